Source: an optimization exercise on an open RTL-to-GDS flow (aim: small area, a short achievable clock period and few clock cycles per item). Production flows keep margins and buffers that such runs may drop.
RTL that was checked went through simulation tests only; none was proved equivalent to the original.
Runs are listed by start time; runs that overlapped did not see each other's results, and the first one shown may already differ from the original design.
Some runs may be left out. An edit can pass the tests and still lose a function that they never use.
For run 1, only the layout was checked, not whether the RTL still works.
Power and IR drop assume default switching activity.

===== flow/run.sh =====
#!/bin/bash
# synth_recipe.tcl (not shown) runs the flow's synth.tcl, then flattens the netlist and writes it again
# the make line also repeats each setting of config.mk as NAME=value (left out here)
make -C /OpenROAD-flow-scripts/flow DESIGN_CONFIG=/design/flow/config.mk WORK_HOME=/design/flow/orfs CLKGATE_MAP_FILE= SYNTH_SCRIPT=/design/flow/synth_recipe.tcl finish

===== flow/config.mk =====
export PLATFORM = sky130hd
export DESIGN_NAME = cache
export DESIGN_NICKNAME = cache
export VERILOG_FILES = /design/flow/design.v
export SDC_FILE = /design/flow/constraint.sdc
export NUM_CORES = 4
export LEC_CHECK = 0
export CAP_MARGIN = 40
export CORE_MARGIN = 2
export CORE_UTILIZATION = 35
export SLEW_MARGIN = 40
export SYNTH_HIERARCHICAL = 1
export SYNTH_MEMORY_MAX_BITS = 65536

===== flow/constraint.sdc =====
create_clock -name core_clock -period 12.0 [get_ports {clk}]
set_input_delay 2.4000 -clock core_clock [delete_from_list [all_inputs] [get_ports {clk}]]
set_output_delay 2.4000 -clock core_clock [all_outputs]
set_load 0.01 [all_outputs]

===== flow/design.v =====
module mp_cache_data_array #(
    parameter NUM_WMASKS = 32,
    parameter DATA_WIDTH = 256,
    parameter ADDR_WIDTH = 4
) (
    input  logic                  clk0,
    input  logic                  csb0,     
    input  logic                  web0,     
    input  logic [NUM_WMASKS-1:0] wmask0,
    input  logic [ADDR_WIDTH-1:0] addr0,
    input  logic [DATA_WIDTH-1:0] din0,
    output logic [DATA_WIDTH-1:0] dout0
);
  localparam RAM_DEPTH = 1 << ADDR_WIDTH;
  logic [DATA_WIDTH-1:0] mem[RAM_DEPTH];
  logic                  web0_reg;
  logic [NUM_WMASKS-1:0] wmask0_reg;
  logic [ADDR_WIDTH-1:0] addr0_reg;
  logic [DATA_WIDTH-1:0] din0_reg;
  always_ff @(posedge clk0) begin
    if (!csb0) begin
      web0_reg   <= web0;
      wmask0_reg <= wmask0;
      addr0_reg  <= addr0;
      din0_reg   <= din0;
    end
  end
  logic [DATA_WIDTH-1:0] bitmask;
  always_comb begin
    for (integer i = 0; i < NUM_WMASKS; i++) bitmask[i*8+:8] = {8{wmask0_reg[i]}};
  end
  always_ff @(posedge clk0) begin
    if (!web0_reg) mem[addr0_reg] <= (mem[addr0_reg] & ~bitmask) | (din0_reg & bitmask);
  end
  assign dout0 = mem[addr0_reg];
endmodule
module mp_cache_tag_array #(
    parameter DATA_WIDTH = 23,
    parameter ADDR_WIDTH = 4
) (
    input  logic                  clk0,
    input  logic                  csb0,     
    input  logic                  web0,     
    input  logic [ADDR_WIDTH-1:0] addr0,
    input  logic [DATA_WIDTH-1:0] din0,
    output logic [DATA_WIDTH-1:0] dout0
);
  localparam RAM_DEPTH = 1 << ADDR_WIDTH;
  logic [DATA_WIDTH-1:0] mem[RAM_DEPTH];
  logic                  web0_reg;
  logic [ADDR_WIDTH-1:0] addr0_reg;
  logic [DATA_WIDTH-1:0] din0_reg;
  always_ff @(posedge clk0) begin
    if (!csb0) begin
      web0_reg  <= web0;
      addr0_reg <= addr0;
      din0_reg  <= din0;
    end
  end
  always_ff @(posedge clk0) begin
    if (!web0_reg) mem[addr0_reg] <= din0_reg;
  end
  assign dout0 = mem[addr0_reg];
endmodule
module sp_ff_array #(
            parameter               S_INDEX     = 4,
            parameter               WIDTH       = 1
)(
    input   logic                   clk0,
    input   logic                   rst0,
    input   logic                   csb0,
    input   logic                   web0,
    input   logic   [S_INDEX-1:0]   addr0,
    input   logic   [WIDTH-1:0]     din0,
    output  logic   [WIDTH-1:0]     dout0
);
            localparam              NUM_SETS    = 2**S_INDEX;
            logic                   web0_reg;
            logic   [S_INDEX-1:0]   addr0_reg;
            logic   [WIDTH-1:0]     din0_reg;
            logic   [WIDTH-1:0]     internal_array [NUM_SETS];
    always_ff @(posedge clk0) begin
        if (rst0) begin
            web0_reg  <= 1'b1;
            addr0_reg <= 'x;
            din0_reg  <= 'x;
        end else begin
            if (!csb0) begin
                web0_reg  <= web0;
                addr0_reg <= addr0;
                din0_reg  <= din0;
            end
        end
    end
    always_ff @(posedge clk0) begin
        if (rst0) begin
            for (integer i = 0; i < NUM_SETS; i++) begin
                internal_array[i] <= '0;
            end
        end else begin
            if (!web0_reg) begin
                internal_array[addr0_reg] <= din0_reg;
            end
        end
    end
    always_comb begin
        dout0 = internal_array[addr0_reg];
    end
endmodule : sp_ff_array
module cache (
    input logic clk,
    input logic rst,
    input  logic [ 31:0] ufp_addr,
    input  logic [  3:0] ufp_rmask,
    input  logic [  3:0] ufp_wmask,
    output logic [255:0] ufp_rdata,
    input  logic [ 31:0] ufp_wdata,
    output logic         ufp_resp,
    output logic [ 31:0] dfp_addr,
    output logic         dfp_read,
    output logic         dfp_write,
    input  logic [255:0] dfp_rdata,
    output logic [255:0] dfp_wdata,
    input  logic         dfp_resp,
    input  logic [ 31:0] dfp_raddr
);
  localparam int L = 16;   
  logic [255:0] data_q [L];
  logic [ 24:0] tag_q  [L];
  logic [L-1:0] valid_q;
  logic [L-1:0] dirty_q;
  logic [  2:0] plru_q [4];
  logic        req;
  logic        is_wr;
  logic [24:0] tag;
  logic [ 1:0] set;
  logic [ 2:0] word;
  assign req   = (ufp_rmask != 4'b0) || (ufp_wmask != 4'b0);
  assign is_wr = (ufp_wmask != 4'b0);
  assign tag   = ufp_addr[31:7];
  assign set   = ufp_addr[6:5];
  assign word  = ufp_addr[4:2];
  logic [L-1:0] set_dec;
  logic [L-1:0] line_hit;
  logic         hit;
  logic [ 1:0] hit_way;
  always_comb begin
    for (int l = 0; l < L; l++) begin
      set_dec[l]  = (set == l[3:2]);
      line_hit[l] = set_dec[l] && valid_q[l] && (tag_q[l] == tag);
    end
    hit = |line_hit;
    hit_way = 2'd0;
    for (int l = 0; l < L; l++) if (line_hit[l]) hit_way = l[1:0];
  end
  logic [2:0] plru;
  logic [1:0] victim;
  logic [L-1:0] victim_line;
  logic [24:0] victim_tag;
  logic victim_dirty;   
  always_comb begin
    plru = plru_q[set];
    casez (plru)
      3'b0?0:  victim = 2'd3;
      3'b1?0:  victim = 2'd2;
      3'b?01:  victim = 2'd1;
      default: victim = 2'd0;
    endcase
    for (int l = 0; l < L; l++) victim_line[l] = set_dec[l] && (victim == l[1:0]);
    victim_tag   = tag_q[{set, victim}];
    victim_dirty = valid_q[{set, victim}] && dirty_q[{set, victim}];
  end
  logic fill;   
  logic wb_done;   
  assign dfp_read  = req && !hit && !victim_dirty;
  assign dfp_write = req && !hit && victim_dirty;
  assign dfp_addr  = victim_dirty ? {victim_tag, set, 5'b0} : {ufp_addr[31:5], 5'b0};
  assign fill      = dfp_read && dfp_resp;
  assign wb_done   = dfp_write && dfp_resp;
  logic [L-1:0] line_sel;
  logic         mem_sel;
  logic [255:0] line_out;
  always_comb begin
    for (int l = 0; l < L; l++)
      line_sel[l] = line_hit[l] || (victim_line[l] && victim_dirty && !hit);
    mem_sel = dfp_resp && !victim_dirty;
  end
  line_mux #(
      .N(L + 1),
      .W(256)
  ) out_mux (
      .sel ({mem_sel, line_sel}),
      .din ({dfp_rdata, data_q[15], data_q[14], data_q[13], data_q[12], data_q[11], data_q[10],
             data_q[9], data_q[8], data_q[7], data_q[6], data_q[5], data_q[4], data_q[3],
             data_q[2], data_q[1], data_q[0]}),
      .dout(line_out)
  );
  assign dfp_wdata = line_out;
  assign ufp_rdata = line_out;
  assign ufp_resp  = req && (hit || dfp_resp && !victim_dirty);
  logic [ 31:0] byte_wr;   
  logic [255:0] new_line;
  logic [  1:0] use_way;
  always_comb begin
    for (int b = 0; b < 32; b++) begin
      byte_wr[b] = is_wr && (word == b[4:2]) && ufp_wmask[b%4];
      new_line[b*8+:8] = byte_wr[b] ? ufp_wdata[(b%4)*8+:8] : dfp_rdata[b*8+:8];
    end
    use_way = hit ? hit_way : victim;
  end
  for (genvar l = 0; l < L; l++) begin : lines
    logic line_fill;
    assign line_fill = fill && victim_line[l];
    for (genvar b = 0; b < 32; b++) begin : bytes
      always_ff @(posedge clk) begin
        if (line_fill || (line_hit[l] && byte_wr[b])) data_q[l][b*8+:8] <= new_line[b*8+:8];
      end
    end
    always_ff @(posedge clk) begin
      if (line_fill) tag_q[l] <= tag;
    end
    always_ff @(posedge clk) begin
      if (rst) begin
        valid_q[l] <= 1'b0;
        dirty_q[l] <= 1'b0;
      end else begin
        if (line_fill) valid_q[l] <= 1'b1;
        if (line_fill || (line_hit[l] && is_wr)) dirty_q[l] <= is_wr;
        else if (wb_done && victim_line[l]) dirty_q[l] <= 1'b0;
      end
    end
  end
  for (genvar s = 0; s < 4; s++) begin : sets
    always_ff @(posedge clk) begin
      if (rst) plru_q[s] <= 3'b000;
      else if (ufp_resp && set == s) begin
        case (use_way)
          2'd0: plru_q[s] <= {plru_q[s][2], 2'b00};
          2'd1: plru_q[s] <= {plru_q[s][2], 2'b10};
          2'd2: plru_q[s] <= {1'b0, plru_q[s][1], 1'b1};
          default: plru_q[s] <= {1'b1, plru_q[s][1], 1'b1};
        endcase
      end
    end
  end
endmodule
module line_mux #(
    parameter int N = 2,
    parameter int W = 1
) (
    input  logic [  N-1:0] sel,
    input  logic [N*W-1:0] din,
    output logic [  W-1:0] dout
);
  always_comb begin
    dout = '0;
    for (int i = 0; i < N; i++) dout = dout | (din[i*W+:W] & {W{sel[i]}});
  end
endmodule

==> impl_metrics.json, run 1 <==
{
  "status": "timing/DRC/antenna clean",
  "cp-end-kind": "primary output",
  "vias_per_cell": 6.03,
  "dpl.hpwl_um": 403000,
  "n_fill_cell": 44800,
  "vias": 112000,
  "yosysWarnings": 11,
  "cp_data_arrival_time_ns": 8.81,
  "num_rows": 260,
  "max_freq_ghz": 0.0892,
  "io_pins": 910,
  "grt_start_max_net_pins": 107,
  "grt_pass1_wl_um": 878000,
  "fin_crit_sh_pct": 93.5,
  "fp.dieH_um": 715,
  "syn_area_sq_um": 177000,
  "grt_use_total_pct": 24.7,
  "drive_above_1_share_pct": 16.1,
  "wl_um": 657000,
  "final_nets": 11700,
  "drtPass1Iterations": 10,
  "finalHoldViolations": 0,
  "postCtsSetupRepairBufs": 0,
  "cts_max_level": 5,
  "synth.ff_latch_count": 4540,
  "cts_made_buffers": 458,
  "die_w_um": 715,
  "hp-class": "flop to flop",
  "fin_skew_ns": 0.102,
  "p_leak_nw": 66.0,
  "synth-edff-count": 4496,
  "overflow": 0,
  "synthCells": 10400,
  "clk-insertion-delay-late_ns": 1.09,
  "avgSynthCellArea_sq_um": 16.9,
  "async_reset_ff_share_pct": 0,
  "worstSetupPathType": "primary input to primary output",
  "setup_tns_ns": 0,
  "fin_crit_ns": 11.21,
  "route.detailed.drc": 0,
  "layout_commonest_cell": "edfxtp_1",
  "clk_pin_slew_ns": 0.06,
  "clockBufferDepth": 4,
  "startpoint_type": "primary input",
  "wl_per_cell_um": 35.4,
  "cts_tree": "yes",
  "fin_util_pct": 41.7,
  "slew_violations": 0,
  "slew_headroom_pct": 30.8,
  "cts_hold_buf": 0,
  "rsz0062_at_grt": "false",
  "required_ns": 9.60,
  "gp_congestion": 0.873,
  "setup_viol": 0,
  "final_antenna_net_count": 0,
  "final_cell_mix": "4496 x edfxtp_1, 1073 x a22oi_1, 809 x clkdlybuf4s50_1",
  "die-area_sq_um": 511000,
  "cts_root_buf": "clkbuf_16",
  "drt_iter0_markers": 18500,
  "max-cap-violations": 0,
  "synth-main-ff-cell": "edfxtp_1",
  "p_per_area_nw_per_um2": 166,
  "crit_fanout": 83,
  "tightestPinTransition_ns": 1.04,
  "cts.sinks": 4540,
  "vdd.ir_drop.worst_uv": 149,
  "portBuffers": 870,
  "area_growth_syn_to_layout_pct": 18.5,
  "core_area_sq_um": 502000,
  "yosysUniqueCellTypes": 66,
  "antenna_found_initial": 124,
  "grt_pass1_vias": 104000,
  "cts_resized": 0,
  "ys_seq_area_share_pct": 76.9,
  "start_util_pct": 35.2
}
==> layout make-up <==
cell class / instances / area, sq um / share of cell area [%]
Sequential cell: 4540 / 136000 / 64.9
Multi-Input combinational cell: 4818 / 36300 / 17.4
Timing Repair Buffer: 1481 / 13900 / 6.62
Clock buffer: 557 / 11900 / 5.68
Tap cell: 6681 / 8360 / 3.99
Clock inverter: 278 / 2590 / 1.24
Antenna cell: 133 / 333 / 0.159
Inverter: 35 / 131 / 0.0627
==> synth_stat cells (all sizes together), types with 14 or more instances <==
| master | instances | area, sq um |
|---|---|---|
| a211oi | 14 | 110 |
| a21oi | 28 | 140 |
| a221oi | 517 | 4660 |
| a222oi | 298 | 2980 |
| a22o | 277 | 2430 |
| a22oi | 1073 | 8060 |
| and3 | 262 | 1640 |
| buf | 563 | 3630 |
| clkbuf | 475 | 1780 |
| dfxtp | 44 | 881 |
| edfxtp | 4496 | 135000 |
| inv | 35 | 131 |
| mux2 | 286 | 3220 |
| nand2 | 367 | 1380 |
| nand2b | 22 | 160 |
| nand3 | 321 | 1610 |
| nand4 | 77 | 497 |
| nor2 | 27 | 114 |
| nor2b | 24 | 150 |
| nor3 | 19 | 110 |
| nor4 | 66 | 413 |
| o21a | 32 | 240 |
| o21ai | 614 | 3180 |
| xnor2 | 213 | 1870 |
| xor2 | 187 | 1640 |
==> state kept, by name, summed over array words and instances, names as in the netlist <==
register  cells
data_q     4096
tag_q       400
dirty_q      16
valid_q      16
plru_q       12
==> worst paths after layout <==
| kind | from | end | slack, ns | cells past startpoint |
|---|---|---|---|---|
| setup / recovery | ufp_addr[5] | ufp_rdata[169] | 0.79 | 17 |
| hold / removal | valid_q[1]$_SDFFE_PP0P_ | valid_q[1]$_SDFFE_PP0P_ | 0.47 | 2 |
| setup reg to reg | plru_q[3][0]$_SDFFE_PP0P_ | data_q[8][29]$_DFFE_PP_ | 6.19 | 12 |
| hold reg to reg | valid_q[1]$_SDFFE_PP0P_ | valid_q[1]$_SDFFE_PP0P_ | 0.47 | 2 |
==> logic make-up (layout without fill, tap and decap cells) <==
logic type	after synthesis	after routing	share of synthesized area, %
buffers and inverters	1073	2351	3.14
xor gates and xnor gates	400	400	1.98
AOI/OAI and AO/OA	2905	2905	12.6
other	1	138	0.00212
muxes	297	297	1.89
and+or+nand+nor	1211	1211	3.54
DFF	4540	4540	76.9
==> metrics by stage <==
| stage | total power, mW | area (sq um) | instances | setup WS (ns) | hold WS, ns |
|---|---|---|---|---|---|
| detailed placement | 21.1 | 195000 | 17600 | 0.961 | 0.462 |
| finish | 34.8 | 209000 | 18500 | 0.786 | 0.468 |
| CTS | 34.8 | 209000 | 18400 | 0.939 | 0.471 |
| global route | 35.6 | 209000 | 18400 | 0.677 | 0.499 |
| global placement | 21.0 | 194000 | 17500 | 0.983 | 0.460 |
| floorplan | 19.4 | 177000 | 10400 | 3.66 | 0.439 |
==> where the power goes <==
group | leakage [nW] | switching, mW | internal [mW] | total [mW]
clock | 7.01 | 6.27 | 7.75 | 14.0
sequential | 40.9 | 0.0514 | 17.7 | 17.8
combinational | 18.1 | 1.91 | 1.09 | 3.00
total | 66.0 | 8.23 | 26.5 | 34.8
==> critical path: stages <==
cell and delay (ns):
buf_2 0.51, nor2b_4 0.69, nand3_1 0.35, nor4_1 0.60
nand4_1 0.38, nand4_1 0.26, nor3_2 0.12, nand2_1 0.14
or2_2 0.46, buf_12 0.24, o21ai_4 0.18, buf_12 0.32
a22oi_1 0.30, nand2_1 0.07, a221oi_1 0.43, nand3_1 0.46
clkdlybuf4s50_1 0.61
==> layer usage <==
metal  vias to the layer above  global-route usage, %  part of all wire [%]
met3                      1196                   6.22                    12
met5                         -                      0                 0.039
met2                      7790                   37.8                    46
met1                     57700                   32.9                    38
li1                      45000                      -                     -
met4                        38                   12.1                   4.6
==> run 2, diff against run 1 <==
--- a/flow/design.v
+++ b/flow/design.v
@@ -130,12 +130,23 @@
   logic [L-1:0] valid_q;
   logic [L-1:0] dirty_q;
   logic [  2:0] plru_q [4];
+  logic         idle_q;   
+  logic         resp_q;   
+  logic         wr_q;   
+  logic         wb_q;   
+  logic         rd_q;   
+  logic [L-1:0] sel_q;   
+  logic [L-1:0] vline_q;   
+  logic [  1:0] vway_q;   
+  logic [ 26:0] maddr_q;   
   logic        req;
+  logic        start;
   logic        is_wr;
   logic [24:0] tag;
   logic [ 1:0] set;
   logic [ 2:0] word;
   assign req   = (ufp_rmask != 4'b0) || (ufp_wmask != 4'b0);
+  assign start = idle_q && req;
   assign is_wr = (ufp_wmask != 4'b0);
   assign tag   = ufp_addr[31:7];
   assign set   = ufp_addr[6:5];
@@ -172,48 +183,90 @@
   end
   logic fill;   
   logic wb_done;   
-  assign dfp_read  = req && !hit && !victim_dirty;
-  assign dfp_write = req && !hit && victim_dirty;
-  assign dfp_addr  = victim_dirty ? {victim_tag, set, 5'b0} : {ufp_addr[31:5], 5'b0};
-  assign fill      = dfp_read && dfp_resp;
-  assign wb_done   = dfp_write && dfp_resp;
-  logic [L-1:0] line_sel;
-  logic         mem_sel;
-  logic [255:0] line_out;
-  always_comb begin
-    for (int l = 0; l < L; l++)
-      line_sel[l] = line_hit[l] || (victim_line[l] && victim_dirty && !hit);
-    mem_sel = dfp_resp && !victim_dirty;
+  assign fill    = rd_q && dfp_resp;
+  assign wb_done = wb_q && dfp_resp;
+  always_ff @(posedge clk) begin
+    if (rst) begin
+      idle_q <= 1'b1;
+      resp_q <= 1'b0;
+      wr_q   <= 1'b0;
+      wb_q   <= 1'b0;
+      rd_q   <= 1'b0;
+    end else if (start) begin
+      idle_q <= 1'b0;
+      resp_q <= hit;
+      wr_q   <= hit && is_wr;
+      wb_q   <= !hit && victim_dirty;
+      rd_q   <= !hit && !victim_dirty;
+    end else begin
+      if (resp_q || fill) idle_q <= 1'b1;
+      resp_q <= 1'b0;
+      wr_q   <= 1'b0;
+      if (wb_q && dfp_resp) begin
+        wb_q <= 1'b0;
+        rd_q <= 1'b1;
+      end
+      if (fill) rd_q <= 1'b0;
+    end
+  end
+  always_ff @(posedge clk) begin
+    if (start) begin
+      vline_q <= victim_line;
+      vway_q  <= victim;
+      maddr_q <= (!hit && victim_dirty) ? {victim_tag, set} : ufp_addr[31:5];
+    end else if (wb_done) begin
+      maddr_q <= ufp_addr[31:5];
+    end
+  end
+  always_ff @(posedge clk) begin
+    if (start || wb_done) sel_q <= sel_d;
+  end
+  assign dfp_read  = rd_q;
+  assign dfp_write = wb_q;
+  assign dfp_addr  = {maddr_q, 5'b0};
+  assign ufp_resp  = resp_q || fill;
+  logic [L-1:0] sel_d;
+  logic         rd_d;
+  assign sel_d = start ? (hit ? line_hit : (victim_dirty ? victim_line : '0))
+                       : (wb_done ? '0 : sel_q);
+  assign rd_d  = start ? (!hit && !victim_dirty) : wb_done || (rd_q && !dfp_resp);
+  for (genvar k = 0; k < 8; k++) begin : slices
+    out_slice #(
+        .W(32)
+    ) slice (
+        .clk     (clk),
+        .rst     (rst),
+        .sel_d   (sel_d),
+        .rd_d    (rd_d),
+        .din     ({data_q[15][k*32+:32], data_q[14][k*32+:32], data_q[13][k*32+:32],
+                   data_q[12][k*32+:32], data_q[11][k*32+:32], data_q[10][k*32+:32],
+                   data_q[9][k*32+:32], data_q[8][k*32+:32], data_q[7][k*32+:32],
+                   data_q[6][k*32+:32], data_q[5][k*32+:32], data_q[4][k*32+:32],
+                   data_q[3][k*32+:32], data_q[2][k*32+:32], data_q[1][k*32+:32],
+                   data_q[0][k*32+:32]}),
+        .mem_data(dfp_rdata[k*32+:32]),
+        .dout_u  (ufp_rdata[k*32+:32]),
+        .dout_d  (dfp_wdata[k*32+:32])
+    );
   end
-  line_mux #(
-      .N(L + 1),
-      .W(256)
-  ) out_mux (
-      .sel ({mem_sel, line_sel}),
-      .din ({dfp_rdata, data_q[15], data_q[14], data_q[13], data_q[12], data_q[11], data_q[10],
-             data_q[9], data_q[8], data_q[7], data_q[6], data_q[5], data_q[4], data_q[3],
-             data_q[2], data_q[1], data_q[0]}),
-      .dout(line_out)
-  );
-  assign dfp_wdata = line_out;
-  assign ufp_rdata = line_out;
-  assign ufp_resp  = req && (hit || dfp_resp && !victim_dirty);
   logic [ 31:0] byte_wr;   
   logic [255:0] new_line;
-  logic [  1:0] use_way;
+  logic         hit_now;   
+  assign hit_now = start && hit;
   always_comb begin
     for (int b = 0; b < 32; b++) begin
       byte_wr[b] = is_wr && (word == b[4:2]) && ufp_wmask[b%4];
       new_line[b*8+:8] = byte_wr[b] ? ufp_wdata[(b%4)*8+:8] : dfp_rdata[b*8+:8];
     end
-    use_way = hit ? hit_way : victim;
   end
   for (genvar l = 0; l < L; l++) begin : lines
     logic line_fill;
-    assign line_fill = fill && victim_line[l];
+    logic line_wr;
+    assign line_fill = rd_q && vline_q[l];
+    assign line_wr   = wr_q && sel_q[l];
     for (genvar b = 0; b < 32; b++) begin : bytes
       always_ff @(posedge clk) begin
-        if (line_fill || (line_hit[l] && byte_wr[b])) data_q[l][b*8+:8] <= new_line[b*8+:8];
+        if (line_fill || (line_wr && byte_wr[b])) data_q[l][b*8+:8] <= new_line[b*8+:8];
       end
     end
     always_ff @(posedge clk) begin
@@ -225,15 +278,18 @@
         dirty_q[l] <= 1'b0;
       end else begin
         if (line_fill) valid_q[l] <= 1'b1;
-        if (line_fill || (line_hit[l] && is_wr)) dirty_q[l] <= is_wr;
-        else if (wb_done && victim_line[l]) dirty_q[l] <= 1'b0;
+        if (line_fill || line_wr) dirty_q[l] <= is_wr;
       end
     end
   end
+  logic       plru_upd;
+  logic [1:0] use_way;
+  assign plru_upd = start;
+  assign use_way  = hit ? hit_way : victim;
   for (genvar s = 0; s < 4; s++) begin : sets
     always_ff @(posedge clk) begin
       if (rst) plru_q[s] <= 3'b000;
-      else if (ufp_resp && set == s) begin
+      else if (plru_upd && set == s) begin
         case (use_way)
           2'd0: plru_q[s] <= {plru_q[s][2], 2'b00};
           2'd1: plru_q[s] <= {plru_q[s][2], 2'b10};
@@ -257,3 +313,60 @@
     for (int i = 0; i < N; i++) dout = dout | (din[i*W+:W] & {W{sel[i]}});
   end
 endmodule
+module out_slice #(
+    parameter int W = 32
+) (
+    input  logic            clk,
+    input  logic            rst,
+    input  logic [    15:0] sel_d,
+    input  logic            rd_d,
+    input  logic [16*W-1:0] din,
+    input  logic [   W-1:0] mem_data,
+    output logic [   W-1:0] dout_u,
+    output logic [   W-1:0] dout_d
+);
+  logic [15:0] sel_q;
+  logic        rd_q;
+  logic [W-1:0] stored;
+  always_ff @(posedge clk) begin
+    sel_q <= sel_d;
+  end
+  always_ff @(posedge clk) begin
+    if (rst) rd_q <= 1'b0;
+    else rd_q <= rd_d;
+  end
+  line_mux #(
+      .N(16),
+      .W(W)
+  ) mux (
+      .sel (sel_q),
+      .din (din),
+      .dout(stored)
+  );
+  or_and #(
+      .W(W)
+  ) last_u (
+      .a   (stored),
+      .b   (mem_data),
+      .bsel(rd_q),
+      .y   (dout_u)
+  );
+  or_and #(
+      .W(W)
+  ) last_d (
+      .a   (stored),
+      .b   (mem_data),
+      .bsel(rd_q),
+      .y   (dout_d)
+  );
+endmodule
+module or_and #(
+    parameter int W = 1
+) (
+    input  logic [W-1:0] a,
+    input  logic [W-1:0] b,
+    input  logic         bsel,
+    output logic [W-1:0] y
+);
+  assign y = a | (b & {W{bsel}});
+endmodule
==> flow/flow/run.sh (new file) <==
#!/bin/bash
set -euo pipefail
cd "$(dirname "$0")/.."
groups=""
for i in $(seq 0 255); do
  groups+="-group_pins {dfp_rdata[$i] ufp_rdata[$i] dfp_wdata[$i]} "
done
bash standard.sh \
  SETUP_SLACK_MARGIN=6.5 \
  "BUFFER_PORTS_ARGS=-buffer_cell sky130_fd_sc_hd__buf_2" \
  "PLACE_PINS_ARGS=$groups" \
  finish > standard.log 2>&1
==> flow/standard.sh (new file) <==
#!/bin/bash
# synth_recipe.tcl (not shown) runs the flow's synth.tcl, then flattens the netlist and writes it again
# the make line also repeats each setting of config.mk as NAME=value (left out here)
make -C /OpenROAD-flow-scripts/flow DESIGN_CONFIG=/design/flow/config.mk WORK_HOME=/design/flow/orfs CLKGATE_MAP_FILE= SYNTH_SCRIPT=/design/flow/synth_recipe.tcl "${@:-finish}"
--- a/flow/config.mk
+++ b/flow/config.mk
@@ -5,9 +5,15 @@
 export SDC_FILE = /design/flow/constraint.sdc
 export NUM_CORES = 4
 export LEC_CHECK = 0
-export CAP_MARGIN = 40
+export CAP_MARGIN = 25
+export CELL_PAD_IN_SITES_DETAIL_PLACEMENT = 1
+export CELL_PAD_IN_SITES_GLOBAL_PLACEMENT = 2
 export CORE_MARGIN = 2
 export CORE_UTILIZATION = 35
-export SLEW_MARGIN = 40
+export CTS_CLUSTER_DIAMETER = 80
+export CTS_CLUSTER_SIZE = 20
+export SETUP_SLACK_MARGIN = 5
+export SLEW_MARGIN = 25
 export SYNTH_HIERARCHICAL = 1
 export SYNTH_MEMORY_MAX_BITS = 65536
+export TNS_END_PERCENT = 100
removed: flow/run.sh
==> impl_metrics.json, run 2 <==
{
  "tightestPinTransition_ns": 1.16,
  "gp_congestion": 0.900,
  "synth_area_leaders": "edfxtp_1 74%, a221oi_1 4.9%, a22o_1 4.8%",
  "synthAdderAreaFrac_pct": 0,
  "antenna_found_initial": 99,
  "async_reset_ff_share_pct": 0,
  "swShare_pct": 26.7,
  "fin_cells": 18600,
  "max_freq_ghz": 0.180,
  "cts_hold_buf": 0,
  "clockBufferDepth": 4,
  "synth.area.mux_share_pct": 1.85,
  "start_util_pct": 35.1,
  "setup_tns_ns": 0,
  "cp_data_arrival_time_ns": 6.28,
  "slew_violations": 0,
  "grt_pass1_vias": 112000,
  "cts_root_buf": "clkbuf_16",
  "avgSynthCellArea_sq_um": 17.6,
  "status": "timing/DRC/antenna clean",
  "synth.ff_latch_count": 4740,
  "vias_per_cell": 6.08,
  "clk_pin_slew_ns": 0.09,
  "yosysUniqueCellTypes": 64,
  "synth_compound_area_share_pct": 14.6,
  "fp.dieH_um": 729,
  "num_rows": 266,
  "synth_top_family_by_area": "compound AO/OA/AOI/OAI gates",
  "ys_seq_area_share_pct": 76.3,
  "drtPass1Iterations": 7,
  "seqPwrFrac_pct": 55.8,
  "worstSetupPathType": "primary input to flop",
  "finalHoldViolations": 0,
  "die-area_sq_um": 532000,
  "p_leak_nw": 65.5,
  "startpoint_type": "primary input",
  "largestRegisters": "data_q: 4096 flops, tag_q: 400 flops, slices.slice.sel_q: 128 flops",
  "portBuffers": 870,
  "drt_iter0_markers": 14300,
  "area_growth_syn_to_layout_pct": 12.2,
  "syn_area_sq_um": 184000,
  "rsz0062_at_grt": "true",
  "crit_family": "simple AND/OR/NAND/NOR gates",
  "wl_um": 728000,
  "largest_reg_flops": 4096,
  "grt_use_total_pct": 26.6,
  "wl_per_cell_um": 39.1,
  "final_antenna_net_count": 0,
  "synthSimpleGateAreaFrac_pct": 2.63,
  "clk-insertion-delay-late_ns": 0.99,
  "grt_pass1_wl_um": 972000,
  "synthCells": 10400,
  "die_w_um": 729,
  "fin_crit_ns": 5.56,
  "clkPwrFrac_pct": 30.8,
  "cts_tree": "yes",
  "power_mw": 33.6,
  "slew_headroom_pct": 22.9,
  "synth-main-ff-cell": "edfxtp_1",
  "regMostFlops": "data_q",
  "synth_top_area_share_pct": 74.3,
  "cts_max_level": 5,
  "vias": 113000,
  "cts.sinks": 4740,
  "combinationalPowerShare_pct": 13.4,
  "p_switching_mw": 8.96,
  "dp.cells": 17900,
  "cp_common_cell": "nand4_1",
  "io_pins": 910,
  "crit_fanout": 37,
  "synth_xor_area_share_pct": 1.91,
  "hp-class": "flop to flop",
  "crit_path_top_delay_cell": "nand4_1",
  "worst-path-buf-inv": 4,
  "setup_viol": 0,
  "layout_commonest_cell": "edfxtp_1",
  "synth-edff-count": 4555,
  "final_cell_mix": "4555 x edfxtp_1, 1009 x a22o_1, 936 x a221oi_1",
  "cts_made_buffers": 289,
  "internal_power_mw": 24.6,
  "yosys.area.top_type": "edfxtp_1",
  "p_per_area_nw_per_um2": 163,
  "drive_above_1_share_pct": 20.5,
  "vdd.ir_drop.worst_uv": 106,
  "synth.most_common_cell": "edfxtp_1",
  "grt_start_max_net_pins": 65,
  "route.detailed.drc": 0,
  "overflow": 0,
  "max-cap-violations": 0,
  "fin_skew_ns": 0.0955,
  "core_area_sq_um": 524000,
  "synth.cells.most_frequent": "4555 x edfxtp_1, 1033 x a221oi_1, 1009 x a22o_1",
  "yosysWarnings": 12,
  "final_nets": 11700,
  "dpl.hpwl_um": 471000,
  "cp_slowest_stage_delay_ns": 0.61,
  "cp-end-kind": "flop",
  "crit_chain": "buf_2 > buf_4 > xnor2_1 > nand4_1 > nor4_1 > nand4_1 > nand4_1 > nor4_4 > nor3b_4 > buf_8 > a221o_4 > buf_4",
  "fin_crit_sh_pct": 46.3,
  "required_ns": 12.72
}
[run 2: stage by stage]
step / worst slack, ns / util (%) / instance area (sq um) / hold WS [ns]
after floorplan: 6.53 / - / 184000 / 0.447
after detailed placement: 4.52 / 37.3 / 195000 / 0.466
after CTS: 6.50 / 39.2 / 205000 / 0.486
after global routing: 6.47 / 39.3 / 206000 / 0.526
after global placement: 4.56 / 37.2 / 195000 / 0.460
final: 6.44 / 39.4 / 207000 / 0.482
[run 2: final timing paths]
| path | startpoint | end | slack [ns] | depth (start not counted) |
|---|---|---|---|---|
| setup / recovery | ufp_addr[25] | sel_q[13]$_DFFE_PP_ | 6.44 | 12 |
| hold / removal | dirty_q[15]$_SDFFE_PP0P_ | dirty_q[15]$_SDFFE_PP0P_ | 0.48 | 2 |
| setup reg to reg | rd_q$_SDFFE_PP0P_ | data_q[12][53]$_DFFE_PP_ | 7.07 | 7 |
| hold reg to reg | dirty_q[15]$_SDFFE_PP0P_ | dirty_q[15]$_SDFFE_PP0P_ | 0.48 | 2 |
[run 2: tightest hold or removal path, cell delays in order, from the launching register on]
cell     delay [ns]
dfxtp_1        0.33
a21oi_1        0.06
nor2_1         0.07
[run 2: cell families after synthesis]
logic type / count (synthesis)
DFF: 4740
AOI/OAI and AO/OA: 3372
and+or+nand+nor: 838
buffers and inverters: 773
xor gates and xnor gates: 401
muxes: 303
other: 1
[run 2: layout make-up]
type	count	area, sq um
timing repair buffer	1339	8060
inverter	44	170
multi-input combinational	4919	40100
antenna	162	405
tap	6968	8720
clock inverter	59	658
fill	51300	318000
sequential	4740	141000
clock buffer	371	7850
[run 2: power by group through the flow]
stage / logic, mW / clock network (mW) / registers, mW
final: 4.50 / 10.4 / 18.7
after detailed placement: 4.29 / 0 / 19.1
after global placement: 4.20 / 0 / 19.1
after CTS: 4.47 / 10.5 / 18.7
after floorplan: 2.17 / 0 / 19.0
after global routing: 4.69 / 11.0 / 18.8
[run 2: timing repair]
action                     in CTS  in global routing
resized for setup             110                 42
setup buffers                 129                 15
setup endpoints to repair     482                149
hold endpoints to repair        0                  0
pin swaps                     138                 14
[run 2: metal layers]
| metal | up-vias | wire length (um) | track usage [%] |
|---|---|---|---|
| li1 | 45700 | - | - |
| met2 | 5881 | 348000 | 43.2 |
| met5 | - | 167 | 0 |
| met3 | 977 | 62700 | 4.65 |
| met1 | 60500 | 288000 | 35.3 |
| met4 | 16 | 28600 | 10.6 |
Testbench counts for the RTL of run 2, summed over its fixed seeds: cycles 83,163, requests 24,000.
==> run 3, diff against run 2 <==
--- a/flow/config.mk
+++ b/flow/config.mk
@@ -10,8 +10,6 @@
 export CELL_PAD_IN_SITES_GLOBAL_PLACEMENT = 2
 export CORE_MARGIN = 2
 export CORE_UTILIZATION = 35
-export CTS_CLUSTER_DIAMETER = 80
-export CTS_CLUSTER_SIZE = 20
 export SETUP_SLACK_MARGIN = 5
 export SLEW_MARGIN = 25
 export SYNTH_HIERARCHICAL = 1
==> impl_metrics.json, run 3 <==
{
  "status": "timing/DRC/antenna clean",
  "reg2reg_to": "data_q[12][73]$_DFFE_PP_",
  "portBuffers": 870,
  "drive_above_1_share_pct": 23.2,
  "core_area_sq_um": 524000,
  "slew_violations": 0,
  "fin_skew_ns": 0.0722,
  "cts.sinks": 4740,
  "p_per_area_nw_per_um2": 181,
  "overflow": 0,
  "cp_slowest_stage_delay_ns": 0.73,
  "vdd.ir_drop.worst_uv": 158,
  "drtPass1Iterations": 9,
  "start_util_pct": 35.1,
  "crit_chain": "a221oi_1 > nand4_1 > buf_4 > a21o_1 > buf_2",
  "slew_headroom_pct": 18.6,
  "fin_cells": 19100,
  "fin_util_pct": 41.0,
  "synth_top_area_share_pct": 74.3,
  "io_pins": 910,
  "cts_made_buffers": 519,
  "cts_root_buf": "clkbuf_16",
  "p_leak_nw": 69.6,
  "setup_tns_ns": 0,
  "synth.area.mux_share_pct": 1.85,
  "rsz0062_at_grt": "true",
  "area_growth_syn_to_layout_pct": 16.7,
  "fin_crit_sh_pct": 46.1,
  "synth_area_leaders": "edfxtp_1 74%, a221oi_1 4.9%, a22o_1 4.8%",
  "synth-edff-count": 4555,
  "maxUsedRoutingLayer": "met5",
  "async_reset_ff_share_pct": 0,
  "wl_um": 735000,
  "layout_commonest_cell": "edfxtp_1",
  "largest_reg_flops": 4096,
  "yosysUniqueCellTypes": 64,
  "regToRegStartpoint": "rd_q$_SDFFE_PP0P_",
  "route.detailed.drc": 0,
  "largestRegisters": "data_q: 4096 flops, tag_q: 400 flops, slices.slice.sel_q: 128 flops",
  "cp-end-kind": "primary output",
  "synth.ff_latch_count": 4740,
  "worstSetupPathType": "flop to primary output",
  "synthAdderAreaFrac_pct": 0,
  "met1_length_um": 290000,
  "drt_iter0_markers": 14400,
  "synth_compound_area_share_pct": 14.6,
  "die_w_um": 729,
  "synthCells": 10400,
  "worst-path-buf-inv": 2,
  "synth_xor_area_share_pct": 1.91,
  "vias": 115000,
  "synth.cells.most_frequent": "4555 x edfxtp_1, 1033 x a221oi_1, 1009 x a22o_1",
  "hp-class": "flop to flop",
  "final_cell_mix": "4555 x edfxtp_1, 1009 x a22o_1, 889 x a221oi_1",
  "required_ns": 9.60,
  "clockBufferDepth": 4,
  "cts_hold_buf": 0,
  "cts_tree": "yes",
  "die-area_sq_um": 532000,
  "grt_pass1_vias": 115000,
  "dpl.hpwl_um": 471000,
  "crit_start": "slices[2].slice.sel_q[7]$_DFF_P_",
  "multi_input_area_sq_um": 40400,
  "finalHoldViolations": 0,
  "yosysWarnings": 12,
  "n_fill_cell": 50900,
  "grt_start_max_net_pins": 65,
  "num_rows": 266,
  "yosys.area.top_type": "edfxtp_1",
  "tightestPinTransition_ns": 1.22,
  "crit_fanout": 32,
  "clk_pin_slew_ns": 0.06,
  "grt_pass1_wl_um": 982000,
  "syn_area_sq_um": 184000,
  "fp.dieH_um": 729,
  "clk-insertion-delay-late_ns": 1.07,
  "met3_length_um": 63700,
  "antenna_found_initial": 102,
  "synth.most_common_cell": "edfxtp_1",
  "max_freq_ghz": 0.181,
  "power_mw": 38.9,
  "final_antenna_net_count": 0,
  "cp_data_arrival_time_ns": 3.13,
  "crit_family": "compound AO/OA/AOI/OAI gates",
  "hold_end": "dirty_q[15]$_SDFFE_PP0P_",
  "avgSynthCellArea_sq_um": 17.6,
  "met2WireLength_um": 348000,
  "synthSimpleGateAreaFrac_pct": 2.63,
  "max-cap-violations": 0,
  "ff_latch_area_sq_um": 141000,
  "vias_per_cell": 6.00,
  "final_nets": 11900,
  "hold_depth": 2,
  "synth_top_family_by_area": "compound AO/OA/AOI/OAI gates",
  "r2r_slack_ns": 7.13,
  "wl_per_cell_um": 38.5,
  "fin_crit_ns": 5.53,
  "ys_seq_area_share_pct": 76.3,
  "rr_worst_depth": 7,
  "setup_viol": 0,
  "grt_use_total_pct": 26.8,
  "regMostFlops": "data_q",
  "gp_congestion": 0.900,
  "startpoint_type": "flop",
  "crit_path_top_delay_cell": "a221oi_1",
  "cts_max_level": 6,
  "hold_start": "dirty_q[15]$_SDFFE_PP0P_",
  "dp.cells": 17900,
  "synth-main-ff-cell": "edfxtp_1"
}
## run 3: per-layer routing
metal  vias up  global-route usage [%]
li1      46500                       -
met1     60900                    35.4
met2      5938                    43.4
met3      1132                    4.87
met4        26                    11.6
met5         -                       0
## run 3: cells by family after synthesis
group | Yosys count
multiplexers | 303
other | 1
buffers and inverters | 773
AO/OA/AOI/OAI | 3372
AND/OR/NAND/NOR | 838
XOR/XNOR | 401
flip-flops | 4740
## run 3: timing repair
action	CTS	global route
setup endpoints to repair	554	184
buffers inserted	149	15
pin swaps	157	11
gates resized for setup	153	66
cloned	0	0
## run 3: worst reg2reg max path, stage by stage (launching register included)
cell and delay, ns:
dfxtp_2 0.62, nand2_4 0.71, inv_1 0.12, buf_4 0.29, a21oi_4 0.91, buf_4 0.66
buf_4 0.71, a21oi_1 0.44
## run 3: final cells by class
| class | count | area share [%] |
|---|---|---|
| flip-flops and latches | 4740 | 65.4 |
| multi-input cells | 4919 | 18.8 |
| clock buffers | 671 | 6.56 |
| well taps | 6968 | 4.06 |
| repair buffers | 1358 | 3.84 |
| clock inverters | 252 | 1.06 |
| diodes | 134 | 0.156 |
| inverters | 44 | 0.0792 |
## run 3: report_power, final
group | internal [mW] | leakage [nW] | switching (mW) | total [mW]
Sequential | 18.5 | 42.7 | 0.269 | 18.8
Combinational | 1.44 | 18.9 | 3.10 | 4.54
Clock | 8.92 | 7.99 | 6.67 | 15.6
Total | 28.9 | 69.6 | 10.0 | 38.9
## run 3: through the flow
step | hold slack, ns | setup WS [ns] | instance area (sq um)
5_1_grt | 0.519 | 6.43 | 215000
6_report | 0.476 | 6.47 | 215000
4_1_cts | 0.479 | 6.39 | 214000
3_3_place_gp | 0.460 | 4.56 | 195000
3_5_place_dp | 0.466 | 4.52 | 195000
2_1_floorplan | 0.447 | 6.53 | 184000
## run 3: how the worst max path moves through the flow
stage | endpoint | cells after the start | slack (ns)
6_report | ufp_rdata[91] | 5 | 6.47
5_1_grt | dfp_wdata[91] | 5 | 6.43
4_1_cts | dfp_wdata[92] | 5 | 6.39
3_5_place_dp | sel_q[11]$_DFFE_PP_ | 11 | 4.52
3_3_place_gp | sel_q[11]$_DFFE_PP_ | 11 | 4.56
2_1_floorplan | maddr_q[0]$_DFFE_PP_ | 8 | 6.53
==> run 4, diff against run 3 <==
==> flow/run.sh (new file) <==
#!/bin/bash
# synth_recipe.tcl (not shown) runs the flow's synth.tcl, then flattens the netlist and writes it again
# the make line also repeats each setting of config.mk as NAME=value (left out here)
make -C /OpenROAD-flow-scripts/flow DESIGN_CONFIG=/design/flow/config.mk WORK_HOME=/design/flow/orfs CLKGATE_MAP_FILE= SYNTH_SCRIPT=/design/flow/synth_recipe.tcl finish
--- a/flow/config.mk
+++ b/flow/config.mk
@@ -5,13 +5,13 @@
 export SDC_FILE = /design/flow/constraint.sdc
 export NUM_CORES = 4
 export LEC_CHECK = 0
-export CAP_MARGIN = 25
+export CAP_MARGIN = 40
 export CELL_PAD_IN_SITES_DETAIL_PLACEMENT = 1
 export CELL_PAD_IN_SITES_GLOBAL_PLACEMENT = 2
 export CORE_MARGIN = 2
 export CORE_UTILIZATION = 35
 export SETUP_SLACK_MARGIN = 5
-export SLEW_MARGIN = 25
+export SLEW_MARGIN = 40
 export SYNTH_HIERARCHICAL = 1
 export SYNTH_MEMORY_MAX_BITS = 65536
 export TNS_END_PERCENT = 100
removed: flow/flow/run.sh
removed: flow/standard.sh
==> impl_metrics.json, run 4 <==
{
  "area_growth_syn_to_layout_pct": 19.0,
  "slew_headroom_pct": 34.4,
  "synth-main-ff-cell": "edfxtp_1",
  "fin_crit_sh_pct": 56.9,
  "startpoint_type": "primary input",
  "route.detailed.drc": 0,
  "cp-endpoint": "ufp_resp",
  "max_freq_ghz": 0.146,
  "yosysUniqueCellTypes": 64,
  "grt_pass1_vias": 113000,
  "setup_viol": 0,
  "cts_tree": "yes",
  "drtPass1Iterations": 6,
  "synth_area_leaders": "edfxtp_1 74%, a221oi_1 4.9%, a22o_1 4.8%",
  "rr_worst_depth": 8,
  "regMostFlops": "data_q",
  "crit_fanout": 4,
  "synthCells": 10400,
  "cts.sinks": 4740,
  "final_nets": 11800,
  "cts_root_buf": "clkbuf_16",
  "cts_resized": 0,
  "avgSynthCellArea_sq_um": 17.6,
  "dpl.hpwl_um": 476000,
  "worst-path-buf-inv": 2,
  "portBuffers": 870,
  "drive_above_1_share_pct": 17.4,
  "slew_violations": 0,
  "wl_um": 729000,
  "wl_per_cell_um": 38.5,
  "p_per_area_nw_per_um2": 181,
  "io_pins": 910,
  "crit_family": "buffers and inverters",
  "cp-end-kind": "primary output",
  "synth.most_common_cell": "edfxtp_1",
  "largestRegisters": "data_q: 4096 flops, tag_q: 400 flops, slices.slice.sel_q: 128 flops",
  "synth.ff_latch_count": 4740,
  "clk_pin_slew_ns": 0.06,
  "die_w_um": 729,
  "holdWs_ns": 0.489,
  "gp_congestion": 0.890,
  "core_area_sq_um": 524000,
  "required_ns": 9.60,
  "p_leak_nw": 69.2,
  "num_rows": 266,
  "grt_use_total_pct": 26.6,
  "cts_hold_buf": 0,
  "fin_skew_ns": 0.0967,
  "vias": 114000,
  "postCtsSetupRepairBufs": 0,
  "grt_pass1_wl_um": 977000,
  "status": "timing/DRC/antenna clean",
  "vias_per_cell": 6.01,
  "cp_data_arrival_time_ns": 4.43,
  "finalHoldViolations": 0,
  "final_antenna_net_count": 0,
  "grt_start_max_net_pins": 65,
  "ys_seq_area_share_pct": 76.3,
  "max-cap-violations": 0,
  "largest_reg_flops": 4096,
  "worstSetupPathType": "primary input to primary output",
  "die-area_sq_um": 532000,
  "dp.cells": 17900,
  "yosys.area.top_type": "edfxtp_1",
  "hp-class": "flop to flop",
  "cp.depth": 3,
  "cp_slowest_stage_delay_ns": 0.91,
  "synth_top_area_share_pct": 74.3,
  "synth-edff-count": 4555,
  "cp_common_cell": "clkdlybuf4s50_1",
  "antenna_found_initial": 84,
  "async_reset_ff_share_pct": 0,
  "drt_iter0_markers": 13500,
  "overflow": 0,
  "yosysWarnings": 12,
  "hold_depth": 2,
  "rsz0062_at_grt": "false",
  "tightestPinTransition_ns": 0.985,
  "cts_max_level": 6,
  "crit_chain": "clkdlybuf4s50_1 > a21o_1 > clkdlybuf4s50_1",
  "regToRegStartpoint": "tag_q[14][2]$_DFFE_PP_",
  "vdd.ir_drop.worst_uv": 155,
  "cts_made_buffers": 527,
  "fin_cells": 18900,
  "syn_area_sq_um": 184000,
  "clk-insertion-delay-late_ns": 1.07,
  "reg2reg_to": "sel_q[15]$_DFFE_PP_",
  "synth.cells.most_frequent": "4555 x edfxtp_1, 1033 x a221oi_1, 1009 x a22o_1",
  "layout_commonest_cell": "edfxtp_1",
  "crit_path_top_delay_cell": "clkdlybuf4s50_1",
  "clockBufferDepth": 4,
  "fp.dieH_um": 729,
  "fin_crit_ns": 6.83,
  "start_util_pct": 35.1,
  "r2r_slack_ns": 7.19,
  "crit_start": "dfp_resp",
  "setup_tns_ns": 0,
  "final_cell_mix": "4555 x edfxtp_1, 1031 x a221oi_1, 1009 x a22o_1"
}
run 4: cells by family (layout without fill, tap and decap cells):
| family | after synthesis | in the layout | synth area share [%] |
|---|---|---|---|
| AOI/OAI and AO/OA | 3372 | 3372 | 14.6 |
| xor gates and xnor gates | 401 | 401 | 1.91 |
| buffers and inverters | 773 | 2202 | 2.70 |
| DFF | 4740 | 4740 | 76.3 |
| muxes | 303 | 303 | 1.85 |
| other | 1 | 98 | 0.00204 |
| and+or+nand+nor | 838 | 838 | 2.63 |
run 4: final cells by class:
type,count,area [sq um]
inverters,44,166
repair buffers,1207,11200
multi-input cells,4919,41000
diodes,93,233
well taps,6968,8720
clock buffers,696,14400
flip-flops and latches,4740,141000
clock inverters,255,2670
fillers,50400,305000
run 4: how the worst min path moves through the flow:
stage                                         start                         to  slack (ns)
after detailed placement    dirty_q[4]$_SDFFE_PP0P_    dirty_q[4]$_SDFFE_PP0P_        0.48
after global routing      plru_q[2][1]$_SDFFE_PP0P_  plru_q[2][1]$_SDFFE_PP0P_        0.52
after global placement     dirty_q[15]$_SDFFE_PP0P_   dirty_q[15]$_SDFFE_PP0P_        0.47
after CTS                   dirty_q[4]$_SDFFE_PP0P_    dirty_q[4]$_SDFFE_PP0P_        0.49
after floorplan             dirty_q[6]$_SDFFE_PP0P_    dirty_q[6]$_SDFFE_PP0P_        0.45
final                       dirty_q[4]$_SDFFE_PP0P_    dirty_q[4]$_SDFFE_PP0P_        0.49
run 4: per-layer routing:
layer  up-vias  global-route usage (%)  share of wire, %
li1      46300                       -                 -
met1     60700                    35.4                40
met2      5729                    42.9                47
met3      1030                    4.70               8.2
met4        20                    11.4               4.5
met5         -                       0             0.020
run 4: power breakdown:
group | leakage, nW | switching (mW) | internal, mW
Combinational | 18.2 | 3.13 | 1.72
Clock | 8.32 | 6.73 | 9.42
Sequential | 42.7 | 0.226 | 18.5
run 4: per-stage QoR:
stage	worst slack (ns)	instance area (sq um)	util (%)	power, mW
3_3_place_gp	4.39	199000	38.0	23.8
4_1_cts	5.31	218000	41.6	39.9
3_5_place_dp	4.44	201000	38.3	23.9
2_1_floorplan	6.25	184000	-	21.1
5_1_grt	5.26	219000	41.8	40.7
6_report	5.17	219000	41.8	39.7
run 4: worst register-to-register path: stages, from the launching register on:
cell	delay (ns)
edfxtp_1	0.45
xor2_1	0.46
nor4_1	0.09
and4_1	0.36
or4b_1	0.63
nor4_2	0.60
nor3b_4	0.50
buf_4	0.57
a221o_2	0.84
==> run 5, diff against run 4 <==
--- a/flow/design.v
+++ b/flow/design.v
@@ -230,23 +230,23 @@
   assign sel_d = start ? (hit ? line_hit : (victim_dirty ? victim_line : '0))
                        : (wb_done ? '0 : sel_q);
   assign rd_d  = start ? (!hit && !victim_dirty) : wb_done || (rd_q && !dfp_resp);
-  for (genvar k = 0; k < 8; k++) begin : slices
+  for (genvar k = 0; k < 16; k++) begin : slices
     out_slice #(
-        .W(32)
+        .W(16)
     ) slice (
         .clk     (clk),
         .rst     (rst),
         .sel_d   (sel_d),
         .rd_d    (rd_d),
-        .din     ({data_q[15][k*32+:32], data_q[14][k*32+:32], data_q[13][k*32+:32],
-                   data_q[12][k*32+:32], data_q[11][k*32+:32], data_q[10][k*32+:32],
-                   data_q[9][k*32+:32], data_q[8][k*32+:32], data_q[7][k*32+:32],
-                   data_q[6][k*32+:32], data_q[5][k*32+:32], data_q[4][k*32+:32],
-                   data_q[3][k*32+:32], data_q[2][k*32+:32], data_q[1][k*32+:32],
-                   data_q[0][k*32+:32]}),
-        .mem_data(dfp_rdata[k*32+:32]),
-        .dout_u  (ufp_rdata[k*32+:32]),
-        .dout_d  (dfp_wdata[k*32+:32])
+        .din     ({data_q[15][k*16+:16], data_q[14][k*16+:16], data_q[13][k*16+:16],
+                   data_q[12][k*16+:16], data_q[11][k*16+:16], data_q[10][k*16+:16],
+                   data_q[9][k*16+:16], data_q[8][k*16+:16], data_q[7][k*16+:16],
+                   data_q[6][k*16+:16], data_q[5][k*16+:16], data_q[4][k*16+:16],
+                   data_q[3][k*16+:16], data_q[2][k*16+:16], data_q[1][k*16+:16],
+                   data_q[0][k*16+:16]}),
+        .mem_data(dfp_rdata[k*16+:16]),
+        .dout_u  (ufp_rdata[k*16+:16]),
+        .dout_d  (dfp_wdata[k*16+:16])
     );
   end
   logic [ 31:0] byte_wr;   
==> flow/flow/run.sh (new file) <==
#!/bin/bash
set -euo pipefail
cd "$(dirname "$0")/.."
groups=""
for i in $(seq 0 255); do
  groups+="-group_pins {dfp_rdata[$i] ufp_rdata[$i] dfp_wdata[$i]} "
done
bash standard.sh \
  SETUP_SLACK_MARGIN=6.6 \
  "BUFFER_PORTS_ARGS=-buffer_cell sky130_fd_sc_hd__buf_2" \
  "PLACE_PINS_ARGS=$groups" \
  finish > standard.log 2>&1
==> flow/standard.sh (new file) <==
#!/bin/bash
# synth_recipe.tcl (not shown) runs the flow's synth.tcl, then flattens the netlist and writes it again
# the make line also repeats each setting of config.mk as NAME=value (left out here)
make -C /OpenROAD-flow-scripts/flow DESIGN_CONFIG=/design/flow/config.mk WORK_HOME=/design/flow/orfs CLKGATE_MAP_FILE= SYNTH_SCRIPT=/design/flow/synth_recipe.tcl "${@:-finish}"
==> flow/config.mk (replaced) <==
export PLATFORM = sky130hd
export DESIGN_NAME = cache
export DESIGN_NICKNAME = cache
export VERILOG_FILES = /design/flow/design.v
export SDC_FILE = /design/flow/constraint.sdc
export NUM_CORES = 4
export LEC_CHECK = 0
export CAP_MARGIN = 25
export CELL_PAD_IN_SITES_DETAIL_PLACEMENT = 1
export CELL_PAD_IN_SITES_GLOBAL_PLACEMENT = 2
export CORE_MARGIN = 2
export CORE_UTILIZATION = 50
export CTS_CLUSTER_DIAMETER = 80
export CTS_CLUSTER_SIZE = 20
export SETUP_SLACK_MARGIN = 5
export SLEW_MARGIN = 25
export SYNTH_HIERARCHICAL = 1
export SYNTH_MEMORY_MAX_BITS = 65536
export TNS_END_PERCENT = 100
removed: flow/run.sh
==> impl_metrics.json, run 5 <==
{
  "status": "finished with violations",
  "violations": "antenna violations",
  "required_ns": 12.62,
  "synthSimpleGateAreaFrac_pct": 2.63,
  "p_leak_nw": 66.0,
  "synth.cells.most_frequent": "4555 x edfxtp_1, 1033 x a221oi_1, 1025 x a22o_1",
  "max_freq_ghz": 0.181,
  "cp_slowest_stage_delay_ns": 0.68,
  "clockBufferDepth": 4,
  "largest_reg_flops": 4096,
  "max-cap-violations": 0,
  "die_w_um": 618,
  "io_pins": 910,
  "route.detailed.drc": 0,
  "grt_pass1_wl_um": 917000,
  "synth_xor_area_share_pct": 1.87,
  "dp.cells": 15900,
  "seqPwrFrac_pct": 57.5,
  "antenna_found_initial": 95,
  "crit_fanout": 33,
  "p_switching_mw": 8.80,
  "yosysWarnings": 12,
  "area_growth_syn_to_layout_pct": 9.67,
  "fin_crit_sh_pct": 46.1,
  "dpl.hpwl_um": 440000,
  "crit_path_top_delay_cell": "or4_1",
  "cp_common_cell": "buf_4",
  "num_rows": 225,
  "finalHoldViolations": 0,
  "core_area_sq_um": 375000,
  "startpoint_type": "primary input",
  "fin_crit_ns": 5.53,
  "synth_area_leaders": "edfxtp_1 73%, a221oi_1 4.8%, a22o_1 4.8%",
  "yosys.area.top_type": "edfxtp_1",
  "final_nets": 11700,
  "cts_root_buf": "clkbuf_16",
  "synth-edff-count": 4555,
  "final_antenna_net_count": 2,
  "clk-insertion-delay-late_ns": 0.97,
  "combinationalPowerShare_pct": 11.9,
  "clkPwrFrac_pct": 30.6,
  "p_per_area_nw_per_um2": 165,
  "gp_congestion": 0.921,
  "largestRegisters": "data_q: 4096 flops, tag_q: 400 flops, slices.slice.sel_q: 256 flops",
  "drive_above_1_share_pct": 20.2,
  "swShare_pct": 25.9,
  "synth.ff_latch_count": 4876,
  "slew_violations": 0,
  "syn_area_sq_um": 188000,
  "cts_hold_buf": 0,
  "regToRegStartpoint": "rd_q$_SDFFE_PP0P_",
  "overflow": 0,
  "clk_pin_slew_ns": 0.09,
  "grt_use_total_pct": 34.7,
  "layout_commonest_cell": "edfxtp_1",
  "hp-class": "flop to flop",
  "cp_data_arrival_time_ns": 6.16,
  "synth-main-ff-cell": "edfxtp_1",
  "grt_start_max_net_pins": 45,
  "synthCells": 10700,
  "hold_start": "dirty_q[1]$_SDFFE_PP0P_",
  "slew_headroom_pct": 24.7,
  "setup_viol": 0,
  "vias": 113000,
  "synth_top_family_by_area": "compound AO/OA/AOI/OAI gates",
  "grt_pass1_vias": 111000,
  "fin_cells": 16700,
  "avgSynthCellArea_sq_um": 17.6,
  "cts_max_level": 5,
  "cts_made_buffers": 288,
  "crit_start": "ufp_addr[9]",
  "die-area_sq_um": 381000,
  "regMostFlops": "data_q",
  "synthAdderAreaFrac_pct": 0,
  "pre_cts_slack_ns": 4.34,
  "wl_per_cell_um": 40.4,
  "tightestPinTransition_ns": 1.13,
  "fp.dieH_um": 618,
  "start_util_pct": 50.2,
  "portBuffers": 870,
  "fin_skew_ns": 0.0457,
  "synth_compound_area_share_pct": 14.3,
  "vdd.ir_drop.worst_uv": 111,
  "wl_um": 674000,
  "fin_ws_ns": 6.47,
  "ys_seq_area_share_pct": 76.1,
  "internal_power_mw": 25.2,
  "synth_top_area_share_pct": 72.7,
  "vias_per_cell": 6.79,
  "synth.area.mux_share_pct": 1.81,
  "crit_chain": "buf_2 > buf_6 > xnor2_2 > nor4b_1 > nand3_1 > or4_1 > nand4_1 > nor4_4 > nor3b_4 > buf_4 > a221o_4 > buf_4",
  "cp-end-kind": "flop",
  "yosysUniqueCellTypes": 64,
  "async_reset_ff_share_pct": 0,
  "cts.sinks": 4876,
  "final_cell_mix": "4555 x edfxtp_1, 1025 x a22o_1, 901 x a221oi_1",
  "worstSetupPathType": "primary input to flop",
  "drt_iter0_markers": 15100,
  "rsz0062_at_grt": "true",
  "synth.most_common_cell": "edfxtp_1",
  "drtPass1Iterations": 6,
  "r2r_slack_ns": 7.71,
  "cts_tree": "yes",
  "setup_tns_ns": 0
}
==> run 5: changes by cell type in the layout (fill, tap and decap cells not counted), moves of 160 or more <==
cell and change:
a21o_1 -161, buf_2 +803, clkdlybuf4s50_1 -812, a21oi_1 +439
clkbuf_16 -243, a21o_2 +160, a21oi_2 -440
==> run 5: power groups by stage <==
| stage | logic [mW] | registers (mW) | clock network [mW] |
|---|---|---|---|
| after floorplan | 2.29 | 19.4 | 0 |
| after global placement | 3.74 | 19.9 | 0 |
| after detailed placement | 3.81 | 19.9 | 0 |
| after CTS | 3.97 | 19.5 | 10.5 |
| after global routing | 4.18 | 19.6 | 11.0 |
| final | 4.03 | 19.5 | 10.4 |
==> run 5: final timing paths <==
path	end	depth (start not counted)
max	sel_q[10]$_DFFE_PP_	12
min	dirty_q[1]$_SDFFE_PP0P_	2
min reg2reg	dirty_q[1]$_SDFFE_PP0P_	2
max reg2reg	data_q[11][211]$_DFFE_PP_	7
==> run 5: logic make-up after synthesis <==
group | Yosys count
compound gates | 3372
xor+xnor | 401
buf+inv | 917
flops | 4876
mux | 303
other cells | 1
simple gates | 846
==> run 5: worst max-delay path: cells and delay by family <==
family / cells / cell delay, ns
buf+inv: 4 / 0.87
xor+xnor: 1 / 0.41
compound gates: 1 / 0.57
simple gates: 6 / 1.88
==> run 5: final cells by class <==
type / count / area [sq um]
Fill cell: 33600 / 169000
Sequential cell: 4876 / 143000
Multi-Input combinational cell: 4927 / 40500
Clock buffer: 483 / 8260
Timing Repair Buffer: 1190 / 7240
Tap cell: 4994 / 6250
Antenna cell: 158 / 395
Clock inverter: 30 / 305
Inverter: 44 / 170
==> run 5: metrics by stage <==
stage | area [sq um] | total power, mW | hold slack (ns) | utilization [%]
4_1_cts | 205000 | 34.0 | 0.504 | 54.7
3_3_place_gp | 195000 | 23.6 | 0.468 | 51.9
5_1_grt | 206000 | 34.8 | 0.526 | 54.9
2_1_floorplan | 188000 | 21.7 | 0.447 | -
6_report | 206000 | 34.0 | 0.505 | 55.0
3_5_place_dp | 195000 | 23.7 | 0.481 | 51.9
==> run 5: routing by layer <==
metal	GRT usage (%)	vias to the layer above	share of wire [%]	wire length, um
li1	-	45900	-	-
met1	47.3	60300	39	264000
met2	55.2	6355	48	321000
met3	6.77	915	9.4	63100
met4	13.7	10	3.9	26300
met5	0	-	0.011	71
==> run 5: what timing repair did <==
action | in CTS | in global routing
pin swaps | 95 | 8
setup buffers | 121 | 10
endpoints found under the setup margin | 674 | 230
resized for setup | 145 | 92
Testbench counts for the RTL of run 5, summed over its fixed seeds: cycles 83,163, requests 24,000.
==> run 6, diff against run 5 <==
--- a/flow/config.mk
+++ b/flow/config.mk
@@ -9,9 +9,9 @@
 export CELL_PAD_IN_SITES_DETAIL_PLACEMENT = 1
 export CELL_PAD_IN_SITES_GLOBAL_PLACEMENT = 2
 export CORE_MARGIN = 2
-export CORE_UTILIZATION = 50
-export CTS_CLUSTER_DIAMETER = 80
-export CTS_CLUSTER_SIZE = 20
+export CORE_UTILIZATION = 55
+export CTS_CLUSTER_DIAMETER = 90
+export CTS_CLUSTER_SIZE = 24
 export SETUP_SLACK_MARGIN = 5
 export SLEW_MARGIN = 25
 export SYNTH_HIERARCHICAL = 1
==> impl_metrics.json, run 6 <==
{
  "ys_seq_area_share_pct": 76.1,
  "cp_common_cell": "buf_4",
  "wl_um": 664000,
  "syn_area_sq_um": 188000,
  "vias_per_cell": 7.13,
  "grt_pass1_wl_um": 905000,
  "cp_slowest_stage_delay_ns": 0.94,
  "reg2reg_to": "data_q[0][91]$_DFFE_PP_",
  "wl_per_cell_um": 41.1,
  "hold_start": "dirty_q[12]$_SDFFE_PP0P_",
  "clk_pin_slew_ns": 0.10,
  "final_nets": 11600,
  "drtPass1Iterations": 8,
  "regMostFlops": "data_q",
  "rsz0062_at_grt": "true",
  "yosysUniqueCellTypes": 64,
  "largest_reg_flops": 4096,
  "design_area_sq_um": 204000,
  "start_util_pct": 55.3,
  "die-area_sq_um": 347000,
  "synthCells": 10700,
  "synth.most_common_cell": "edfxtp_1",
  "slew_violations": 0,
  "grt_use_total_pct": 37.6,
  "synth.ff_latch_count": 4876,
  "finalHoldViolations": 0,
  "hp-class": "flop to flop",
  "synth_area_leaders": "edfxtp_1 73%, a221oi_1 4.8%, a22o_1 4.8%",
  "avgSynthCellArea_sq_um": 17.6,
  "fin_crit_sh_pct": 46.0,
  "multi_input_area_sq_um": 40400,
  "hold_end": "dirty_q[12]$_SDFFE_PP0P_",
  "overflow": 0,
  "synth-main-ff-cell": "edfxtp_1",
  "fp.dieH_um": 589,
  "crit_chain": "buf_4 > mux4_2 > nand2b_2 > nor2_2 > buf_4 > a222oi_1 > nand3_1 > o22ai_1 > mux2i_1",
  "cp.depth": 9,
  "vias": 115000,
  "final_cell_mix": "4555 x edfxtp_1, 1025 x a22o_1, 911 x a221oi_1",
  "cp-end-kind": "flop",
  "drt_iter0_markers": 17400,
  "slew_headroom_pct": 19.0,
  "fin_skew_ns": 0.0510,
  "regToRegStartpoint": "rd_q$_SDFFE_PP0P_",
  "tightestPinTransition_ns": 1.21,
  "ff_latch_area_sq_um": 143000,
  "route.detailed.drc": 0,
  "core_area_sq_um": 340000,
  "antenna_found_initial": 84,
  "worst-path-buf-inv": 2,
  "dp.cells": 15400,
  "cp_data_arrival_time_ns": 6.24,
  "power_mw": 32.6,
  "cts.sinks": 4876,
  "drive_above_1_share_pct": 19.9,
  "crit_family": "compound AO/OA/AOI/OAI gates",
  "n_fill_cell": 29900,
  "async_reset_ff_share_pct": 0,
  "grt_pass1_vias": 112000,
  "status": "timing/DRC/antenna clean",
  "area_growth_syn_to_layout_pct": 8.23,
  "largestRegisters": "data_q: 4096 flops, tag_q: 400 flops, slices.slice.sel_q: 256 flops",
  "worstSetupPathType": "primary input to flop",
  "grt_start_max_net_pins": 51,
  "crit_path_top_delay_cell": "a222oi_1",
  "startpoint_type": "primary input",
  "setup_viol": 0,
  "layout_commonest_cell": "edfxtp_1",
  "cts_max_level": 4,
  "crit_fanout": 20,
  "vdd.ir_drop.worst_uv": 158,
  "hold_depth": 2,
  "num_rows": 214,
  "max-cap-violations": 0,
  "required_ns": 12.72,
  "portBuffers": 870,
  "dpl.hpwl_um": 434000,
  "gp_congestion": 0.955,
  "setup_tns_ns": 0,
  "io_pins": 910,
  "die_w_um": 589,
  "clockBufferDepth": 4,
  "yosys.area.top_type": "edfxtp_1",
  "synth_top_area_share_pct": 72.7,
  "cts_tree": "yes",
  "rr_worst_depth": 7,
  "fin_crit_ns": 5.52,
  "fin_cells": 16200,
  "max_freq_ghz": 0.181,
  "p_leak_nw": 65.0,
  "cts_made_buffers": 228,
  "dpl-instance-area_sq_um": 194000,
  "final_antenna_net_count": 0,
  "cts_root_buf": "clkbuf_16",
  "clk-insertion-delay-late_ns": 1.02,
  "yosysWarnings": 12,
  "p_per_area_nw_per_um2": 160,
  "r2r_slack_ns": 7.23,
  "synth-edff-count": 4555,
  "synth.cells.most_frequent": "4555 x edfxtp_1, 1033 x a221oi_1, 1025 x a22o_1"
}
==> run 6: layout make-up <==
type                            count  share of cell area, %
Antenna cell                      179                  0.220
Clock buffer                      399                   3.17
Clock inverter                     21                 0.0897
Inverter                           44                 0.0835
Multi-Input combinational cell   4927                   19.8
Sequential cell                  4876                   70.4
Tap cell                         4536                   2.79
Timing Repair Buffer             1188                   3.47
==> run 6: worst min-delay path, cell delays in order (launching register included) <==
cell and delay, ns:
dfxtp_1 0.35, a21oi_1 0.07, nor2_1 0.07
==> run 6: repair_timing <==
action,in CTS,in global routing
setup endpoints to repair,650,291
hold buffers,0,0
pin swaps,102,8
gates resized for setup,158,112
setup buffers,112,9
==> run 6: cells by family after synthesis <==
group,synth area share (%)
compound gates,14.3
xor+xnor,1.87
buf+inv,3.27
flops,76.1
mux,1.81
other cells,0.00199
simple gates,2.63
==> run 6: per-stage QoR <==
step / utilization (%) / hold slack, ns / worst slack [ns]
after floorplan: - / 0.447 / 6.63
after global placement: 57.0 / 0.467 / 4.11
after detailed placement: 57.1 / 0.486 / 4.11
after CTS: 59.6 / 0.511 / 6.54
after global routing: 59.8 / 0.535 / 6.56
final: 59.9 / 0.511 / 6.48
==> run 6: report_power, final <==
group	internal, mW	switching (mW)
Combinational	1.38	2.63
Sequential	19.0	0.581
Clock	3.71	5.30
==> run 6: worst max path at each step <==
stage / slack, ns / endpoint / startpoint
floorplan: 6.63 / sel_q[0]$_DFFE_PP_ / ufp_addr[5]
global placement: 4.11 / sel_q[12]$_DFFE_PP_ / ufp_addr[13]
detailed placement: 4.11 / sel_q[12]$_DFFE_PP_ / ufp_addr[13]
CTS: 6.54 / dfp_wdata[235] / slices[14].slice.sel_q[4]$_DFF_P_
global route: 6.56 / dfp_wdata[18] / slices[1].slice.sel_q[12]$_DFF_P_
finish: 6.48 / maddr_q[8]$_DFFE_PP_ / ufp_addr[5]
==> run 6: metal layers <==
metal / up-vias / track usage [%] / wire [um]
met5: - / 0 / 116
met4: 18 / 17.1 / 31800
met3: 1151 / 7.80 / 76600
met2: 7614 / 57.2 / 304000
met1: 60800 / 52.5 / 252000
li1: 45800 / - / -
==> run 7, diff against run 6 <==
--- a/flow/design.v
+++ b/flow/design.v
@@ -345,20 +345,13 @@
   );
   or_and #(
       .W(W)
-  ) last_u (
+  ) last (
       .a   (stored),
       .b   (mem_data),
       .bsel(rd_q),
       .y   (dout_u)
   );
-  or_and #(
-      .W(W)
-  ) last_d (
-      .a   (stored),
-      .b   (mem_data),
-      .bsel(rd_q),
-      .y   (dout_d)
-  );
+  assign dout_d = dout_u;
 endmodule
 module or_and #(
     parameter int W = 1
--- a/flow/config.mk
+++ b/flow/config.mk
@@ -9,9 +9,9 @@
 export CELL_PAD_IN_SITES_DETAIL_PLACEMENT = 1
 export CELL_PAD_IN_SITES_GLOBAL_PLACEMENT = 2
 export CORE_MARGIN = 2
-export CORE_UTILIZATION = 55
-export CTS_CLUSTER_DIAMETER = 90
-export CTS_CLUSTER_SIZE = 24
+export CORE_UTILIZATION = 35
+export CTS_CLUSTER_DIAMETER = 80
+export CTS_CLUSTER_SIZE = 20
 export SETUP_SLACK_MARGIN = 5
 export SLEW_MARGIN = 25
 export SYNTH_HIERARCHICAL = 1
==> impl_metrics.json, run 7 <==
{
  "cts_hold_buf": 0,
  "startpoint_type": "primary input",
  "final_cell_mix": "4555 x edfxtp_1, 1025 x a22o_1, 815 x a221oi_1",
  "synthAdderAreaFrac_pct": 0,
  "reg2reg_to": "data_q[10][215]$_DFFE_PP_",
  "die_w_um": 736,
  "vias_per_cell": 5.98,
  "largest_reg_flops": 4096,
  "fin_crit_sh_pct": 45.3,
  "core_area_sq_um": 535000,
  "p_leak_nw": 65.2,
  "fin_skew_ns": 0.0817,
  "dpl.hpwl_um": 477000,
  "antenna_found_initial": 92,
  "synth_top_family_by_area": "compound AO/OA/AOI/OAI gates",
  "multi_input_area_sq_um": 39400,
  "clockBufferDepth": 4,
  "regMostFlops": "data_q",
  "largestRegisters": "data_q: 4096 flops, tag_q: 400 flops, slices.slice.sel_q: 256 flops",
  "clk_pin_slew_ns": 0.09,
  "slew_violations": 0,
  "area_growth_syn_to_layout_pct": 11.3,
  "num_rows": 269,
  "cts_root_buf": "clkbuf_16",
  "synth_compound_area_share_pct": 13.3,
  "syn_area_sq_um": 188000,
  "synthSimpleGateAreaFrac_pct": 2.64,
  "cts_tree": "yes",
  "vias": 111000,
  "yosysWarnings": 12,
  "synth_area_leaders": "edfxtp_1 73%, a221oi_1 4.8%, a22o_1 4.8%",
  "p_per_area_nw_per_um2": 166,
  "crit_fanout": 39,
  "wl_um": 721000,
  "synth_xor_area_share_pct": 1.87,
  "final_antenna_net_count": 0,
  "r2r_slack_ns": 7.15,
  "hold_depth": 2,
  "fp.dieH_um": 736,
  "synth.most_common_cell": "edfxtp_1",
  "hold_start": "dirty_q[8]$_SDFFE_PP0P_",
  "route.detailed.drc": 0,
  "synth-edff-count": 4555,
  "hp-class": "flop to flop",
  "rr_worst_depth": 8,
  "synth_top_area_share_pct": 72.9,
  "fin_crit_ns": 5.43,
  "max_freq_ghz": 0.184,
  "setup_viol": 0,
  "layout_commonest_cell": "edfxtp_1",
  "hold_end": "dirty_q[8]$_SDFFE_PP0P_",
  "required_ns": 12.70,
  "ys_seq_area_share_pct": 76.3,
  "grt_pass1_wl_um": 959000,
  "grt_pass1_vias": 109000,
  "vdd.ir_drop.worst_uv": 102,
  "overflow": 0,
  "max-cap-violations": 0,
  "drtPass1Iterations": 7,
  "portBuffers": 870,
  "avgSynthCellArea_sq_um": 17.6,
  "finalHoldViolations": 0,
  "cts.sinks": 4876,
  "die-area_sq_um": 542000,
  "synth.area.mux_share_pct": 1.82,
  "cts_made_buffers": 304,
  "drt_iter0_markers": 13700,
  "final_nets": 11400,
  "synth.cells.most_frequent": "4555 x edfxtp_1, 1033 x a221oi_1, 1025 x a22o_1",
  "n_fill_cell": 52000,
  "synth-main-ff-cell": "edfxtp_1",
  "rsz0062_at_grt": "true",
  "async_reset_ff_share_pct": 0,
  "yosys.area.top_type": "edfxtp_1",
  "cp-end-kind": "flop",
  "gp_congestion": 0.918,
  "synth.ff_latch_count": 4876,
  "wl_per_cell_um": 38.9,
  "status": "timing/DRC/antenna clean",
  "synthCells": 10700,
  "worstSetupPathType": "primary input to flop",
  "clk-insertion-delay-late_ns": 1.01,
  "slew_headroom_pct": 22.6,
  "drive_above_1_share_pct": 21.7,
  "grt_use_total_pct": 25.7,
  "cts_max_level": 5,
  "ff_latch_area_sq_um": 143000,
  "io_pins": 910,
  "cp_data_arrival_time_ns": 6.13,
  "fin_util_pct": 39.0,
  "yosysUniqueCellTypes": 64,
  "tightestPinTransition_ns": 1.16,
  "setup_tns_ns": 0,
  "grt_start_max_net_pins": 48,
  "start_util_pct": 35.1,
  "regToRegStartpoint": "rd_q$_SDFFE_PP0P_"
}
-- run 7: cell count changes after synthesis --
cell and delta:
a21o_1 -160, buf_6 -32, buf_4 +256, a21o_2 -96
-- run 7: cells by family (layout without fill, tap and decap cells) --
logic type | count (synthesis) | count (layout)
other | 1 | 135
and+or+nand+nor | 846 | 846
buffers and inverters | 1141 | 1672
DFF | 4876 | 4876
muxes | 303 | 303
xor gates and xnor gates | 401 | 401
AOI/OAI and AO/OA | 3116 | 3116
-- run 7: routing by layer --
| layer | global-route usage (%) | share of wire [%] | wire, um |
|---|---|---|---|
| met2 | 40.9 | 47 | 337000 |
| met3 | 3.98 | 7.8 | 56300 |
| met4 | 11.4 | 4.6 | 33300 |
| met5 | 0 | 0.0071 | 51 |
| met1 | 34.8 | 41 | 295000 |
-- run 7: worst max path at each step --
| stage | slack (ns) | endpoint | from |
|---|---|---|---|
| 3_5_place_dp | 4.14 | sel_q[10]$_DFFE_PP_ | ufp_addr[10] |
| 3_3_place_gp | 4.17 | sel_q[2]$_DFFE_PP_ | ufp_addr[10] |
| 5_1_grt | 6.57 | dfp_wdata[150] | slices[9].slice.sel_q[10]$_DFF_P_ |
| 6_report | 6.57 | sel_q[10]$_DFFE_PP_ | ufp_addr[6] |
| 4_1_cts | 6.48 | ufp_rdata[144] | slices[9].slice.sel_q[10]$_DFF_P_ |
| 2_1_floorplan | 6.63 | sel_q[0]$_DFFE_PP_ | ufp_addr[5] |
-- run 7: metrics by stage --
step | instances | hold WS (ns) | power [mW] | cell area, sq um | setup WS [ns]
after floorplan | 10700 | 0.447 | 21.8 | 188000 | 6.63
after global placement | 17800 | 0.474 | 23.6 | 195000 | 4.17
after detailed placement | 17800 | 0.490 | 23.7 | 196000 | 4.14
after CTS | 18400 | 0.513 | 34.8 | 208000 | 6.48
after global routing | 18400 | 0.536 | 35.5 | 209000 | 6.57
final | 18500 | 0.513 | 34.7 | 209000 | 6.57
-- run 7: worst max-delay path, cell delays in order --
cell and delay, ns:
buf_2 0.47, and2_1 0.43, nand3_1 0.22, nor2_1 0.36, and4_1 0.67, or4b_1 0.34, nor4_4 0.08, nor3b_4 0.17
buf_12 0.21, a221o_4 0.43, buf_4 0.27
-- run 7: area by class of cell --
type | count | share of cell area (%)
Clock buffer | 453 | 4.08
Inverter | 44 | 0.0814
Clock inverter | 79 | 0.489
Sequential cell | 4876 | 68.7
Timing Repair Buffer | 1096 | 3.37
Tap cell | 7181 | 4.30
Antenna cell | 130 | 0.156
Multi-Input combinational cell | 4671 | 18.9
-- run 7: power by group --
group | internal, mW | leakage (nW) | switching (mW) | total, mW
clock network | 5.29 | 4.60 | 5.87 | 11.2
logic | 1.28 | 16.8 | 2.67 | 3.95
registers | 19.0 | 43.9 | 0.609 | 19.6
-- run 7: timing repair --
action / CTS / global route
pin swaps: 54 / 12
setup buffers: 23 / 1
gates resized for setup: 582 / 87
setup endpoints to repair: 763 / 185
Testbench counts for the RTL of run 7, summed over its fixed seeds: cycles 83,163, requests 24,000.
==> run 8, diff against run 7 <==
--- a/flow/config.mk
+++ b/flow/config.mk
@@ -5,7 +5,7 @@
 export SDC_FILE = /design/flow/constraint.sdc
 export NUM_CORES = 4
 export LEC_CHECK = 0
-export CAP_MARGIN = 25
+export CAP_MARGIN = 15
 export CELL_PAD_IN_SITES_DETAIL_PLACEMENT = 1
 export CELL_PAD_IN_SITES_GLOBAL_PLACEMENT = 2
 export CORE_MARGIN = 2
@@ -13,7 +13,7 @@
 export CTS_CLUSTER_DIAMETER = 80
 export CTS_CLUSTER_SIZE = 20
 export SETUP_SLACK_MARGIN = 5
-export SLEW_MARGIN = 25
+export SLEW_MARGIN = 15
 export SYNTH_HIERARCHICAL = 1
 export SYNTH_MEMORY_MAX_BITS = 65536
 export TNS_END_PERCENT = 100
==> impl_metrics.json, run 8 <==
{
  "cp-end-kind": "flop",
  "r2r_slack_ns": 7.18,
  "fin_crit_ns": 5.54,
  "antenna_found_initial": 94,
  "setup_viol": 0,
  "pre_cts_slack_ns": 4.10,
  "final_nets": 11400,
  "synthCells": 10700,
  "setup_tns_ns": 0,
  "final_antenna_net_count": 0,
  "cts_max_level": 5,
  "grt_pass1_wl_um": 957000,
  "drtPass1Iterations": 6,
  "tightestPinTransition_ns": 1.30,
  "clk-insertion-delay-late_ns": 1.00,
  "crit_chain": "buf_2 > and2_1 > nand3_1 > nor2_1 > and4_1 > or4b_1 > nor4_4 > nor3b_4 > buf_12 > a221o_4 > buf_4",
  "synth_area_leaders": "edfxtp_1 73%, a221oi_1 4.8%, a22o_1 4.8%",
  "cts_root_buf": "clkbuf_16",
  "worst-path-buf-inv": 3,
  "crit_path_top_delay_cell": "and4_1",
  "die_w_um": 736,
  "clockBufferDepth": 4,
  "vias_per_cell": 5.97,
  "die-area_sq_um": 542000,
  "grt_use_total_pct": 25.6,
  "drt_iter0_markers": 14000,
  "p_leak_nw": 65.2,
  "avgSynthCellArea_sq_um": 17.6,
  "fin_crit_sh_pct": 46.2,
  "fp.dieH_um": 736,
  "dpl.hpwl_um": 477000,
  "vias": 111000,
  "gp_congestion": 0.918,
  "hp-class": "flop to flop",
  "p_per_area_nw_per_um2": 165,
  "num_rows": 269,
  "synth.most_common_cell": "edfxtp_1",
  "async_reset_ff_share_pct": 0,
  "cp_data_arrival_time_ns": 6.21,
  "yosys.area.top_type": "edfxtp_1",
  "route.detailed.drc": 0,
  "portBuffers": 870,
  "cts.sinks": 4876,
  "yosysWarnings": 12,
  "cp_slowest_stage_delay_ns": 0.68,
  "synth.cells.most_frequent": "4555 x edfxtp_1, 1033 x a221oi_1, 1025 x a22o_1",
  "wl_um": 721000,
  "largestRegisters": "data_q: 4096 flops, tag_q: 400 flops, slices.slice.sel_q: 256 flops",
  "worstSetupPathType": "primary input to flop",
  "largest_reg_flops": 4096,
  "rsz0062_at_grt": "true",
  "crit_family": "simple AND/OR/NAND/NOR gates",
  "syn_area_sq_um": 188000,
  "fin_skew_ns": 0.0546,
  "final_cell_mix": "4555 x edfxtp_1, 1025 x a22o_1, 809 x a221oi_1",
  "max-cap-violations": 0,
  "finalHoldViolations": 0,
  "required_ns": 12.67,
  "synth.ff_latch_count": 4876,
  "max_freq_ghz": 0.180,
  "grt_start_max_net_pins": 48,
  "grt_pass1_vias": 109000,
  "regMostFlops": "data_q",
  "slew_headroom_pct": 13.6,
  "ys_seq_area_share_pct": 76.3,
  "synth_top_area_share_pct": 72.9,
  "crit_fanout": 39,
  "synth-edff-count": 4555,
  "wl_per_cell_um": 38.9,
  "yosysUniqueCellTypes": 64,
  "startpoint_type": "primary input",
  "synth-main-ff-cell": "edfxtp_1",
  "status": "timing/DRC/antenna clean",
  "overflow": 0,
  "io_pins": 910,
  "drive_above_1_share_pct": 21.4,
  "area_growth_syn_to_layout_pct": 11.1,
  "core_area_sq_um": 535000,
  "start_util_pct": 35.1,
  "fin_ws_ns": 6.46,
  "layout_commonest_cell": "edfxtp_1",
  "cts_tree": "yes",
  "slew_violations": 0,
  "clk_pin_slew_ns": 0.07,
  "cts_made_buffers": 302,
  "vdd.ir_drop.worst_uv": 120
}
==> run 8: cell counts after synthesis <==
No cell type changed its count.
==> run 8: cell type report <==
class	count	area, sq um
Antenna cell	120	300
Clock buffer	436	8300
Clock inverter	82	918
Fill cell	52100	327000
Inverter	44	170
Multi-Input combinational cell	4671	39400
Sequential cell	4876	143000
Tap cell	7181	8980
Timing Repair Buffer	1112	7170
==> run 8: per-layer routing <==
| metal | up-vias | track usage (%) | share of wire, % |
|---|---|---|---|
| met5 | - | 0 | 0.016 |
| met4 | 16 | 11.0 | 4.4 |
| met3 | 909 | 4.47 | 8.4 |
| met2 | 5588 | 40.8 | 47 |
| met1 | 59300 | 34.7 | 40 |
| li1 | 44800 | - | - |
==> run 8: timing repair <==
action                                  4_1_cts  5_1_grt
endpoints found under the setup margin      761      209
pin swaps                                    53       27
hold buffers                                  0        0
setup buffers                                22       26
hold endpoints to repair                      0        0
resized for setup                           612       87
==> run 8: power by group <==
group | internal [mW] | switching (mW)
Clock | 5.06 | 5.86
Sequential | 19.0 | 0.603
Combinational | 1.29 | 2.67
==> run 8: kinds of logic after synthesis <==
family	synth area share [%]
other	0.00200
AND/OR/NAND/NOR	2.64
AO/OA/AOI/OAI	13.3
flip-flops	76.3
XOR/XNOR	1.87
buffers and inverters	4.11
multiplexers	1.82
==> run 8: metrics by stage <==
step | util (%) | cell area, sq um | std cells | hold slack, ns | power, mW
2_1_floorplan | - | 188000 | 10700 | 0.447 | 21.8
3_3_place_gp | 36.5 | 195000 | 17800 | 0.474 | 23.6
3_5_place_dp | 36.5 | 196000 | 17800 | 0.490 | 23.7
4_1_cts | 38.8 | 208000 | 18400 | 0.510 | 34.6
5_1_grt | 38.9 | 208000 | 18400 | 0.537 | 35.3
6_report | 39.0 | 209000 | 18500 | 0.509 | 34.5
==> run 8: worst register-to-register path, stage by stage, from the launching register on <==
cell	delay [ns]
dfxtp_2	0.54
buf_4	0.47
nand2_4	0.66
inv_1	0.22
buf_4	0.45
a21oi_4	0.25
buf_4	0.37
buf_4	0.42
a21oi_1	1.08
==> run 8: path summary, 6_finish.rpt <==
path | startpoint | end | cells past startpoint
min | dirty_q[4]$_SDFFE_PP0P_ | dirty_q[4]$_SDFFE_PP0P_ | 2
max reg2reg | rd_q$_SDFFE_PP0P_ | data_q[10][217]$_DFFE_PP_ | 8
max | ufp_addr[6] | sel_q[10]$_DFFE_PP_ | 11
min reg2reg | dirty_q[4]$_SDFFE_PP0P_ | dirty_q[4]$_SDFFE_PP0P_ | 2
==> run 9, diff against run 8 <==
==> flow/config.mk (replaced) <==
export PLATFORM = sky130hd
export DESIGN_NAME = cache
export DESIGN_NICKNAME = cache
export VERILOG_FILES = /design/flow/design.v
export SDC_FILE = /design/flow/constraint.sdc
export NUM_CORES = 4
export LEC_CHECK = 0
export CAP_MARGIN = 25
export CELL_PAD_IN_SITES_DETAIL_PLACEMENT = 1
export CELL_PAD_IN_SITES_GLOBAL_PLACEMENT = 2
export CORE_MARGIN = 2
export CORE_UTILIZATION = 55
export CTS_CLUSTER_DIAMETER = 90
export CTS_CLUSTER_SIZE = 24
export SETUP_SLACK_MARGIN = 5
export SLEW_MARGIN = 25
export SYNTH_HIERARCHICAL = 1
export SYNTH_MEMORY_MAX_BITS = 65536
export TNS_END_PERCENT = 100
==> impl_metrics.json, run 9 <==
{
  "status": "timing/DRC/antenna clean",
  "final_nets": 11200,
  "max_freq_ghz": 0.185,
  "synth.cells.most_frequent": "4555 x edfxtp_1, 1033 x a221oi_1, 1025 x a22o_1",
  "ff_latch_area_sq_um": 143000,
  "grt_pass1_wl_um": 892000,
  "grt_use_total_pct": 37.3,
  "crit_fanout": 2,
  "yosysWarnings": 12,
  "vias_per_cell": 7.10,
  "drtPass1Iterations": 6,
  "synth-main-ff-cell": "edfxtp_1",
  "cp-end-kind": "primary output",
  "fin_crit_ns": 5.41,
  "p_per_area_nw_per_um2": 161,
  "worstSetupPathType": "primary input to primary output",
  "setup_tns_ns": 0,
  "cts_hold_buf": 0,
  "cts_root_buf": "clkbuf_16",
  "route.detailed.drc": 0,
  "largest_reg_flops": 4096,
  "overflow": 0,
  "rr_worst_depth": 6,
  "slew_headroom_pct": 21.8,
  "largestRegisters": "data_q: 4096 flops, tag_q: 400 flops, slices.slice.sel_q: 256 flops",
  "clk_pin_slew_ns": 0.10,
  "wl_um": 659000,
  "die_w_um": 588,
  "slew_violations": 0,
  "final_antenna_net_count": 0,
  "async_reset_ff_share_pct": 0,
  "ys_seq_area_share_pct": 76.3,
  "portBuffers": 870,
  "regToRegStartpoint": "rd_q$_SDFFE_PP0P_",
  "cts_made_buffers": 229,
  "avgSynthCellArea_sq_um": 17.6,
  "drive_above_1_share_pct": 18.5,
  "dpl.hpwl_um": 427000,
  "io_pins": 910,
  "crit_start": "dfp_rdata[99]",
  "cp_data_arrival_time_ns": 3.01,
  "finalHoldViolations": 0,
  "tightestPinTransition_ns": 1.17,
  "vdd.ir_drop.worst_uv": 130,
  "area_growth_syn_to_layout_pct": 7.09,
  "required_ns": 9.60,
  "synthCells": 10700,
  "synth_top_area_share_pct": 72.9,
  "hp-class": "flop to flop",
  "multi_input_area_sq_um": 38500,
  "p_leak_nw": 63.2,
  "synth-edff-count": 4555,
  "drt_iter0_markers": 16800,
  "startpoint_type": "primary input",
  "layout_commonest_cell": "edfxtp_1",
  "core_area_sq_um": 340000,
  "grt_start_max_net_pins": 40,
  "synth_area_leaders": "edfxtp_1 73%, a221oi_1 4.8%, a22o_1 4.8%",
  "grt_pass1_vias": 109000,
  "n_fill_cell": 29700,
  "synth.most_common_cell": "edfxtp_1",
  "cts_tree": "yes",
  "vias": 112000,
  "start_util_pct": 55.3,
  "syn_area_sq_um": 188000,
  "cp-endpoint": "ufp_rdata[99]",
  "final_cell_mix": "4555 x edfxtp_1, 1025 x a22o_1, 915 x a221oi_1",
  "reg2reg_to": "data_q[9][138]$_DFFE_PP_",
  "yosysUniqueCellTypes": 64,
  "r2r_slack_ns": 7.35,
  "clk-insertion-delay-late_ns": 1.01,
  "cts.sinks": 4876,
  "rsz0062_at_grt": "false",
  "cts_max_level": 4,
  "fin_ws_ns": 6.59,
  "regMostFlops": "data_q",
  "die-area_sq_um": 346000,
  "fp.dieH_um": 588,
  "wl_per_cell_um": 41.8,
  "synth.ff_latch_count": 4876,
  "yosys.area.top_type": "edfxtp_1",
  "max-cap-violations": 0,
  "fin_crit_sh_pct": 45.1,
  "pre_cts_slack_ns": 4.31,
  "fin_skew_ns": 0.0510,
  "setup_viol": 0,
  "num_rows": 214,
  "antenna_found_initial": 95,
  "gp_congestion": 0.944,
  "clockBufferDepth": 4
}
-- run 9: cell types whose count changed in the layout (fill, tap and decap cells not counted), sizes merged --
cell      previous run  this run
clkinvlp             9         2
clkbuf             438       409
buf               1110      1055
clkinv              39         4
inv                 72        52
bufinv               6         0
diode              120       167
-- run 9: cell families (layout without fill, tap and decap cells) --
logic type	count (synthesis)	count (layout)	synth area share, %
flops	4876	4876	76.3
compound gates	3116	3116	13.3
buf+inv	1141	1522	4.11
simple gates	846	846	2.64
xor+xnor	401	401	1.87
mux	303	303	1.82
other cells	1	172	0.00200
-- run 9: metrics by stage --
step	area (sq um)	util [%]	total power, mW	instances	hold slack, ns
finish	201000	59.2	32.3	15800	0.503
global placement	192000	56.5	23.3	15200	0.470
CTS	200000	58.9	32.2	15600	0.501
detailed placement	192000	56.5	23.4	15200	0.483
floorplan	188000	-	21.8	10700	0.447
global route	201000	59.1	33.0	15700	0.541
-- run 9: metal layers --
metal,global-route usage [%],vias to the layer above,part of all wire [%]
met5,0,-,0.023
met4,18.8,22,4.9
met3,7.98,1126,11
met2,57.3,7430,47
met1,50.6,58900,37
li1,-,44500,-
-- run 9: cell type report --
| type | count | area share (%) |
|---|---|---|
| Multi-Input combinational cell | 4671 | 19.2 |
| Antenna cell | 167 | 0.208 |
| Sequential cell | 4876 | 71.3 |
| Timing Repair Buffer | 1057 | 3.10 |
| Clock buffer | 407 | 3.27 |
| Tap cell | 4536 | 2.82 |
| Clock inverter | 14 | 0.0747 |
| Inverter | 44 | 0.0846 |
-- run 9: what timing repair did --
item                                    in CTS  in global routing
pin swaps                                   24                  7
buffers inserted                            26                  2
cloned                                       0                  0
endpoints found under the setup margin     617                257
resized for setup                          258                 82
-- run 9: worst min path at each step --
stage / from / endpoint / cells past startpoint
finish: dirty_q[11]$_SDFFE_PP0P_ / dirty_q[11]$_SDFFE_PP0P_ / 2
global route: dirty_q[12]$_SDFFE_PP0P_ / dirty_q[12]$_SDFFE_PP0P_ / 2
CTS: dirty_q[11]$_SDFFE_PP0P_ / dirty_q[11]$_SDFFE_PP0P_ / 2
detailed placement: dirty_q[11]$_SDFFE_PP0P_ / dirty_q[11]$_SDFFE_PP0P_ / 2
global placement: dirty_q[2]$_SDFFE_PP0P_ / dirty_q[2]$_SDFFE_PP0P_ / 2
floorplan: dirty_q[6]$_SDFFE_PP0P_ / dirty_q[6]$_SDFFE_PP0P_ / 2
-- run 9: power by group --
part	internal [mW]	switching, mW
clock network	3.76	5.31
registers	19.0	0.578
logic	1.20	2.50
total	23.9	8.40
-- run 9: worst max-delay path, stage by stage --
cell	delay (ns)
buf_2	0.16
a21o_2	0.29
buf_2	0.16

==> re-timing with driven ports <==
Ports are ideal in the flow. The routed layouts listed here were re-timed in OpenROAD.
Step 1, drivers: a clkbuf_16 drives clk and a buf_2 each remaining input, both assumed.
Step 2 also shifts input and output timing later by t, the mid clock arrival at the registers, as if the neighbouring blocks saw the same clock.
a / b / c = ideal ports / drivers / drivers and shift; a / b = the first two.
run | t, ns | slack for setup (ns) | worst setup path at the end
run 1 | 1.167 | 0.786 / 0.764 / 0.764 | input to output
run 2 | 1.081 | 6.444 / 6.367 / 5.468 | input to register
run 3 | 1.164 | 6.472 / 6.339 / 5.441 | input to register
run 4 | 1.159 | 5.174 / 5.149 / 4.417 | input to register
run 5 | 1.052 | 6.465 / 6.536 / 5.501 | input to register
run 6 | 1.095 | 6.484 / 6.430 / 5.470 | input to register
run 7 | 1.112 | 6.568 / 6.455 / 5.569 | input to register
run 8 | 1.105 | 6.459 / 6.453 / 5.462 | input to register
run 9 | 1.094 | 6.586 / 6.340 / 5.591 | input to register
For run 3, which loses most, drivers alone change the setup slack by -0.133 ns; drivers and shift together by -1.031 ns.
